From an optimization exercise on the open Yosys and OpenROAD flow, aimed at small area and few clock cycles; shortcuts taken in it are not production practice. The RTL was checked by simulation tests, not by an equivalence proof against the original design. The runs stand in the order in which they began. Some may have run side by side, so a run need not build on the results above it, and the first need not be the original design. Not every run is shown, and edits may drop behaviour that the tests do not exercise. Power figures rest on the tool's default switching activity, not on a simulated workload.

$ cat design/flow/constraint.sdc
create_clock -name core_clock -period 13.0 [get_ports {clk}]
set_input_delay 2.6000 -clock core_clock [delete_from_list [all_inputs] [get_ports {clk}]]
set_output_delay 2.6000 -clock core_clock [all_outputs]
set_load 0.01 [all_outputs]
$ cat design/flow/config.mk
export PLATFORM = sky130hd
export DESIGN_NAME = risc_v_core
export DESIGN_NICKNAME = risc_v_core
export VERILOG_FILES = /design/flow/design.v
export SDC_FILE = /design/flow/constraint.sdc
export NUM_CORES = 4
export LEC_CHECK = 0
export CAP_MARGIN = 20
export CORE_MARGIN = 2
export CORE_UTILIZATION = 30
export PLACE_DENSITY = 0.45
export SLEW_MARGIN = 20
$ cat design/flow/design.v
module risc_v_core (
    input  logic        clk,
    input  logic        rst_n,
    output logic        imem_req,
    output logic [31:0] imem_addr,
    input  logic [31:0] imem_rdata,
    input  logic        imem_ready,
    input  logic        imem_err,
    output logic        dmem_req,
    output logic        dmem_we,
    output logic [3:0]  dmem_be,
    output logic [31:0] dmem_addr,
    output logic [31:0] dmem_wdata,
    input  logic [31:0] dmem_rdata,
    input  logic        dmem_ready,
    input  logic        dmem_err,
    input  logic        fetch_enable,
    input  logic [31:0] irq,
    input  logic        debug_req,
    output logic        core_sleep,
    input  logic        scan_mode,
    input  logic        scan_en,
    input  logic        scan_in,
    output logic        scan_out
);
    logic [31:0] pc_reg, pc_next;
    logic [31:0] regfile [31:0];
    logic [31:0] instruction;
    logic [6:0]  opcode;
    logic [4:0]  rd, rs1, rs2;
    logic [2:0]  funct3;
    logic [6:0]  funct7;
    logic [31:0] imm_i, imm_s, imm_b, imm_u, imm_j;
    logic [31:0] alu_op1, alu_op2, alu_result;
    logic [31:0] rs1_data, rs2_data;
    logic        reg_write_en;
    logic [31:0] reg_write_data;
    logic        branch_taken;
    logic [31:0] branch_target;
    logic        stall;
    logic        instr_valid;    
    logic        commit;         
    logic wfi_state;
    localparam WFI_IMM = 32'h105;   
    assign instruction = imem_rdata;
    assign opcode = instruction[6:0];
    assign rd     = instruction[11:7];
    assign rs1    = instruction[19:15];
    assign rs2    = instruction[24:20];
    assign funct3 = instruction[14:12];
    assign funct7 = instruction[31:25];
    assign imm_i = {{20{instruction[31]}}, instruction[31:20]};
    assign imm_s = {{20{instruction[31]}}, instruction[31:25], instruction[11:7]};
    assign imm_b = {{19{instruction[31]}}, instruction[31], instruction[7], 
                    instruction[30:25], instruction[11:8], 1'b0};
    assign imm_u = {instruction[31:12], 12'b0};
    assign imm_j = {{11{instruction[31]}}, instruction[31], instruction[19:12],
                    instruction[20], instruction[30:21], 1'b0};
    assign rs1_data = (rs1 == 5'd0) ? 32'd0 : regfile[rs1];
    assign rs2_data = (rs2 == 5'd0) ? 32'd0 : regfile[rs2];
    always_ff @(posedge clk or negedge rst_n) begin
        if (!rst_n) begin
            for (int i = 0; i < 32; i++) begin
                regfile[i] <= 32'd0;
            end
        end else if (reg_write_en && rd != 5'd0 && commit) begin
            regfile[rd] <= reg_write_data;
        end
    end
    always_ff @(posedge clk or negedge rst_n) begin
        if (!rst_n) begin
            pc_reg <= 32'h0000_0000;
        end else if (!scan_mode && fetch_enable && !stall && !wfi_state && imem_ready) begin
            pc_reg <= pc_next;
        end
    end
    always_comb begin
        alu_result = 32'd0;
        case (opcode)
            7'b0110011: begin  
                case (funct3)
                    3'b000: alu_result = (funct7[5]) ? (alu_op1 - alu_op2) : (alu_op1 + alu_op2);  
                    3'b001: alu_result = alu_op1 << alu_op2[4:0];                                  
                    3'b010: alu_result = ($signed(alu_op1) < $signed(alu_op2)) ? 32'd1 : 32'd0;   
                    3'b011: alu_result = (alu_op1 < alu_op2) ? 32'd1 : 32'd0;                      
                    3'b100: alu_result = alu_op1 ^ alu_op2;                                        
                    3'b101: alu_result = (funct7[5]) ? ($signed(alu_op1) >>> alu_op2[4:0]) :      
                                                        (alu_op1 >> alu_op2[4:0]);
                    3'b110: alu_result = alu_op1 | alu_op2;                                        
                    3'b111: alu_result = alu_op1 & alu_op2;                                        
                endcase
            end
            7'b0010011: begin  
                case (funct3)
                    3'b000: alu_result = alu_op1 + alu_op2;                                       
                    3'b001: alu_result = alu_op1 << alu_op2[4:0];                                 
                    3'b010: alu_result = ($signed(alu_op1) < $signed(alu_op2)) ? 32'd1 : 32'd0;  
                    3'b011: alu_result = (alu_op1 < alu_op2) ? 32'd1 : 32'd0;                     
                    3'b100: alu_result = alu_op1 ^ alu_op2;                                       
                    3'b101: alu_result = (funct7[5]) ? ($signed(alu_op1) >>> alu_op2[4:0]) :     
                                                        (alu_op1 >> alu_op2[4:0]);
                    3'b110: alu_result = alu_op1 | alu_op2;                                       
                    3'b111: alu_result = alu_op1 & alu_op2;                                       
                endcase
            end
            7'b0000011,  
            7'b0100011: alu_result = alu_op1 + alu_op2;  
            7'b1100011: alu_result = alu_op1 - alu_op2;  
            7'b0110111: alu_result = alu_op2;  
            7'b0010111: alu_result = pc_reg + alu_op2;  
            7'b1101111,  
            7'b1100111: alu_result = pc_reg + 32'd4;  
            default: alu_result = 32'd0;
        endcase
    end
    logic [31:0] mem_addr_temp;
    logic        dmem_stall;
    logic [31:0] load_word;
    logic [31:0] load_half;
    assign load_half = mem_addr_temp[1] ? {16'd0, dmem_rdata[31:16]} : dmem_rdata;
    always_comb begin
        alu_op1 = rs1_data;
        alu_op2 = rs2_data;
        reg_write_en = 1'b0;
        reg_write_data = alu_result;
        branch_taken = 1'b0;
        branch_target = pc_reg + 32'd4;
        pc_next = pc_reg + 32'd4;
        dmem_req = 1'b0;
        dmem_we = 1'b0;
        dmem_be = 4'b0000;
        dmem_addr = 32'd0;
        dmem_wdata = 32'd0;
        dmem_stall = 1'b0;
        load_word = dmem_rdata;
        mem_addr_temp = rs1_data + ((opcode == 7'b0100011) ? imm_s : imm_i);   
        case (opcode)
            7'b0110011: begin  
                alu_op2 = rs2_data;
                reg_write_en = 1'b1;
            end
            7'b0010011: begin  
                alu_op2 = imm_i;
                reg_write_en = 1'b1;
            end
            7'b0000011: begin  
                alu_op2 = imm_i;
                dmem_req = instr_valid;
                dmem_addr = mem_addr_temp;
                reg_write_en = 1'b1;
                load_word = dmem_rdata >> {mem_addr_temp[1:0], 3'b000};
                case (funct3)
                    3'b000: reg_write_data = {{24{load_word[7]}}, load_word[7:0]};      
                    3'b001: reg_write_data = {{16{load_half[15]}}, load_half[15:0]};    
                    3'b010: reg_write_data = dmem_rdata;                                 
                    3'b100: reg_write_data = {24'd0, load_word[7:0]};                    
                    3'b101: reg_write_data = {16'd0, load_half[15:0]};                   
                    default: reg_write_data = dmem_rdata;
                endcase
                if (!dmem_ready) dmem_stall = instr_valid;
            end
            7'b0100011: begin  
                alu_op2 = imm_s;
                dmem_req = instr_valid;
                dmem_we = instr_valid;
                dmem_addr = mem_addr_temp;
                case (funct3)
                    3'b000:  dmem_wdata = {4{rs2_data[7:0]}};
                    3'b001:  dmem_wdata = {2{rs2_data[15:0]}};
                    default: dmem_wdata = rs2_data;
                endcase
                case (funct3)
                    3'b000: dmem_be = 4'b0001 << (mem_addr_temp[1:0] & 2'b11);  
                    3'b001: dmem_be = 4'b0011 << (mem_addr_temp[1:0] & 2'b10);  
                    3'b010: dmem_be = 4'b1111;                                   
                    default: dmem_be = 4'b0000;
                endcase
                if (!dmem_ready) dmem_stall = instr_valid;
            end
            7'b1100011: begin  
                case (funct3)
                    3'b000: branch_taken = (rs1_data == rs2_data);                            
                    3'b001: branch_taken = (rs1_data != rs2_data);                            
                    3'b100: branch_taken = ($signed(rs1_data) < $signed(rs2_data));           
                    3'b101: branch_taken = ($signed(rs1_data) >= $signed(rs2_data));          
                    3'b110: branch_taken = (rs1_data < rs2_data);                             
                    3'b111: branch_taken = (rs1_data >= rs2_data);                            
                    default: branch_taken = 1'b0;
                endcase
                if (branch_taken) begin
                    branch_target = pc_reg + imm_b;
                    pc_next = branch_target;
                end
            end
            7'b1101111: begin  
                reg_write_en = 1'b1;
                branch_target = pc_reg + imm_j;
                pc_next = branch_target;
            end
            7'b1100111: begin  
                reg_write_en = 1'b1;
                branch_target = (rs1_data + imm_i) & ~32'd1;
                pc_next = branch_target;
            end
            7'b0110111: begin  
                alu_op2 = imm_u;
                reg_write_en = 1'b1;
            end
            7'b0010111: begin  
                alu_op2 = imm_u;
                reg_write_en = 1'b1;
            end
            7'b1110011: begin  
                if (funct3 == 3'b000 && imm_i == WFI_IMM) begin
                end
            end
            default: begin
            end
        endcase
    end
    assign imem_req = fetch_enable && !wfi_state && !scan_mode;
    assign imem_addr = pc_reg;
    assign stall = (!imem_ready && imem_req) || dmem_stall;
    assign instr_valid = fetch_enable && imem_ready && !wfi_state && !scan_mode;
    assign commit      = instr_valid && !dmem_stall;
    always_ff @(posedge clk or negedge rst_n) begin
        if (!rst_n) begin
            wfi_state <= 1'b0;
        end else if (!scan_mode) begin
            if (commit && opcode == 7'b1110011 && funct3 == 3'b000 && imm_i == WFI_IMM) begin
                wfi_state <= 1'b1;  
            end else if (|irq || debug_req) begin
                wfi_state <= 1'b0;  
            end
        end
    end
    assign core_sleep = wfi_state;
    logic [31:0] scan_chain;
    always_ff @(posedge clk or negedge rst_n) begin
        if (!rst_n) begin
            scan_chain <= 32'd0;
        end else if (scan_mode && scan_en) begin
            scan_chain <= {scan_in, scan_chain[31:1]};
        end
    end
    assign scan_out = scan_chain[0];
endmodule
$ cat design/flow/run.sh
#!/bin/bash
# synth_recipe.tcl (not shown) runs the flow's synth.tcl, then flattens the netlist and writes it again
# the make line also repeats each setting of config.mk as NAME=value (left out here)
make -C /OpenROAD-flow-scripts/flow DESIGN_CONFIG=/design/flow/config.mk WORK_HOME=/design/flow/orfs CLKGATE_MAP_FILE= SYNTH_SCRIPT=/design/flow/synth_recipe.tcl finish
==> impl_metrics.yaml, run 1 <==
run_status:
  outcome: "no timing/DRC/antenna violations"
global_routing:
  grt_max_degree: 156
  grt-ovfl-total: 0
  grt_pass1_vias: 76000
  antenna_found_initial: 40
  grt_pass1_wl_mm: 675
  grt.total_usage_pct: 38.9
drt:
  wl_mm: 506
  dr.first_iter.drc_count: 12300
  wire_per_inst_um: 41.7
  vias_per_cell: 6.66
  drtAntennaViolNets: 0
  drc: 0
  dr_total_vias: 80900
  firstDrtPassIters: 7
cts:
  path_clk_slew_ns: 0.06
  cts_tree: "built"
  insertion_delay_ns: 0.84
  clock_path_buffers: 3
  htreeDepth: 4
  cts_hold_buf: 0
  cts_setup_buffers: 0
  cts.sinks: 1056
  cts_resized: 0
  cts_made_buffers: 135
  cts-root-buf: "clkbuf_16"
synthesis:
  netlist_instances: 8522
  ys_ff_latch: 1056
  ys_seq_area_share_pct: 35.6
  async_flop_share_pct: 100
  synth_edf_count: 0
  ys_warn_count: 2
  synth_flop_cell: "dfrtp_1"
  avgSynthCellArea_um2: 8.71
  synthDistinctLibCells: 108
  syn_area_um2: 74200
timing:
  report.final.slew_viol_count: 0
  finalWorstSetupSlack_ns: 1.17
  tns_ns: 0
  maxSlewHeadroom_pct: 18.0
  timing.fmax_mhz: 84.6
  rsz0062_at_grt: "no"
  worstMarginPinSlew_ns: 1.23
  setup_viol: 0
  fin_crit_sh_pct: 91.0
  min_period_ns: 11.83
  hold_ws_ns: 0.497
  hold_violations: 0
  fin_skew_ns: 0.0453
critical_path:
  path_max_fanout: 35
  crit_required_ns: 10.40
  startpoint_type: "primary input"
  setup.worst_path.start: "imem_rdata[17]"
  critPathArrivalTime_ns: 9.23
  r2r_start: "regfile[2][4]"
  endpoint_kind: "primary output"
  critPathKind: "in -> out"
floorplanning:
  die_h_um: 501
  io_pins: 212
  dieArea_um2: 251000
  core-area_um2: 246000
  start_util_pct: 30.2
  die_x_um: 501
  rows: 182
finish:
  final_cells: 12100
  largest_reg_flops: 992
  drive_gt1_share_pct: 19.6
  fin_util_pct: 35.8
  fin_nets: 9135
  syn_to_final_growth_pct: 18.5
pwr:
  switchingPower_w: 0.00304
  power.share.clock_pct: 42.2
  p_int_w: 0.00618
  p_per_area_nw_per_um2: 105
  p_sw_share_pct: 32.9
  seq_power_share_pct: 37.6
  p_comb_share_pct: 20.2
  peakVddDrop_mv: 0.125
  p_leak_nw: 38.1
placed_design:
  dpl_worst_slack_ns: 1.47
  place_congestion: 1.03
  dp.cells: 11900
  dp_hpwl_mm: 357
  port_buffers: 208
flow_run:
  maxCapViolCount: 0
worst_hold_path:
  min_from: "scan_chain[12]"
  holdCritPathClass: "reg -> reg"
## layout make-up
| type | instances | area [um^2] |
|---|---|---|
| inverters | 196 | 738 |
| diodes | 28 | 70.1 |
| repair buffers | 862 | 7430 |
| clock buffers | 194 | 3860 |
| clock inverters | 51 | 636 |
| flip-flops and latches | 1056 | 26400 |
| multi-input cells | 6531 | 44700 |
| well taps | 3220 | 4030 |
| fillers | 25300 | 158000 |
## worst paths after layout
kind	end	slack, ns	cells after the start
min in group asynchronous	regfile[10][19]	1.83	1
max reg2reg	regfile[4][27]	5.12	27
max in group asynchronous	scan_chain[13]	8.88	3
min	scan_chain[11]	0.50	1
max	dmem_addr[30]	1.17	23
min reg2reg	scan_chain[11]	0.50	1
## Yosys cell counts (all sizes together) (15+ instances only)
cell type	number	area share, %
a2111oi	95	1.1
a211o	27	0.32
a211oi	70	0.72
a21o	68	0.69
a21oi	551	3.7
a221o	34	0.46
a221oi	140	1.7
a222oi	36	0.49
a22o	90	1.1
a22oi	374	3.8
a31oi	72	0.61
a32oi	29	0.34
and2	38	0.32
and3	303	2.6
buf	229	1.8
clkbuf	510	2.6
dfrtp	1056	36
ha	239	4.0
inv	194	0.98
mux2	617	9.5
mux2i	100	1.3
nand2	862	4.4
nand2b	56	0.47
nand3	357	2.4
nand3b	37	0.39
nand4	195	1.6
nor2	551	2.8
nor2b	37	0.31
nor3	121	0.82
nor4	68	0.58
o211ai	43	0.45
o21a	37	0.37
o21ai	611	4.1
o21bai	36	0.36
o221ai	31	0.37
o22ai	72	0.62
o31ai	81	0.82
o32ai	15	0.19
or2	38	0.32
or3	26	0.22
xnor2	114	1.3
xor2	56	0.66
## metal layers
layer	track usage [%]	up-vias	routed length, um
met3	11.2	1737	54600
met1	47.8	40700	192000
met4	29.6	18	46300
met5	0.212	-	177
met2	57.4	5960	213000
li1	-	32500	-
## cell families (layout without fill, tap and decap cells)
family	count (synthesis)	after routing	share of synthesized area, %
buffers and inverters	935	1303	5.37
flip-flops	1056	1056	35.6
adder cells (fa/ha/maj)	246	246	4.22
multiplexers	717	717	10.9
AO/OA/AOI/OAI	2645	2645	24.0
other	2	30	0.0101
XOR/XNOR	170	170	2.01
AND/OR/NAND/NOR	2751	2751	18.0
## power by group through the flow
stage,Combinational (W),Sequential [W],Clock [W]
6_report,0.00187,0.00346,0.00389
5_1_grt,0.00194,0.00346,0.00405
4_1_cts,0.00181,0.00346,0.00392
3_5_place_dp,0.00180,0.00352,0
3_3_place_gp,0.00180,0.00352,0
2_1_floorplan,0.000926,0.00346,0
## worst max-delay path, cell delays in order
cell and delay [ns]:
buf_2 0.57, buf_4 0.44, and3b_4 0.41, buf_4 0.43, and3_1 0.28, nor4_1 0.23, nand4_1 0.24, o21ai_1 0.81
inv_1 0.13, buf_4 0.26, ha_1 0.41, a21oi_1 0.17, o21ai_0 0.11, a21oi_1 0.18, o21ai_0 0.13, a21o_1 0.19
a21oi_1 0.15, o21bai_1 0.09, a21oi_1 0.21, o21ai_0 0.14, xnor2_1 0.18, nor2_1 0.10, clkdlybuf4s50_1 0.56
## per-stage QoR
| stage | instance area, um^2 | total power (W) |
|---|---|---|
| after global placement | 83300 | 0.00532 |
| after global routing | 87900 | 0.00945 |
| final | 87900 | 0.00921 |
| after detailed placement | 83300 | 0.00532 |
| after floorplan | 74200 | 0.00438 |
| after CTS | 87800 | 0.00919 |
## placed cells by master, fill, tap and decap left out, types with 37 or more instances in the layout
cell type / count
mux2i_1: 100
dfrtp_1: 1056
o21a_1: 37
ha_1: 239
a22o_1: 90
inv_1: 184
nor4_1: 65
nor2_4: 65
nor2_1: 457
buf_12: 37
o22ai_1: 68
nand3_1: 355
buf_4: 616
a211oi_1: 67
xnor2_1: 114
nand2b_1: 53
and3_1: 300
nand4_1: 195
o21ai_0: 588
o211ai_1: 41
a22oi_1: 373
xor2_1: 56
nand2_1: 859
mux2_2: 583
a221oi_1: 137
a2111oi_0: 95
o31ai_1: 80
nor3_1: 116
a21oi_1: 529
clkdlybuf4s50_1: 193
a31oi_1: 67
a21o_1: 67
clkbuf_16: 138
Testbench counts, summed over its fixed seeds: cycles 8,987.
==> run 2, diff against run 1 <==
==> design/flow/design.v (replaced) <==
module risc_v_core (
    input  logic        clk,
    input  logic        rst_n,
    output logic        imem_req,
    output logic [31:0] imem_addr,
    input  logic [31:0] imem_rdata,
    input  logic        imem_ready,
    input  logic        imem_err,
    output logic        dmem_req,
    output logic        dmem_we,
    output logic [3:0]  dmem_be,
    output logic [31:0] dmem_addr,
    output logic [31:0] dmem_wdata,
    input  logic [31:0] dmem_rdata,
    input  logic        dmem_ready,
    input  logic        dmem_err,
    input  logic        fetch_enable,
    input  logic [31:0] irq,
    input  logic        debug_req,
    output logic        core_sleep,
    input  logic        scan_mode,
    input  logic        scan_en,
    input  logic        scan_in,
    output logic        scan_out
);
    logic [31:1] pc_q;               
    logic [31:1][31:0] rf_q;         
    logic [31:1] rf_valid_q;         
    logic        wfi_q;
    logic [31:0] scan_q;
    wire [31:0] pc = {pc_q, 1'b0};
    wire [31:0] ins = imem_rdata;
    wire [4:0]  rd  = ins[11:7];
    wire [4:0]  rs1 = ins[19:15];
    wire [4:0]  rs2 = ins[24:20];
    wire [2:0]  f3  = ins[14:12];
    wire b6 = ins[6], b5 = ins[5], b4 = ins[4], b3 = ins[3], b2 = ins[2];
    wire is_load   = ~b5 & ~b4 & ~b3;
    wire is_store  = ~b6 &  b5 & ~b4;
    wire is_branch =  b6 & ~b4 & ~b2;
    wire is_jalr   =  b6 & ~b3 &  b2;
    wire is_jal    =  b6 &  b3;
    wire is_lui    =  b5 &  b4 &  b2;
    wire is_auipc  = ~b5 &  b4 &  b2;
    wire is_alu    =  b4 & ~b2 & ~b6;         
    wire is_opimm  = ~b5;                     
    wire is_system =  b6 &  b4;
    wire is_fence  = ~b6 &  b3;
    wire is_wfi    = is_system & ins[22];
    wire writes_rd = ~(is_fence | is_store | is_branch | is_system);
    wire instr_valid = fetch_enable & imem_ready & ~wfi_q & ~scan_mode;
    wire is_mem      = is_load | is_store;
    wire commit      = instr_valid & ~(is_mem & ~dmem_ready);
    wire rs1_en = ~(is_lui | is_auipc | is_jal);
    logic [31:1] sel1, sel2;
    always_comb begin
        for (int i = 1; i < 32; i++) begin
            sel1[i] = rs1_en & rf_valid_q[i] & (rs1 == 5'(i));
            sel2[i] = rf_valid_q[i] & (rs2 == 5'(i));
        end
    end
    logic [31:0] rs1_data, rs2_data;
    rf_read_port u_rd1 (.sel(sel1), .rf(rf_q), .data(rs1_data));
    rf_read_port u_rd2 (.sel(sel2), .rf(rf_q), .data(rs2_data));
    wire use_pc = is_auipc | is_jal;
    wire [31:0] op_a = rs1_data | ({32{use_pc}} & pc);
    wire [31:0] imm_i = {{20{ins[31]}}, ins[31:20]};
    wire [31:0] imm_s = {{20{ins[31]}}, ins[31:25], ins[11:7]};
    wire [31:0] imm_u = {ins[31:12], 12'b0};
    wire [31:0] imm_b = {{19{ins[31]}}, ins[31], ins[7], ins[30:25], ins[11:8], 1'b0};
    wire [31:0] imm_j = {{11{ins[31]}}, ins[31], ins[19:12], ins[20], ins[30:21], 1'b0};
    logic [31:0] op_b;
    always_comb begin
        if (is_jal)                      op_b = 32'd4;
        else if (is_lui | is_auipc)      op_b = imm_u;
        else if (is_store)               op_b = imm_s;
        else if (is_branch | (is_alu & ~is_opimm)) op_b = rs2_data;
        else                             op_b = imm_i;
    end
    wire do_sub = is_branch | (is_alu & (f3[2:1] == 2'b01)) |
                  (is_alu & ~is_opimm & (f3 == 3'b000) & ins[30]);
    wire [31:0] op_bx = op_b ^ {32{do_sub}};
    wire [32:0] sum_c = {1'b0, op_a} + {1'b0, op_bx} + {32'd0, do_sub};
    wire [31:0] sum   = sum_c[31:0];
    wire        cout  = sum_c[32];
    wire ltu = ~cout;
    wire lt  = (op_a[31] ^ op_b[31]) ? op_a[31] : ltu;
    wire eq  = ((op_a ^ op_b) == 32'd0);
    wire        sh_left = ~f3[2];
    logic [31:0] sh_in, sh_rev_out;
    always_comb for (int i = 0; i < 32; i++) sh_in[i] = sh_left ? op_a[31 - i] : op_a[i];
    wire [31:0] sh_out  = sh_in >> op_b[4:0];
    always_comb for (int i = 0; i < 32; i++) sh_rev_out[i] = sh_out[31 - i];
    logic [31:0] alu_res;
    always_comb begin
        case (f3)
            3'b000:  alu_res = sum;
            3'b001:  alu_res = sh_rev_out;
            3'b010:  alu_res = {31'd0, lt};
            3'b011:  alu_res = {31'd0, ltu};
            3'b100:  alu_res = op_a ^ op_b;
            3'b101:  alu_res = sh_out;
            3'b110:  alu_res = op_a | op_b;
            default: alu_res = op_a & op_b;
        endcase
    end
    logic taken;
    always_comb begin
        case ({f3[2], f3[1]})
            2'b00:   taken = eq;
            2'b10:   taken = lt;
            default: taken = ltu;
        endcase
        taken = is_branch & (taken ^ f3[0]);
    end
    wire [31:0] pc_off = is_jal ? imm_j : (taken ? imm_b : 32'd4);
    wire [31:1] pc_add = pc_q + pc_off[31:1];
    wire [31:1] pc_next = is_jalr ? sum[31:1] : pc_add;
    wire [1:0] ea = sum[1:0];
    logic [7:0]  ld_b0;
    logic [7:0]  ld_b1;
    logic        ld_sign;
    logic [31:0] ld_data;
    always_comb begin
        if (f3[1])      ld_b0 = dmem_rdata[7:0];
        else if (f3[0]) ld_b0 = ea[1] ? dmem_rdata[23:16] : dmem_rdata[7:0];
        else case (ea)
            2'd0: ld_b0 = dmem_rdata[7:0];
            2'd1: ld_b0 = dmem_rdata[15:8];
            2'd2: ld_b0 = dmem_rdata[23:16];
            default: ld_b0 = dmem_rdata[31:24];
        endcase
        ld_b1 = (~f3[1] & ea[1]) ? dmem_rdata[31:24] : dmem_rdata[15:8];
        ld_sign = ~f3[2] & (f3[0] ? ld_b1[7] : ld_b0[7]);
        if (f3[1])      ld_data = dmem_rdata;
        else if (f3[0]) ld_data = {{16{ld_sign}}, ld_b1, ld_b0};
        else            ld_data = {{24{ld_sign}}, ld_b0};
    end
    logic [31:0] wb_data;
    always_comb begin
        if (is_load)      wb_data = ld_data;
        else if (is_jalr) wb_data = {pc_add, 1'b0};
        else if (is_alu)  wb_data = alu_res;
        else              wb_data = sum;
    end
    wire rf_we = commit & writes_rd;
    logic [31:1] we_row, hold_row;
    always_comb begin
        for (int i = 1; i < 32; i++) begin
            we_row[i]   = rf_we & (rd == 5'(i));
            hold_row[i] = ~we_row[i];
        end
    end
    logic [31:1][31:0] rf_d;
    for (genvar i = 1; i < 32; i++) begin : g_row
        for (genvar b = 0; b < 32; b++) begin : g_bit
            rf_wmux u_wm (.we(we_row[i]), .hold(hold_row[i]), .d(wb_data[b]),
                          .q(rf_q[i][b]), .y(rf_d[i][b]));
        end
    end
    always_ff @(posedge clk) rf_q <= rf_d;
    always_ff @(posedge clk or negedge rst_n) begin
        if (!rst_n) rf_valid_q <= '0;
        else for (int i = 1; i < 32; i++)
            if (we_row[i]) rf_valid_q[i] <= 1'b1;
    end
    always_ff @(posedge clk or negedge rst_n) begin
        if (!rst_n)      pc_q <= '0;
        else if (commit) pc_q <= pc_next;
    end
    assign imem_req  = fetch_enable & ~wfi_q & ~scan_mode;
    assign imem_addr = pc;
    assign dmem_req  = instr_valid & is_mem;
    assign dmem_we   = instr_valid & is_store;
    assign dmem_addr = sum;
    always_comb begin
        case (f3[1:0])
            2'b00:   dmem_be = 4'b0001 << ea;
            2'b01:   dmem_be = ea[1] ? 4'b1100 : 4'b0011;
            default: dmem_be = 4'b1111;
        endcase
        case (f3[1:0])
            2'b00:   dmem_wdata = {4{rs2_data[7:0]}};
            2'b01:   dmem_wdata = {2{rs2_data[15:0]}};
            default: dmem_wdata = rs2_data;
        endcase
    end
    always_ff @(posedge clk or negedge rst_n) begin
        if (!rst_n) begin
            wfi_q <= 1'b0;
        end else if (!scan_mode) begin
            if (commit && is_wfi)         wfi_q <= 1'b1;
            else if (|irq || debug_req)   wfi_q <= 1'b0;
        end
    end
    assign core_sleep = wfi_q;
    always_ff @(posedge clk or negedge rst_n) begin
        if (!rst_n)                    scan_q <= 32'd0;
        else if (scan_mode && scan_en) scan_q <= {scan_in, scan_q[31:1]};
    end
    assign scan_out = scan_q[0];
endmodule
module rf_wmux (
    input  logic we,
    input  logic hold,
    input  logic d,
    input  logic q,
    output logic y
);
    assign y = (we & d) | (hold & q);
endmodule
module rf_aoi3 (
    input  logic s0, d0,
    input  logic s1, d1,
    input  logic s2, d2,
    output logic y
);
    assign y = ~((s0 & d0) | (s1 & d1) | (s2 & d2));
endmodule
module rf_read_port (
    input  logic [31:1]       sel,
    input  logic [31:1][31:0] rf,
    output logic [31:0]       data
);
    for (genvar b = 0; b < 32; b++) begin : g_bit
        logic [10:0] g;
        for (genvar k = 0; k < 10; k++) begin : g_aoi
            rf_aoi3 u_aoi (.s0(sel[3*k+1]), .d0(rf[3*k+1][b]),
                           .s1(sel[3*k+2]), .d1(rf[3*k+2][b]),
                           .s2(sel[3*k+3]), .d2(rf[3*k+3][b]),
                           .y(g[k]));
        end
        assign g[10] = ~(sel[31] & rf[31][b]);
        assign data[b] = ~&g;
    end
endmodule
--- a/design/flow/config.mk
+++ b/design/flow/config.mk
@@ -10,3 +10,5 @@
 export CORE_UTILIZATION = 30
 export PLACE_DENSITY = 0.45
 export SLEW_MARGIN = 20
+export SYNTH_HIERARCHICAL = 1
+export SYNTH_MINIMUM_KEEP_SIZE = 0
==> impl_metrics.yaml, run 2 <==
synthesis:
  synth_area_leaders: "dfxtp_1 38%, a22o_1 17%, a222oi_1 12%, dfrtp_1 4.5%, ha_1 3.0%"
  ys_seq_area_share_pct: 42.1
  synth_area_leader_cell: "dfxtp_1"
  synth_edf_count: 0
  yosysMostFrequentCell: "a22o_1"
  netlist_instances: 5097
  synth_top_cell_area_share_pct: 37.6
  synthDistinctLibCells: 89
  avgSynthCellArea_um2: 10.4
  yosys-top-cells-count: "999 x a22o_1, 992 x dfxtp_1, 649 x a222oi_1, 300 x nand2_1, 208 x a21oi_1"
  synth_flop_cell: "dfxtp_1"
  async_flop_share_pct: 8.74
  ys_warn_count: 7
  ys_ff_latch: 1087
  syn_area_um2: 52800
floorplanning:
  dieArea_um2: 179000
  die_x_um: 424
  start_util_pct: 30.3
  rows: 153
  core-area_um2: 174000
  die_h_um: 424
  io_pins: 212
timing:
  timing.fmax_mhz: 78.7
  min_period_ns: 12.70
  hold_ws_ns: 0.477
  worstMarginPinSlew_ns: 1.11
  rsz0062_at_grt: "no"
  fin_skew_ns: 0.0825
  maxSlewHeadroom_pct: 25.8
  tns_ns: 0
  report.final.slew_viol_count: 0
  fin_crit_sh_pct: 97.7
  setup_viol: 0
  hold_violations: 0
critical_path:
  critPathKind: "in -> out"
  rrSetupSlack_ns: 3.53
  cpPeakStageDelay_ns: 0.91
  endpoint_kind: "primary output"
  crit_slowest_cell: "nor3_1"
  reg2reg_to: "rf_q[339]"
  cp_common_cell: "nand2_1"
  path_cells: "clkdlybuf4s50_1, nand2_1, nand2_1, nor3_1, and3_2, buf_4, a222oi_1, nand4_1, a2111o_1, a21o_1, ha_1, buf_4, a21oi_1, o21ai_0, a311oi_1, nand2_1, o211ai_2, a21oi_1, a41oi_1, o31ai_1, xnor2_1, inv_1, clkdlybuf4s50_1"
  startpoint_type: "primary input"
  cp-endpoint: "dmem_addr[27]"
  crit_cells: 23
  critPathArrivalTime_ns: 10.10
  path_max_fanout: 9
  path_buf_inv: 5
  ff2ff_path_depth: 35
  r2r_start: "rf_valid_q[24]"
  setup.worst_path.start: "imem_rdata[2]"
  cp_top_family: "compound AO/OA/AOI/OAI gates"
  crit_required_ns: 10.40
drt:
  dr_total_vias: 55300
  wl_met1_mm: 120
  firstDrtPassIters: 14
  top_layer: "met5"
  wl_met3_mm: 23.9
  wl_mm: 296
  wl_met2_mm: 133
  wire_per_inst_um: 35.8
  vias_per_cell: 6.69
  drc: 0
  drtAntennaViolNets: 0
  dr.first_iter.drc_count: 9687
global_routing:
  antenna_found_initial: 11
  grt_pass1_vias: 51800
  grt_max_degree: 59
  grt_pass1_wl_mm: 411
  grt.total_usage_pct: 31.4
  grt-ovfl-total: 0
flow_run:
  maxCapViolCount: 0
run_status:
  outcome: "no timing/DRC/antenna violations"
placed_design:
  dp_hpwl_mm: 219
  place_congestion: 1.02
  port_buffers: 206
pwr:
  p_sw_share_pct: 36.4
  p_per_area_nw_per_um2: 165
  switchingPower_w: 0.00401
  p_comb_share_pct: 31.8
  p_int_w: 0.00699
  peakVddDrop_mv: 0.128
  power.share.clock_pct: 33.4
  seq_power_share_pct: 34.7
  p_leak_nw: 26.9
cts:
  clock_path_buffers: 3
  path_clk_slew_ns: 0.06
  cts_made_buffers: 121
  htreeDepth: 3
  insertion_delay_ns: 0.80
  cts_hold_buf: 0
  cts-root-buf: "clkbuf_16"
  cts_setup_buffers: 0
  cts_resized: 0
  cts_tree: "built"
  cts.sinks: 1087
finish:
  layout_commonest_cell: "a22o_1"
  largest_register: "rf_q"
  fin_nets: 6069
  largest_reg_flops: 992
  layout_common_cells: "999 x a22o_1, 992 x dfxtp_1, 649 x a222oi_1"
  syn_to_final_growth_pct: 26.5
  drive_gt1_share_pct: 16.4
worst_hold_path:
  holdCritPathClass: "reg -> reg"
run 2: final cells by class:
class / instances / area, um^2
fillers: 17200 / 108000
multi-input cells: 3714 / 29700
flip-flops and latches: 1087 / 22200
repair buffers: 771 / 7140
clock buffers: 190 / 3600
well taps: 2325 / 2910
clock inverters: 37 / 611
inverters: 139 / 527
diodes: 6 / 15.0
run 2: per-module statistics from Yosys, one instance, submodules excluded:
module	area, um^2	flops+latches	cells	copies in the design
rf_read_port	915	0	131	2
rf_aoi3	10.0	0	1	640
risc_v_core	35900	1087	3203	1
rf_wmux	8.76	0	1	992
run 2: metal layers:
metal  global-route usage (%)  vias to the layer above
li1                         -                    23500
met1                     40.4                    27900
met2                     50.2                     3308
met3                     4.93                      618
met4                     17.0                       12
met5                        0                        -
run 2: worst min path at each step:
stage | to | startpoint | cells after the start
5_1_grt | rf_valid_q[10] | rf_valid_q[10] | 1
2_1_floorplan | rf_valid_q[10] | rf_valid_q[10] | 1
6_report | rf_valid_q[10] | rf_valid_q[10] | 1
3_5_place_dp | rf_valid_q[10] | rf_valid_q[10] | 1
3_3_place_gp | rf_valid_q[10] | rf_valid_q[10] | 1
4_1_cts | rf_valid_q[10] | rf_valid_q[10] | 1
run 2: worst reg2reg max path, delay by kind of cell, from the launching register on:
family	cells	cell delay (ns)
flops	1	0.38
compound gates	17	5.07
xor+xnor	3	0.46
simple gates	7	1.50
fa+ha+maj	3	1.03
buf+inv	5	0.94
run 2: logic make-up after synthesis:
kind of cell	count (synthesis)	synth area share [%]
adder cells (fa/ha/maj)	128	3.06
XOR/XNOR	88	1.49
AND/OR/NAND/NOR	942	8.81
multiplexers	136	3.21
flip-flops	1087	42.1
AO/OA/AOI/OAI	2419	39.0
buffers and inverters	296	2.30
other	1	0.00710
run 2: per-stage QoR:
step,total power [W],setup WS [ns],utilization [%],area [um^2],std cells
after CTS,0.0109,0.425,38.2,66700,8260
after global placement,0.00727,0.128,35.8,62400,8031
final,0.0110,0.296,38.3,66800,8269
after global routing,0.0113,0.101,38.3,66800,8264
after floorplan,0.00529,1.09,-,52800,5097
after detailed placement,0.00727,0.124,35.8,62500,8033
run 2: power by group through the flow:
stage	clock (W)	sequential (W)	combinational [W]
floorplan	0	0.00377	0.00152
global placement	0	0.00388	0.00339
detailed placement	0	0.00388	0.00339
CTS	0.00373	0.00381	0.00341
global route	0.00386	0.00383	0.00365
finish	0.00368	0.00382	0.00350
Testbench counts for the RTL of run 2, summed over its fixed seeds: cycles 8,987.
==> run 3, diff against run 2 <==
==> design/flow/config.mk (replaced) <==
export PLATFORM = sky130hd
export DESIGN_NAME = risc_v_core
export DESIGN_NICKNAME = risc_v_core
export VERILOG_FILES = /design/flow/design.v
export SDC_FILE = /design/flow/constraint.sdc
export NUM_CORES = 4
export LEC_CHECK = 0
export CAP_MARGIN = 5
export CORE_MARGIN = 2
export CORE_UTILIZATION = 60
export CTS_BUF_LIST = sky130_fd_sc_hd__clkbuf_4 sky130_fd_sc_hd__clkbuf_8
export GPL_TIMING_DRIVEN = 0
export PLACE_DENSITY = 0.75
export SLEW_MARGIN = 5
export SYNTH_HIERARCHICAL = 1
export SYNTH_MINIMUM_KEEP_SIZE = 0
==> impl_metrics.yaml, run 3 <==
run_status:
  outcome: "did not finish"
  haltStage: "5_1_grt"
  error: "[ERROR GRT-0232] Routing congestion too high. Check the congestion heatmap in the GUI."
placed_design:
  dpl_worst_slack_ns: -2.65
  port_buffers: 201
  place_congestion: 1.11
  place_area_um2: 58400
  dp_hpwl_mm: 197
synthesis:
  synth_area_leader_cell: "dfxtp_1"
  synth_area_leaders: "dfxtp_1 38%, a22o_1 17%, a222oi_1 12%, dfrtp_1 4.5%, ha_1 3.0%"
  synthDistinctLibCells: 89
  synth_top_cell_area_share_pct: 37.6
  yosysMostFrequentCell: "a22o_1"
  ys_seq_area_share_pct: 42.1
  yosys-top-cells-count: "999 x a22o_1, 992 x dfxtp_1, 649 x a222oi_1, 300 x nand2_1, 208 x a21oi_1"
  avgSynthCellArea_um2: 10.4
  synth_flop_cell: "dfxtp_1"
  syn_area_um2: 52800
  ys_warn_count: 7
  synth_edf_count: 0
  netlist_instances: 5097
  async_flop_share_pct: 8.74
  ys_ff_latch: 1087
floorplanning:
  rows: 108
  io_pins: 212
  die_h_um: 301
  die_x_um: 301
  start_util_pct: 60.7
cts:
  clock_path_buffers: 3
  cts_made_buffers: 166
  htreeDepth: 4
  cts.sinks: 1087
  cts-root-buf: "clkbuf_8"
global_routing:
  grt-ovfl-total: 148
  grt_max_degree: 66
  grt.total_usage_pct: 77.2
run 3: cell counts after synthesis:
No cell type changed its count.
run 3: modules after synthesis (local to each module, per instance):
module,cell area (um^2),cells,flip-flops and latches
rf_aoi3,10.0,1,0
rf_read_port,915,131,0
rf_wmux,8.76,1,0
risc_v_core,35900,3203,1087
run 3: power groups by stage:
| stage | Sequential, W | Clock [W] | Combinational (W) |
|---|---|---|---|
| CTS | 0.00384 | 0.00318 | 0.00317 |
| detailed placement | 0.00390 | 0 | 0.00308 |
| floorplan | 0.00377 | 0 | 0.00152 |
| global placement | 0.00389 | 0 | 0.00282 |
run 3: worst min-delay path by stage:
stage,to,slack (ns),depth (start not counted)
floorplan,rf_valid_q[10],0.44,1
global placement,rf_valid_q[16],0.45,1
detailed placement,rf_valid_q[14],0.46,1
CTS,rf_valid_q[14],0.48,1
run 3: cell families after synthesis:
| kind of cell | synth area share [%] |
|---|---|
| XOR/XNOR | 1.49 |
| flip-flops | 42.1 |
| other | 0.00710 |
| AND/OR/NAND/NOR | 8.81 |
| AO/OA/AOI/OAI | 39.0 |
| multiplexers | 3.21 |
| adder cells (fa/ha/maj) | 3.06 |
| buffers and inverters | 2.30 |
run 3: per-layer routing:
| metal | global-route usage [%] | overflow |
|---|---|---|
| met3 | 62.6 | 4 |
| met4 | 71.6 | 68 |
| met2 | 92.2 | 69 |
| met1 | 79.5 | 5 |
| met5 | 36.7 | 2 |
run 3: repair_timing:
| item | 4_1_cts |
|---|---|
| hold buffers | 0 |
| setup endpoints to repair | 979 |
| gates resized for setup | 58 |
| cloned | 0 |
| setup buffers | 7 |
| pin swaps | 7 |
run 3: metrics by stage:
stage          util (%)  TNS [ns]  hold WS, ns  total power, W  instances
2_1_floorplan         -         0        0.440         0.00529       5097
3_3_place_gp       64.6  -3357.04        0.455         0.00671       6453
3_5_place_dp       67.1  -1841.22        0.458         0.00698       6547
4_1_cts            71.7         0        0.476          0.0102       6852
==> run 4, diff against run 3 <==
--- a/design/flow/design.v
+++ b/design/flow/design.v
@@ -80,30 +80,22 @@
     wire do_sub = is_branch | (is_alu & (f3[2:1] == 2'b01)) |
                   (is_alu & ~is_opimm & (f3 == 3'b000) & ins[30]);
     wire [31:0] op_bx = op_b ^ {32{do_sub}};
-    wire [32:0] sum_c = {1'b0, op_a} + {1'b0, op_bx} + {32'd0, do_sub};
-    wire [31:0] sum   = sum_c[31:0];
-    wire        cout  = sum_c[32];
+    logic [31:0] sum, add_p, add_g;
+    logic        cout;
+    rv_bk_add #(.W(32)) u_add (.a(op_a), .b(op_bx), .cin(do_sub), .s(sum), .cout(cout),
+                               .p(add_p), .g(add_g));
     wire ltu = ~cout;
     wire lt  = (op_a[31] ^ op_b[31]) ? op_a[31] : ltu;
-    wire eq  = ((op_a ^ op_b) == 32'd0);
+    wire eq  = &add_p;    
     wire        sh_left = ~f3[2];
-    logic [31:0] sh_in, sh_rev_out;
-    always_comb for (int i = 0; i < 32; i++) sh_in[i] = sh_left ? op_a[31 - i] : op_a[i];
-    wire [31:0] sh_out  = sh_in >> op_b[4:0];
-    always_comb for (int i = 0; i < 32; i++) sh_rev_out[i] = sh_out[31 - i];
-    logic [31:0] alu_res;
-    always_comb begin
-        case (f3)
-            3'b000:  alu_res = sum;
-            3'b001:  alu_res = sh_rev_out;
-            3'b010:  alu_res = {31'd0, lt};
-            3'b011:  alu_res = {31'd0, ltu};
-            3'b100:  alu_res = op_a ^ op_b;
-            3'b101:  alu_res = sh_out;
-            3'b110:  alu_res = op_a | op_b;
-            default: alu_res = op_a & op_b;
-        endcase
-    end
+    logic [31:0] sh_in;
+    wire sh_right = ~sh_left;
+    for (genvar i = 0; i < 32; i++) begin : g_shin
+        rf_wmux u_rev (.we(sh_left), .hold(sh_right), .d(op_a[31 - i]), .q(op_a[i]),
+                       .y(sh_in[i]));
+    end
+    logic [31:0] sh_out;
+    rv_shr u_shr (.x(sh_in), .sh(op_b[4:0]), .y(sh_out));
     logic taken;
     always_comb begin
         case ({f3[2], f3[1]})
@@ -114,8 +106,19 @@
         taken = is_branch & (taken ^ f3[0]);
     end
     wire [31:0] pc_off = is_jal ? imm_j : (taken ? imm_b : 32'd4);
-    wire [31:1] pc_add = pc_q + pc_off[31:1];
-    wire [31:1] pc_next = is_jalr ? sum[31:1] : pc_add;
+    logic [31:1] pc_add;
+    logic [30:0] pc_add_p, pc_add_g;
+    logic        pc_add_c;
+    rv_bk_add #(.W(31)) u_pcadd (.a(pc_q), .b(pc_off[31:1]), .cin(1'b0), .s(pc_add),
+                                 .cout(pc_add_c), .p(pc_add_p), .g(pc_add_g));
+    wire pc_j = commit & is_jalr;
+    wire pc_a = commit & ~is_jalr;
+    wire pc_h = ~commit;
+    logic [31:1] pc_d;
+    for (genvar i = 1; i < 32; i++) begin : g_pcd
+        rv_ao3 u_pcd (.s0(pc_j), .d0(sum[i]), .s1(pc_a), .d1(pc_add[i]),
+                      .s2(pc_h), .d2(pc_q[i]), .y(pc_d[i]));
+    end
     wire [1:0] ea = sum[1:0];
     logic [7:0]  ld_b0;
     logic [7:0]  ld_b1;
@@ -136,12 +139,25 @@
         else if (f3[0]) ld_data = {{16{ld_sign}}, ld_b1, ld_b0};
         else            ld_data = {{24{ld_sign}}, ld_b0};
     end
+    wire f3_0 = (f3 == 3'b000), f3_1 = (f3 == 3'b001), f3_2 = (f3 == 3'b010);
+    wire f3_3 = (f3 == 3'b011), f3_4 = (f3 == 3'b100), f3_5 = (f3 == 3'b101);
+    wire f3_6 = (f3 == 3'b110), f3_7 = (f3 == 3'b111);
+    wire r_sum  = ~is_load & ~is_jalr & (~is_alu | f3_0);
+    wire r_shl  = is_alu & f3_1;
+    wire r_shr  = is_alu & f3_5;
+    wire r_p    = is_alu & (f3_4 | f3_6);
+    wire r_g    = is_alu & (f3_7 | f3_6);
+    wire r_ld   = is_load;
+    wire r_link = is_jalr;
+    wire set_bit = is_alu & ((f3_2 & lt) | (f3_3 & ltu));
+    wire [31:0] link = {pc_add, 1'b0};
     logic [31:0] wb_data;
     always_comb begin
-        if (is_load)      wb_data = ld_data;
-        else if (is_jalr) wb_data = {pc_add, 1'b0};
-        else if (is_alu)  wb_data = alu_res;
-        else              wb_data = sum;
+        for (int i = 0; i < 32; i++)
+            wb_data[i] = (r_sum & sum[i]) | (r_shl & sh_out[31 - i]) | (r_shr & sh_out[i]) |
+                         (r_p & add_p[i]) | (r_g & add_g[i]) | (r_ld & ld_data[i]) |
+                         (r_link & link[i]);
+        wb_data[0] = wb_data[0] | set_bit;
     end
     wire rf_we = commit & writes_rd;
     logic [31:1] we_row, hold_row;
@@ -165,8 +181,8 @@
             if (we_row[i]) rf_valid_q[i] <= 1'b1;
     end
     always_ff @(posedge clk or negedge rst_n) begin
-        if (!rst_n)      pc_q <= '0;
-        else if (commit) pc_q <= pc_next;
+        if (!rst_n) pc_q <= '0;
+        else        pc_q <= pc_d;
     end
     assign imem_req  = fetch_enable & ~wfi_q & ~scan_mode;
     assign imem_addr = pc;
@@ -194,9 +210,17 @@
         end
     end
     assign core_sleep = wfi_q;
+    wire scan_sh = scan_mode & scan_en;
+    wire scan_hold = ~scan_sh;
+    wire [31:0] scan_nx = {scan_in, scan_q[31:1]};
+    logic [31:0] scan_d;
+    for (genvar i = 0; i < 32; i++) begin : g_scan
+        rf_wmux u_sm (.we(scan_sh), .hold(scan_hold), .d(scan_nx[i]), .q(scan_q[i]),
+                      .y(scan_d[i]));
+    end
     always_ff @(posedge clk or negedge rst_n) begin
-        if (!rst_n)                    scan_q <= 32'd0;
-        else if (scan_mode && scan_en) scan_q <= {scan_in, scan_q[31:1]};
+        if (!rst_n) scan_q <= 32'd0;
+        else        scan_q <= scan_d;
     end
     assign scan_out = scan_q[0];
 endmodule
@@ -234,3 +258,94 @@
         assign data[b] = ~&g;
     end
 endmodule
+module rv_bk_add #(parameter int W = 32) (
+    input  logic [W-1:0] a,
+    input  logic [W-1:0] b,
+    input  logic         cin,
+    output logic [W-1:0] s,
+    output logic         cout,
+    output logic [W-1:0] p,
+    output logic [W-1:0] g
+);
+    localparam int N = W + 1;
+    logic [N-1:0] gg [0:10];
+    logic [N-1:0] pp [0:10];
+    assign gg[0] = {g, cin};
+    assign pp[0] = {p, 1'b0};
+    for (genvar i = 0; i < W; i++) begin : g_pg
+        rv_pg u_pg (.a(a[i]), .b(b[i]), .p(p[i]), .g(g[i]));
+    end
+    for (genvar l = 1; l <= 5; l++) begin : g_up
+        for (genvar i = 0; i < N; i++) begin : g_b
+            if ((i % (1 << l)) == ((1 << l) - 1)) begin : g_c
+                if (i + 1 == (1 << l)) begin : g_go
+                    rv_gc u_g (.gh(gg[l-1][i]), .ph(pp[l-1][i]), .gl(gg[l-1][i - (1 << (l-1))]),
+                               .g(gg[l][i]));
+                    assign pp[l][i] = 1'b0;
+                end else begin : g_gp
+                    rv_gpc u_gp (.gh(gg[l-1][i]), .ph(pp[l-1][i]), .gl(gg[l-1][i - (1 << (l-1))]),
+                                 .pl(pp[l-1][i - (1 << (l-1))]), .g(gg[l][i]), .p(pp[l][i]));
+                end
+            end else begin : g_pass
+                assign gg[l][i] = gg[l-1][i];
+                assign pp[l][i] = pp[l-1][i];
+            end
+        end
+    end
+    for (genvar l = 6; l <= 10; l++) begin : g_dn
+        localparam int SP = 1 << (10 - l);
+        for (genvar i = 0; i < N; i++) begin : g_b
+            if (i >= 2 * SP && ((i + 1) % (2 * SP)) == SP) begin : g_c
+                rv_gc u_g (.gh(gg[l-1][i]), .ph(pp[l-1][i]), .gl(gg[l-1][i - SP]), .g(gg[l][i]));
+                assign pp[l][i] = 1'b0;
+            end else begin : g_pass
+                assign gg[l][i] = gg[l-1][i];
+                assign pp[l][i] = pp[l-1][i];
+            end
+        end
+    end
+    for (genvar i = 0; i < W; i++) begin : g_s
+        assign s[i] = p[i] ^ gg[10][i];
+    end
+    assign cout = gg[10][W];
+endmodule
+module rv_pg (input logic a, b, output logic p, g);
+    assign p = a ^ b;
+    assign g = a & b;
+endmodule
+module rv_gc (input logic gh, ph, gl, output logic g);
+    assign g = gh | (ph & gl);
+endmodule
+module rv_gpc (input logic gh, ph, gl, pl, output logic g, p);
+    assign g = gh | (ph & gl);
+    assign p = ph & pl;
+endmodule
+module rv_ao3 (
+    input  logic s0, d0,
+    input  logic s1, d1,
+    input  logic s2, d2,
+    output logic y
+);
+    assign y = (s0 & d0) | (s1 & d1) | (s2 & d2);
+endmodule
+module rv_shr (
+    input  logic [31:0] x,
+    input  logic [4:0]  sh,
+    output logic [31:0] y
+);
+    logic [5:0][31:0] st;
+    assign st[0] = x;
+    for (genvar k = 0; k < 5; k++) begin : g_stage
+        wire on = sh[k];
+        wire off = ~sh[k];
+        for (genvar i = 0; i < 32; i++) begin : g_bit
+            if (i + (1 << k) < 32) begin : g_mux
+                rf_wmux u_m (.we(on), .hold(off), .d(st[k][i + (1 << k)]), .q(st[k][i]),
+                             .y(st[k+1][i]));
+            end else begin : g_zero
+                assign st[k+1][i] = off & st[k][i];
+            end
+        end
+    end
+    assign y = st[5];
+endmodule
==> design/flow/flow/run.sh (new file) <==
#!/bin/bash
# Standard layout, with every port buffered by a small buffer cell instead of the
# default pick. Each tool's output goes to its own log file here.
set -euo pipefail
export BUFFER_PORTS_ARGS="-buffer_cell sky130_fd_sc_hd__buf_2"
bash standard.sh > standard_flow.log 2>&1
==> design/flow/standard.sh (new file) <==
#!/bin/bash
# synth_recipe.tcl (not shown) runs the flow's synth.tcl, then flattens the netlist and writes it again
# the make line also repeats each setting of config.mk as NAME=value (left out here)
make -C /OpenROAD-flow-scripts/flow DESIGN_CONFIG=/design/flow/config.mk WORK_HOME=/design/flow/orfs CLKGATE_MAP_FILE= SYNTH_SCRIPT=/design/flow/synth_recipe.tcl "${@:-finish}"
==> design/flow/config.mk (replaced) <==
export PLATFORM = sky130hd
export DESIGN_NAME = risc_v_core
export DESIGN_NICKNAME = risc_v_core
export VERILOG_FILES = /design/flow/design.v
export SDC_FILE = /design/flow/constraint.sdc
export NUM_CORES = 4
export LEC_CHECK = 0
export CAP_MARGIN = 20
export CORE_MARGIN = 2
export CORE_UTILIZATION = 50
export CTS_BUF_LIST = sky130_fd_sc_hd__clkbuf_8 sky130_fd_sc_hd__clkbuf_16
export CTS_CLUSTER_DIAMETER = 80
export CTS_CLUSTER_SIZE = 30
export PLACE_DENSITY = 0.65
export SLEW_MARGIN = 20
export SYNTH_HIERARCHICAL = 1
export SYNTH_MINIMUM_KEEP_SIZE = 0
removed: design/flow/run.sh
==> impl_metrics.yaml, run 4 <==
drt:
  wl_mm: 245
  drtAntennaViolNets: 0
  dr.first_iter.drc_count: 12100
  dr_total_vias: 50500
  firstDrtPassIters: 14
  drc: 0
  wire_per_inst_um: 39.9
  vias_per_cell: 8.24
placed_design:
  port_buffers: 206
  dp_hpwl_mm: 163
  dpl_worst_slack_ns: 0.850
  place_area_um2: 53400
  place_congestion: 1.02
synthesis:
  ys_warn_count: 17
  netlist_instances: 4452
  avgSynthCellArea_um2: 11.1
  syn_area_um2: 49500
timing:
  tns_ns: 0
  fin_crit_sh_pct: 92.8
  min_period_ns: 12.07
  timing.fmax_mhz: 82.9
  worstMarginPinSlew_ns: 1.31
  finalWorstSetupSlack_ns: 0.933
  maxSlewHeadroom_pct: 12.9
  hold_violations: 0
  report.final.slew_viol_count: 0
  rsz0062_at_grt: "no"
  setup_viol: 0
  fin_skew_ns: 0.0487
cts:
  cts_tree: "built"
  insertion_delay_ns: 0.73
  path_clk_slew_ns: 0.11
  cts_hold_buf: 0
  cts_resized: 0
  cts_made_buffers: 51
  cts.sinks: 1087
  htreeDepth: 2
  cts-root-buf: "clkbuf_16"
  cts_setup_buffers: 0
  clock_path_buffers: 3
pwr:
  p_per_area_nw_per_um2: 145
  power.share.clock_pct: 26.4
  seq_power_share_pct: 46.5
  peakVddDrop_mv: 0.141
  p_int_w: 0.00508
  p_leak_nw: 23.8
  switchingPower_w: 0.00295
  p_comb_share_pct: 27.1
  p_sw_share_pct: 36.8
global_routing:
  grt.total_usage_pct: 45.6
  grt-ovfl-total: 0
  grt_pass1_vias: 45800
  grt_max_degree: 72
  antenna_found_initial: 27
  grt_pass1_wl_mm: 341
critical_path:
  endpoint_kind: "flip-flop"
  ff2ff_path_depth: 35
  crit_required_ns: 13.60
  r2r_start: "rf_valid_q[9]"
  critPathKind: "in -> reg"
  critPathArrivalTime_ns: 12.67
  cp_common_cell: "a21o_1"
  cpPeakStageDelay_ns: 1.10
  crit_slowest_cell: "and3_1"
  path_max_fanout: 31
  reg2reg_to: "rf_q[255]"
  rrSetupSlack_ns: 3.26
  startpoint_type: "primary input"
flow_run:
  maxCapViolCount: 0
finish:
  final_area_um2: 55200
  fin_nets: 4969
  area.sequential_um2: 22200
  largest_register: "rf_q"
  largest_reg_flops: 992
  drive_gt1_share_pct: 12.6
  fillers: 8635
  syn_to_final_growth_pct: 11.5
  layout_common_cells: "1196 x a22o_1, 992 x dfxtp_1, 676 x a222oi_1"
  multi_input_area_um2: 26300
  layout_commonest_cell: "a22o_1"
worst_hold_path:
  hold_end: "rf_valid_q[27]"
  holdCritPathClass: "reg -> reg"
  min_from: "rf_valid_q[27]"
  whs_path_depth: 1
floorplanning:
  io_pins: 212
  rows: 115
  core-area_um2: 98300
  die_x_um: 319
  die_h_um: 319
  dieArea_um2: 102000
  start_util_pct: 50.4
run_status:
  outcome: "no timing/DRC/antenna violations"
==> run 4: worst max path at each step <==
stage | from | endpoint | cells past startpoint
after floorplan | imem_rdata[23] | rf_q[127] | 35
after global placement | imem_rdata[22] | rf_q[543] | 36
after detailed placement | imem_rdata[22] | rf_q[927] | 36
after CTS | imem_rdata[22] | rf_q[255] | 36
after global routing | imem_rdata[2] | rf_q[255] | 36
final | imem_rdata[22] | rf_q[255] | 36
==> run 4: worst max-delay path, delay by kind of cell <==
| family | cells | cell delay (ns) |
|---|---|---|
| AO/OA/AOI/OAI | 20 | 5.29 |
| AND/OR/NAND/NOR | 6 | 2.50 |
| buffers and inverters | 4 | 0.73 |
| adder cells (fa/ha/maj) | 2 | 0.71 |
| XOR/XNOR | 3 | 0.59 |
| multiplexers | 1 | 0.19 |
==> run 4: final cells by class <==
| cell class | count | share of cell area (%) |
|---|---|---|
| multi-input cells | 3146 | 47.7 |
| flip-flops and latches | 1087 | 40.3 |
| repair buffers | 433 | 5.28 |
| well taps | 1287 | 2.92 |
| clock buffers | 56 | 2.50 |
| clock inverters | 28 | 0.777 |
| inverters | 80 | 0.544 |
| diodes | 15 | 0.0680 |
==> run 4: power groups by stage <==
| stage | registers (W) | clock network (W) | logic, W |
|---|---|---|---|
| after CTS | 0.00372 | 0.00211 | 0.00209 |
| after global placement | 0.00379 | 0 | 0.00208 |
| after global routing | 0.00375 | 0.00224 | 0.00224 |
| after floorplan | 0.00373 | 0 | 0.00116 |
| after detailed placement | 0.00379 | 0 | 0.00208 |
| final | 0.00373 | 0.00212 | 0.00218 |
==> run 4: per-stage QoR <==
step / util [%] / cells / total power (W) / hold WS [ns]
2_1_floorplan: - / 4454 / 0.00489 / 0.440
3_3_place_gp: 54.3 / 6033 / 0.00587 / 0.454
3_5_place_dp: 54.3 / 6033 / 0.00587 / 0.459
4_1_cts: 56.1 / 6117 / 0.00792 / 0.487
5_1_grt: 56.2 / 6124 / 0.00822 / 0.502
6_report: 56.2 / 6132 / 0.00803 / 0.490
==> run 4: routing by layer <==
metal / vias up / wire length [um] / track usage [%]
li1: 20400 / - / -
met1: 24600 / 88000 / 58.0
met2: 4559 / 97300 / 64.8
met3: 984 / 37400 / 15.6
met4: 20 / 21700 / 31.5
met5: - / 146 / 0.142
Testbench counts for the RTL of run 4, summed over its fixed seeds: cycles 8,987.
==> run 5, diff against run 4 <==
==> design/flow/flow/run.sh (replaced) <==
#!/bin/bash
# Standard layout, with every port buffered by a small buffer cell instead of the
# default pick. Each tool's output goes to its own log file here.
set -euo pipefail
export BUFFER_PORTS_ARGS="-buffer_cell sky130_fd_sc_hd__buf_1"
bash standard.sh > standard_flow.log 2>&1
--- a/design/flow/config.mk
+++ b/design/flow/config.mk
@@ -10,7 +10,7 @@
 export CORE_UTILIZATION = 50
 export CTS_BUF_LIST = sky130_fd_sc_hd__clkbuf_8 sky130_fd_sc_hd__clkbuf_16
 export CTS_CLUSTER_DIAMETER = 80
-export CTS_CLUSTER_SIZE = 30
+export CTS_CLUSTER_SIZE = 25
 export PLACE_DENSITY = 0.65
 export SLEW_MARGIN = 20
 export SYNTH_HIERARCHICAL = 1
==> impl_metrics.yaml, run 5 <==
drt:
  wl_mm: 245
  firstDrtPassIters: 17
  drc: 0
  dr_total_vias: 51000
  dr.first_iter.drc_count: 12100
  drtAntennaViolNets: 0
  wire_per_inst_um: 39.9
  vias_per_cell: 8.31
finish:
  largest_register: "rf_q"
  fin_nets: 4972
  syn_to_final_growth_pct: 10.9
  layout_commonest_cell: "a22o_1"
  final_cells: 6133
  final_area_um2: 54900
  layout_common_cells: "1196 x a22o_1, 992 x dfxtp_1, 676 x a222oi_1"
  largest_reg_flops: 992
  fillers: 8690
  drive_gt1_share_pct: 8.22
timing:
  tns_ns: 0
  rsz0062_at_grt: "no"
  min_period_ns: 12.32
  timing.fmax_mhz: 81.2
  fin_skew_ns: 0.0624
  report.final.slew_viol_count: 0
  maxSlewHeadroom_pct: 15.0
  hold_violations: 0
  setup_viol: 0
  worstMarginPinSlew_ns: 1.27
  fin_crit_sh_pct: 94.8
synthesis:
  ys_warn_count: 17
  avgSynthCellArea_um2: 11.1
  syn_area_um2: 49500
  netlist_instances: 4452
pwr:
  p_per_area_nw_per_um2: 144
  power_w: 0.00792
  peakVddDrop_mv: 0.153
  power.share.clock_pct: 25.7
  p_int_w: 0.00501
  p_sw_share_pct: 36.8
  p_comb_share_pct: 27.2
  seq_power_share_pct: 47.1
  p_leak_nw: 23.2
  switchingPower_w: 0.00291
critical_path:
  startpoint_type: "primary input"
  critPathArrivalTime_ns: 12.94
  critPathKind: "in -> reg"
  crit_slowest_cell: "and3_1"
  endpoint_kind: "flip-flop"
  crit_required_ns: 13.62
  path_max_fanout: 31
  path_buf_inv: 4
  cp_common_cell: "a21o_1"
  cp_top_family: "compound AO/OA/AOI/OAI gates"
  cpPeakStageDelay_ns: 0.87
placed_design:
  place_congestion: 1.05
  dp.cells: 6033
  dp_hpwl_mm: 160
  place_area_um2: 53200
  port_buffers: 206
floorplanning:
  dieArea_um2: 102000
  die_h_um: 319
  core-area_um2: 98300
  die_x_um: 319
  rows: 115
  start_util_pct: 50.4
  io_pins: 212
global_routing:
  antenna_found_initial: 23
  grt-ovfl-total: 0
  grt.total_usage_pct: 45.5
  grt_max_degree: 59
  grt_pass1_vias: 46000
  grt_pass1_wl_mm: 341
cts:
  insertion_delay_ns: 0.75
  htreeDepth: 2
  cts_hold_buf: 0
  cts_setup_buffers: 0
  cts-root-buf: "clkbuf_16"
  path_clk_slew_ns: 0.10
  clock_path_buffers: 3
  cts.sinks: 1087
  cts_made_buffers: 54
  cts_resized: 0
  cts_tree: "built"
flow_run:
  maxCapViolCount: 0
run_status:
  outcome: "no timing/DRC/antenna violations"
worst_hold_path:
  holdCritPathClass: "reg -> reg"
run 5: changes by cell type in the layout (fill, tap and decap cells not counted), sizes merged:
cell,delta
buf,-4
bufinv,-2
clkbuf,+5
clkinv,-2
clkinvlp,-3
diode,+4
inv,+3
run 5: final cells by class:
type	instances	area, um^2	share of cell area [%]
multi-input combinational	3146	26300	47.9
sequential	1087	22200	40.5
timing repair buffer	433	2710	4.94
tap	1287	1610	2.93
clock buffer	57	1400	2.56
inverter	80	300	0.547
clock inverter	24	277	0.504
antenna	19	47.5	0.0866
run 5: per-layer routing:
layer / share of wire (%) / track usage [%] / up-vias
li1: - / - / 20400
met1: 35 / 58.3 / 24800
met2: 40 / 65.0 / 4831
met3: 16 / 14.6 / 986
met4: 8.5 / 30.9 / 20
met5: 0.058 / 0 / -
run 5: worst reg2reg max path: cells and delay by family, from the launching register on:
family / cells / cell delay, ns
compound gates: 14 / 3.96
xor+xnor: 3 / 0.97
fa+ha+maj: 2 / 0.85
buf+inv: 4 / 0.92
flops: 1 / 0.40
simple gates: 10 / 2.44
run 5: final timing paths:
| check | slack (ns) | from | cells after the start | endpoint |
|---|---|---|---|---|
| max | 0.68 | imem_rdata[20] | 34 | rf_q[846] |
| min | 0.49 | rf_valid_q[9] | 1 | rf_valid_q[9] |
| max reg2reg | 3.35 | rf_valid_q[7] | 33 | rf_q[846] |
| min reg2reg | 0.49 | rf_valid_q[9] | 1 | rf_valid_q[9] |
| max in group asynchronous | 9.82 | rst_n | 2 | pc_q[1] |
| min in group asynchronous | 1.89 | rst_n | 1 | pc_q[17] |
run 5: power by group through the flow:
stage | combinational (W) | clock [W] | sequential, W
floorplan | 0.00116 | 0 | 0.00373
global placement | 0.00204 | 0 | 0.00379
detailed placement | 0.00205 | 0 | 0.00379
CTS | 0.00205 | 0.00203 | 0.00372
global route | 0.00220 | 0.00216 | 0.00374
finish | 0.00215 | 0.00204 | 0.00373
run 5: through the flow:
| step | hold WS [ns] | utilization (%) | worst slack (ns) |
|---|---|---|---|
| final | 0.486 | 55.9 | 0.681 |
| after CTS | 0.485 | 55.8 | 1.19 |
| after global routing | 0.502 | 55.8 | 0.767 |
| after detailed placement | 0.458 | 54.1 | 0.465 |
| after floorplan | 0.440 | - | 0.644 |
| after global placement | 0.455 | 54.1 | 0.522 |
==> run 6, diff against run 5 <==
==> design/flow/config.mk (replaced) <==
export PLATFORM = sky130hd
export DESIGN_NAME = risc_v_core
export DESIGN_NICKNAME = risc_v_core
export VERILOG_FILES = /design/flow/design.v
export SDC_FILE = /design/flow/constraint.sdc
export NUM_CORES = 4
export LEC_CHECK = 0
export CAP_MARGIN = 10
export CORE_MARGIN = 2
export CORE_UTILIZATION = 55
export CTS_BUF_LIST = sky130_fd_sc_hd__clkbuf_8 sky130_fd_sc_hd__clkbuf_16
export CTS_CLUSTER_DIAMETER = 80
export CTS_CLUSTER_SIZE = 25
export PLACE_DENSITY = 0.7
export SLEW_MARGIN = 10
export SYNTH_HIERARCHICAL = 1
export SYNTH_MINIMUM_KEEP_SIZE = 0
==> impl_metrics.yaml, run 6 <==
global_routing:
  grt_pass1_vias: 46000
  grt_max_degree: 56
  antenna_found_initial: 28
  grt_pass1_wl_mm: 332
  grt.total_usage_pct: 48.4
  grt-ovfl-total: 0
placed_design:
  place_area_um2: 53100
  port_buffers: 206
  dpl_worst_slack_ns: 1.11
  dp_hpwl_mm: 155
  place_congestion: 1.05
floorplanning:
  core-area_um2: 89600
  die_x_um: 304
  die_h_um: 304
  rows: 110
  io_pins: 212
  dieArea_um2: 92400
  start_util_pct: 55.2
timing:
  setup_viol: 0
  timing.fmax_mhz: 83.9
  maxSlewHeadroom_pct: 4.71
  report.final.slew_viol_count: 0
  tns_ns: 0
  fin_skew_ns: 0.0468
  min_period_ns: 11.92
  hold_violations: 0
  worstMarginPinSlew_ns: 1.43
  rsz0062_at_grt: "no"
  finalWorstSetupSlack_ns: 1.08
  fin_crit_sh_pct: 91.7
finish:
  largest_reg_flops: 992
  final_area_um2: 54800
  layout_common_cells: "1196 x a22o_1, 992 x dfxtp_1, 676 x a222oi_1"
  largest_register: "rf_q"
  fin_nets: 4972
  drive_gt1_share_pct: 8.00
  layout_commonest_cell: "a22o_1"
  syn_to_final_growth_pct: 10.7
  fin_util_pct: 61.2
pwr:
  p_leak_nw: 23.2
  peakVddDrop_mv: 0.169
  power_w: 0.00797
  p_per_area_nw_per_um2: 145
cts:
  cts_setup_buffers: 0
  cts_resized: 0
  cts_made_buffers: 55
  path_clk_slew_ns: 0.11
  cts_hold_buf: 0
  cts.sinks: 1087
  clock_path_buffers: 3
  htreeDepth: 2
  insertion_delay_ns: 0.71
  cts-root-buf: "clkbuf_16"
  cts_tree: "built"
synthesis:
  syn_area_um2: 49500
  ys_warn_count: 17
  avgSynthCellArea_um2: 11.1
  netlist_instances: 4452
critical_path:
  critPathKind: "in -> out"
  startpoint_type: "primary input"
  rrSetupSlack_ns: 3.53
  path_max_fanout: 32
  critPathArrivalTime_ns: 9.32
  crit_required_ns: 10.40
  endpoint_kind: "primary output"
drt:
  firstDrtPassIters: 13
  vias_per_cell: 8.45
  wl_mm: 237
  dr_total_vias: 50900
  drtAntennaViolNets: 0
  drc: 0
  wire_per_inst_um: 39.4
  dr.first_iter.drc_count: 11800
run_status:
  outcome: "no timing/DRC/antenna violations"
worst_hold_path:
  holdCritPathClass: "reg -> reg"
flow_run:
  maxCapViolCount: 0
==> run 6: where the power goes <==
part           internal (W)  total (W)  switching [W]
clock network      0.000861    0.00206        0.00120
logic              0.000680    0.00217        0.00149
registers           0.00351    0.00374       0.000222
==> run 6: worst max-delay path, cell delays in order <==
cell	delay [ns]
buf_1	0.59
buf_4	0.27
nand2_1	0.06
nor2_1	0.41
and3_2	0.97
a222oi_1	0.22
nand4_1	0.17
a2111o_1	0.27
mux2i_1	0.16
a211oi_4	0.47
xor2_1	0.21
ha_1	0.31
a21o_1	0.25
a21o_1	0.23
a21o_1	0.27
a21o_1	0.22
buf_4	0.17
a21o_1	0.24
a21o_1	0.24
a21o_1	0.19
a21o_1	0.17
xor2_1	0.33
buf_1	0.24
==> run 6: layer usage <==
metal | track usage, % | wire [um] | share of wire (%) | up-vias
li1 | - | - | - | 20400
met1 | 61.4 | 81700 | 34 | 24400
met2 | 67.3 | 93700 | 40 | 5014
met3 | 16.8 | 39100 | 16 | 1073
met4 | 36.8 | 22500 | 9.5 | 22
met5 | 0.258 | 126 | 0.053 | -
==> run 6: area by class of cell <==
| type | count | area (um^2) |
|---|---|---|
| clock inverters | 20 | 254 |
| multi-input cells | 3146 | 26300 |
| repair buffers | 432 | 2750 |
| inverters | 80 | 300 |
| well taps | 1176 | 1470 |
| flip-flops and latches | 1087 | 22200 |
| diodes | 17 | 42.5 |
| fillers | 7508 | 34800 |
| clock buffers | 59 | 1470 |
==> run 6: final timing paths <==
kind | startpoint | endpoint | cells after the start
setup / recovery | imem_rdata[23] | dmem_addr[30] | 23
hold / removal | rf_valid_q[7] | rf_valid_q[7] | 1
setup reg to reg | rf_valid_q[8] | rf_q[991] | 34
hold reg to reg | rf_valid_q[7] | rf_valid_q[7] | 1
max in group asynchronous | rst_n | pc_q[30] | 2
min in group asynchronous | rst_n | scan_q[14] | 1
==> run 6: stage by stage <==
step | hold slack, ns | instances
finish | 0.489 | 6017
global route | 0.501 | 6010
CTS | 0.486 | 6000
detailed placement | 0.458 | 5921
global placement | 0.453 | 5921
floorplan | 0.440 | 4454
==> run 7, diff against run 6 <==
==> design/flow/flow/run.sh (replaced) <==
#!/bin/bash
# Standard layout with two changes: every port is buffered by a small buffer
# cell (instead of the default pick), and clock tree synthesis inserts no dummy
# loads. Each tool's output goes to its own log file here.
set -euo pipefail
export BUFFER_PORTS_ARGS="-buffer_cell sky130_fd_sc_hd__buf_1"
export CTS_ARGS="-sink_clustering_enable -repair_clock_nets -dont_use_dummy_load -sink_clustering_size 25 -sink_clustering_max_diameter 80 -buf_list {sky130_fd_sc_hd__clkbuf_8 sky130_fd_sc_hd__clkbuf_16}"
bash standard.sh > standard_flow.log 2>&1
==> impl_metrics.yaml, run 7 <==
run_status:
  outcome: "no timing/DRC/antenna violations"
cts:
  cts.sinks: 1087
  cts_setup_buffers: 0
  insertion_delay_ns: 0.71
  cts_resized: 0
  htreeDepth: 2
  path_clk_slew_ns: 0.11
  cts-root-buf: "clkbuf_16"
  cts_made_buffers: 55
  cts_hold_buf: 0
  clock_path_buffers: 3
  cts_tree: "built"
floorplanning:
  rows: 110
  die_h_um: 304
  start_util_pct: 55.2
  io_pins: 212
  die_x_um: 304
  core-area_um2: 89600
  dieArea_um2: 92400
critical_path:
  critPathArrivalTime_ns: 12.52
  setup.worst_path.start: "imem_rdata[24]"
  crit_required_ns: 13.53
  rrSetupSlack_ns: 3.51
  path_max_fanout: 31
  critPathKind: "in -> reg"
  ff2ff_path_depth: 35
  cp_common_cell: "a21o_1"
  r2r_start: "rf_valid_q[8]"
  crit_slowest_cell: "nand4_1"
  reg2reg_to: "rf_q[831]"
  startpoint_type: "primary input"
  cpPeakStageDelay_ns: 0.78
  endpoint_kind: "flip-flop"
global_routing:
  grt_pass1_vias: 46000
  grt_max_degree: 56
  grt.total_usage_pct: 48.4
  grt-ovfl-total: 0
  grt_pass1_wl_mm: 332
  antenna_found_initial: 24
synthesis:
  syn_area_um2: 49500
  avgSynthCellArea_um2: 11.1
  ys_warn_count: 17
  netlist_instances: 4452
timing:
  min_period_ns: 11.99
  fin_skew_ns: 0.105
  setup_viol: 0
  timing.fmax_mhz: 83.4
  hold_violations: 0
  tns_ns: 0
  maxSlewHeadroom_pct: 7.19
  worstMarginPinSlew_ns: 1.39
  rsz0062_at_grt: "no"
  report.final.slew_viol_count: 0
  fin_crit_sh_pct: 92.2
  hold_ws_ns: 0.485
placed_design:
  port_buffers: 206
  place_congestion: 1.05
  dp_hpwl_mm: 155
  place_area_um2: 53100
  dp.cells: 5921
drt:
  wire_per_inst_um: 39.6
  wl_mm: 237
  dr_total_vias: 50700
  drc: 0
  firstDrtPassIters: 15
  drtAntennaViolNets: 0
  vias_per_cell: 8.46
  dr.first_iter.drc_count: 12000
finish:
  final_cells: 5991
  layout_common_cells: "1196 x a22o_1, 992 x dfxtp_1, 676 x a222oi_1"
  fin_nets: 4972
  syn_to_final_growth_pct: 10.0
  largest_reg_flops: 992
  final_area_um2: 54500
  layout_commonest_cell: "a22o_1"
  drive_gt1_share_pct: 7.69
  largest_register: "rf_q"
flow_run:
  maxCapViolCount: 0
pwr:
  p_leak_nw: 23.0
  power_w: 0.00777
  peakVddDrop_mv: 0.130
  p_per_area_nw_per_um2: 143
worst_hold_path:
  min_from: "rf_valid_q[7]"
  holdCritPathClass: "reg -> reg"
  whs_path_depth: 1
  hold_end: "rf_valid_q[7]"
==> run 7: worst max path at each step <==
stage	endpoint	slack [ns]	cells past startpoint
detailed placement	rf_q[863]	1.11	38
floorplan	rf_q[127]	0.64	35
finish	rf_q[831]	1.01	37
global placement	rf_q[255]	1.17	38
CTS	dmem_addr[30]	1.55	22
global route	rf_q[831]	1.06	38
==> run 7: final cells by class <==
class                   instances  area, um^2
diodes                         15        37.5
clock buffers                  55        1380
fillers                      7546       35100
inverters                      80         300
multi-input cells            3146       26300
flip-flops and latches       1087       22200
well taps                    1176        1470
repair buffers                432        2750
==> run 7: metal layers <==
metal | up-vias | track usage [%] | wire, um
met5 | - | 0.207 | 112
met4 | 18 | 35.6 | 22200
met3 | 1074 | 17.6 | 39300
met2 | 4888 | 67.7 | 93300
met1 | 24400 | 60.9 | 82100
li1 | 20300 | - | -
==> run 7: power by group <==
part           total (W)  internal [W]  switching [W]
registers        0.00373       0.00351       0.000220
logic            0.00217      0.000680        0.00149
clock network    0.00186      0.000752        0.00111
==> run 7: worst max-delay path: cells and delay by family <==
family                   cells  cell delay, ns
AO/OA/AOI/OAI               16            3.95
AND/OR/NAND/NOR             11            2.97
buffers and inverters        5            1.51
adder cells (fa/ha/maj)      2            0.78
XOR/XNOR                     3            0.65
==> run 7: metrics by stage <==
stage | worst slack (ns) | utilization [%]
after floorplan | 0.644 | -
after global placement | 1.17 | 59.2
after detailed placement | 1.11 | 59.2
after CTS | 1.55 | 60.7
after global routing | 1.06 | 60.8
final | 1.01 | 60.8
==> run 8, diff against run 7 <==
==> design/flow/flow/run.sh (replaced) <==
#!/bin/bash
# Standard layout with two changes: every port is buffered by a small buffer
# cell (instead of the default pick), and clock tree synthesis inserts no dummy
# loads; after global routing, gates on paths with positive slack are
# downsized (ORFS RECOVER_POWER). Each tool's output goes to its own log file here.
set -euo pipefail
export BUFFER_PORTS_ARGS="-buffer_cell sky130_fd_sc_hd__buf_1"
export CTS_ARGS="-sink_clustering_enable -repair_clock_nets -dont_use_dummy_load -sink_clustering_size 25 -sink_clustering_max_diameter 80 -buf_list {sky130_fd_sc_hd__clkbuf_8 sky130_fd_sc_hd__clkbuf_16}"
export RECOVER_POWER=100
bash standard.sh > standard_flow.log 2>&1
==> impl_metrics.yaml, run 8 <==
run_status:
  outcome: "complete, but fails checks"
  so_faults: "max-capacitance violations, max-slew violations"
placed_design:
  dp.cells: 5921
  dpl_worst_slack_ns: 1.11
  dp_hpwl_mm: 155
  place_area_um2: 53100
  port_buffers: 206
  place_congestion: 1.05
floorplanning:
  die_h_um: 304
  die_x_um: 304
  io_pins: 212
  rows: 110
  dieArea_um2: 92400
  start_util_pct: 55.2
  core-area_um2: 89600
timing:
  fin_skew_ns: 0.115
  report.final.slew_viol_count: 1217
  fin_crit_sh_pct: 97.3
  setup_viol: 0
  timing.fmax_mhz: 79.1
  worstMarginPinSlew_ns: 3.33
  hold_violations: 0
  maxSlewHeadroom_pct: -122
  tns_ns: 0
  min_period_ns: 12.65
  finalWorstSetupSlack_ns: 0.355
  rsz0062_at_grt: "no"
drt:
  drc: 0
  dr_total_vias: 50800
  wl_mm: 237
  wire_per_inst_um: 39.6
  drtAntennaViolNets: 0
  dr.first_iter.drc_count: 11800
  firstDrtPassIters: 15
  vias_per_cell: 8.48
finish:
  drive_gt1_share_pct: 6.25
  fin_nets: 4972
  final_area_um2: 54200
  largest_register: "rf_q"
  final_cells: 5991
  layout_common_cells: "1196 x a22o_1, 992 x dfxtp_1, 676 x a222oi_1"
  syn_to_final_growth_pct: 9.46
  largest_reg_flops: 992
  layout_commonest_cell: "a22o_1"
  fillers: 7616
synthesis:
  avgSynthCellArea_um2: 11.1
  netlist_instances: 4452
  syn_area_um2: 49500
  ys_warn_count: 17
global_routing:
  grt_pass1_vias: 46000
  grt_pass1_wl_mm: 332
  use_met3_pct: 17.6
  grt_max_degree: 56
  antenna_found_initial: 23
  grtUsageMet2_pct: 67.7
  top_usage_layer: "met2"
  grt_util_met1_pct: 60.9
  grt-ovfl-total: 0
  grt.total_usage_pct: 48.4
pwr:
  power.share.clock_pct: 24.1
  seq_power_share_pct: 48.3
  p_per_area_nw_per_um2: 143
  p_leak_nw: 22.8
  p_sw_share_pct: 36.5
  power_w: 0.00773
  p_int_w: 0.00491
  switchingPower_w: 0.00282
  p_comb_share_pct: 27.6
  peakVddDrop_mv: 0.132
cts:
  htreeDepth: 2
  cts_setup_buffers: 0
  insertion_delay_ns: 0.72
  cts.sinks: 1087
  cts_made_buffers: 55
  clock_path_buffers: 3
  cts-root-buf: "clkbuf_16"
  cts_resized: 0
  cts_hold_buf: 0
  path_clk_slew_ns: 0.11
  cts_tree: "built"
critical_path:
  cpPeakStageDelay_ns: 1.28
  critPathKind: "in -> out"
  critPathArrivalTime_ns: 10.05
  endpoint_kind: "primary output"
  crit_required_ns: 10.40
  crit_slowest_cell: "and3_1"
  startpoint_type: "primary input"
  cp_common_cell: "a21o_1"
  path_cells: "clkbuf_1, nor2b_1, and3_1, buf_4, a222oi_1, nand4_1, a2111o_1, mux2i_1, a211oi_1, xor2_1, ha_1, a21o_1, a21o_1, a21o_1, a21o_1, buf_4, a21o_1, a21o_1, a21o_1, a21o_1, xor2_1, buf_1"
  path_max_fanout: 22
worst_hold_path:
  holdCritPathClass: "reg -> reg"
flow_run:
  maxCapViolCount: 35
-- run 8: changes by cell type in the layout (fill, tap and decap cells not counted), moves of 2 or more --
cell / before / now
nand2_1: 169 / 171
buf_12: 22 / 18
mux2_2: 19 / 6
mux2_1: 0 / 13
clkbuf_1: 0 / 50
buf_1: 202 / 198
nor3b_2: 2 / 0
nor3b_1: 7 / 9
clkbuf_2: 3 / 12
nand2_2: 12 / 10
and2_1: 64 / 62
and2_0: 2 / 4
buf_4: 204 / 152
-- run 8: final cells by class --
type	instances	area, um^2	area share, %
inverter	80	300	0.554
sequential	1087	22200	41.0
timing repair buffer	432	2510	4.63
antenna	15	37.5	0.0693
multi-input combinational	3146	26300	48.5
clock buffer	55	1380	2.54
tap	1176	1470	2.72
-- run 8: power by group through the flow --
stage,clock [W],sequential (W),combinational [W]
after floorplan,0,0.00373,0.00116
after global placement,0,0.00379,0.00204
after detailed placement,0,0.00379,0.00204
after CTS,0.00185,0.00372,0.00206
after global routing,0.00196,0.00375,0.00217
final,0.00187,0.00373,0.00213
-- run 8: per-stage QoR --
step                util (%)  hold slack, ns
global route            60.4           0.500
detailed placement      59.2           0.458
finish                  60.5           0.487
floorplan                  -           0.440
CTS                     60.7           0.482
global placement        59.2           0.453
-- run 8: final timing paths --
kind,from,endpoint,slack [ns],cells after the start
max in group asynchronous,rst_n,pc_q[27],6.04,2
min in group asynchronous,rst_n,scan_q[14],2.70,1
worst max-delay path,imem_rdata[21],dmem_addr[30],0.35,22
worst min register to register,rf_valid_q[7],rf_valid_q[7],0.49,1
worst max register to register,rf_valid_q[19],rf_q[198],3.19,30
worst min-delay path,rf_valid_q[7],rf_valid_q[7],0.49,1
-- run 8: routing by layer --
layer  vias to the layer above  routed length (um)
met4                        20               22700
met3                      1086               39700
met2                      4930               93400
li1                      20300                   -
met1                     24400               81500
met5                         -                 127
-- run 8: worst max-delay path: cells and delay by family --
kind	cells	cell delay, ns
AO/OA/AOI/OAI	11	3.02
AND/OR/NAND/NOR	3	2.04
buffers and inverters	4	1.32
XOR/XNOR	2	0.51
adder cells (fa/ha/maj)	1	0.39
multiplexers	1	0.11
==> run 9, diff against run 8 <==
==> design/flow/flow/run.sh (replaced) <==
#!/bin/bash
# Standard layout with two changes: every port is buffered by a small buffer
# cell (instead of the default pick), and clock tree synthesis inserts no dummy
# loads. Each tool's output goes to its own log file here.
set -euo pipefail
export BUFFER_PORTS_ARGS="-buffer_cell sky130_fd_sc_hd__buf_1"
export CTS_ARGS="-sink_clustering_enable -repair_clock_nets -dont_use_dummy_load -sink_clustering_size 25 -sink_clustering_max_diameter 80 -buf_list {sky130_fd_sc_hd__clkbuf_8 sky130_fd_sc_hd__clkbuf_16}"
bash standard.sh > standard_flow.log 2>&1
--- a/design/flow/config.mk
+++ b/design/flow/config.mk
@@ -11,7 +11,7 @@
 export CTS_BUF_LIST = sky130_fd_sc_hd__clkbuf_8 sky130_fd_sc_hd__clkbuf_16
 export CTS_CLUSTER_DIAMETER = 80
 export CTS_CLUSTER_SIZE = 25
-export PLACE_DENSITY = 0.7
+export PLACE_DENSITY = 0.8
 export SLEW_MARGIN = 10
 export SYNTH_HIERARCHICAL = 1
 export SYNTH_MINIMUM_KEEP_SIZE = 0
==> impl_metrics.yaml, run 9 <==
run_status:
  outcome: "no timing/DRC/antenna violations"
drt:
  dr.first_iter.drc_count: 13400
  firstDrtPassIters: 17
  wire_per_inst_um: 38.9
  vias_per_cell: 8.61
  drtAntennaViolNets: 0
  drc: 0
  wl_mm: 233
  dr_total_vias: 51700
pwr:
  p_leak_nw: 23.0
  p_int_w: 0.00487
  seq_power_share_pct: 48.8
  peakVddDrop_mv: 0.133
  switchingPower_w: 0.00280
  p_comb_share_pct: 27.6
  p_sw_share_pct: 36.6
  p_per_area_nw_per_um2: 141
  power.share.clock_pct: 23.6
timing:
  tns_ns: 0
  worstMarginPinSlew_ns: 1.43
  timing.fmax_mhz: 81.7
  rsz0062_at_grt: "no"
  hold_violations: 0
  min_period_ns: 12.23
  fin_crit_sh_pct: 94.1
  maxSlewHeadroom_pct: 4.61
  report.final.slew_viol_count: 0
  setup_viol: 0
  fin_skew_ns: 0.0842
cts:
  cts_setup_buffers: 0
  cts_hold_buf: 0
  cts_resized: 0
  path_clk_slew_ns: 0.10
  cts.sinks: 1087
  htreeDepth: 2
  cts_made_buffers: 52
  insertion_delay_ns: 0.72
  cts-root-buf: "clkbuf_16"
  clock_path_buffers: 3
  cts_tree: "built"
placed_design:
  dp.cells: 5941
  dp_hpwl_mm: 155
  place_area_um2: 53000
  place_congestion: 1.06
  port_buffers: 206
global_routing:
  grt_pass1_wl_mm: 330
  antenna_found_initial: 25
  grt.total_usage_pct: 47.6
  grtUsageMet2_pct: 65.5
  grt_pass1_vias: 46800
  use_met3_pct: 21.5
  grt_util_met1_pct: 58.3
  grt_max_degree: 63
  top_usage_layer: "met2"
  grt-ovfl-total: 0
synthesis:
  ys_warn_count: 17
  syn_area_um2: 49500
  netlist_instances: 4452
  avgSynthCellArea_um2: 11.1
finish:
  final_area_um2: 54300
  layout_commonest_cell: "a22o_1"
  fillers: 7426
  layout_common_cells: "1196 x a22o_1, 992 x dfxtp_1, 676 x a222oi_1"
  drive_gt1_share_pct: 7.64
  multi_input_area_um2: 26300
  fin_nets: 4989
  final_cells: 6006
  largest_register: "rf_q"
  largest_reg_flops: 992
  area.sequential_um2: 22200
  syn_to_final_growth_pct: 9.71
  fin_util_pct: 60.6
critical_path:
  crit_required_ns: 13.61
  setup.worst_path.start: "imem_rdata[21]"
  crit_slowest_cell: "nand4_1"
  cpPeakStageDelay_ns: 0.70
  crit_cells: 35
  path_buf_inv: 4
  cp-endpoint: "rf_q[215]"
  critPathKind: "in -> reg"
  cp_common_cell: "a21o_1"
  ff2ff_path_depth: 35
  cp_top_family: "compound AO/OA/AOI/OAI gates"
  startpoint_type: "primary input"
  critPathArrivalTime_ns: 12.85
  r2r_start: "rf_valid_q[18]"
  reg2reg_to: "rf_q[215]"
  path_max_fanout: 31
  endpoint_kind: "flip-flop"
  rrSetupSlack_ns: 3.26
floorplanning:
  die_x_um: 304
  rows: 110
  die_h_um: 304
  dieArea_um2: 92400
  start_util_pct: 55.2
  core-area_um2: 89600
  io_pins: 212
flow_run:
  maxCapViolCount: 0
worst_hold_path:
  holdCritPathClass: "reg -> reg"
-- run 9: layout make-up --
cell class | instances | area share (%)
clock buffers | 52 | 2.40
multi-input cells | 3146 | 48.3
repair buffers | 452 | 5.00
diodes | 13 | 0.0599
flip-flops and latches | 1087 | 40.9
well taps | 1176 | 2.71
inverters | 80 | 0.553
-- run 9: metal layers --
layer / routed length, um / vias to the layer above
met5: 185 / -
met2: 89200 / 5443
met4: 23300 / 30
met1: 77600 / 24500
li1: - / 20400
met3: 43200 / 1327
-- run 9: power groups by stage --
stage          clock network, W  registers (W)  logic, W
2_1_floorplan                 0        0.00373   0.00116
3_3_place_gp                  0        0.00380   0.00197
3_5_place_dp                  0        0.00380   0.00198
4_1_cts                 0.00177        0.00373   0.00199
5_1_grt                 0.00189        0.00376   0.00215
6_report                0.00181        0.00375   0.00212
-- run 9: how the worst min path moves through the flow --
stage,start,endpoint,slack [ns],cells past startpoint
CTS,rf_valid_q[21],rf_valid_q[21],0.48,1
detailed placement,rf_valid_q[21],rf_valid_q[21],0.46,1
finish,rf_valid_q[3],rf_valid_q[3],0.48,1
global placement,rf_valid_q[21],rf_valid_q[21],0.45,1
global route,rf_valid_q[5],rf_valid_q[5],0.50,1
floorplan,rf_valid_q[10],rf_valid_q[10],0.44,1
-- run 9: per-stage QoR --
step                power, W  setup slack, ns  hold slack, ns
finish               0.00767            0.766           0.484
CTS                  0.00750             1.52           0.483
detailed placement   0.00578            0.862           0.457
global route         0.00780            0.902           0.498
global placement     0.00577            0.900           0.455
floorplan            0.00489            0.644           0.440

[what the ideal ports hide]
The flow's constraints put no driver on any port. The routed layouts listed below were extracted and timed again, unchanged, in two steps.
Step 1, drivers: a clkbuf_16 drives clk and a buf_2 each remaining input, both assumed.
Step 2 times the ports against the registers' clock, not the clock port: input delays grow and output delays shrink by t, the midpoint of the rising clock arrivals with the driver on.
Three values: ideal ports, drivers, drivers and shift; two values: the first two.
run | t, ns | slack for setup (ns) | worst setup path after step 2 | latest minus earliest clock arrival (ns) | worst slew at a driven data input, ns
run 1 | 0.914 | 1.175 / 1.147 / 1.013 | input to register | 0.046 / 0.046 | 0.12
run 2 | 0.839 | 0.296 / 0.255 / -0.111 | input to register | 0.083 / 0.083 | 0.15
run 4 | 0.782 | 0.933 / 0.960 / 0.178 | input to register | 0.049 / 0.049 | 0.14
run 5 | 0.800 | 0.681 / 0.625 / -0.175 | input to register | 0.063 / 0.062 | 0.13
run 6 | 0.762 | 1.082 / 1.047 / 0.372 | input to register | 0.047 / 0.047 | 0.13
run 7 | 0.736 | 1.008 / 1.016 / 0.281 | input to register | 0.105 / 0.105 | 0.14
run 8 | 0.738 | 0.355 / 0.230 / -0.336 | input to register | 0.115 / 0.114 | 0.14
run 9 | 0.764 | 0.766 / 0.814 / 0.050 | input to register | 0.084 / 0.084 | 0.16
The setup slack of run 5, which loses most, moves by -0.056 ns with the drivers and by -0.856 ns with both steps.
